This design comes from an exercise in tuning for small area on the open sky130 flow, not from production work. RTL that was checked went through simulation tests only; none was proved equivalent to the original. The runs stand in the order in which they began. Some may have run side by side, so a run need not build on the results above it, and the first need not be the original design. The series may have gaps, and a smaller design here may also do less where the tests do not look. The RTL of runs 2, 3 and 6 was laid out without a check of its function.

==> flow/design.v <==
module rising (
    input clk,
    input signal,
    output wire is_rising
);
    reg sig1, sig2, sig3;
    always @(posedge clk) begin
        sig1 <= signal;
        sig2 <= sig1;
        sig3 <= sig2;
    end
    assign is_rising = ~sig3 & sig2;
endmodule
module falling (
    input clk,
    input signal,
    output wire is_falling
);
    reg sig1, sig2, sig3;
    always @(posedge clk) begin
        sig1 <= signal;
        sig2 <= sig1;
        sig3 <= sig2;
    end
    assign is_falling = ~sig2 & sig3;
endmodule
module debouncer (
    input clk,
    input rst,  
    input signal,
    output reg stable
);
    parameter delay = 32'd16;
    reg [31:0] counter;
    always @(posedge clk) begin
        if (rst) begin
            counter <= 32'd0;
            stable <= 1'b0;
        end else begin
        counter <= (signal == stable) ? 32'd0 : (counter + 32'd1);
        stable <= (counter >= delay) ? signal : stable;
        end
    end
endmodule
module minmax4 (
    data0, data1, data2, data3,
    min, max
);
    parameter BIT_WIDTH = 16;
    input [BIT_WIDTH-1:0] data0, data1, data2, data3;
    output wire [BIT_WIDTH-1:0] min, max;
    wire [BIT_WIDTH-1:0] min01, min23, max01, max23;
    assign min01 = data0 < data1 ? data0 : data1;
    assign max01 = data0 < data1 ? data1 : data0;
    assign min23 = data2 < data3 ? data2 : data3;
    assign max23 = data2 < data3 ? data3 : data2;
    assign min = min01 < min23 ? min01 : min23;
    assign max = max01 > max23 ? max01 : max23;
endmodule
module minmax8 (
    data0, data1, data2, data3,
    data4, data5, data6, data7,
    min, max
);
    parameter BIT_WIDTH = 16;
    input [BIT_WIDTH-1:0] data0, data1, data2, data3;
    input [BIT_WIDTH-1:0] data4, data5, data6, data7;
    output wire [BIT_WIDTH-1:0] min, max;
    wire [BIT_WIDTH-1:0] min0, min1, max0, max1;
    minmax4 #(BIT_WIDTH) comp1 (data0, data1, data2, data3, min0, max0);
    minmax4 #(BIT_WIDTH) comp2 (data4, data5, data6, data7, min1, max1);
    assign min = min0 < min1 ? min0 : min1;
    assign max = max0 > max1 ? max0 : max1;
endmodule
module pwm (
    input wire clk,
    input rst,  
    input enable,
    input [15:0] timeon,
    output reg PWM
    );
    reg [15:0] timerPWM;
    always @(posedge clk)
    begin
        if (rst)
        begin
            timerPWM <= 0;
            PWM <= 0;
        end
        else if (enable)
        begin
            timerPWM <= timerPWM + 1'b1;
            if (timerPWM == 16'd16000)
            begin
                timerPWM <= 0;
                PWM <= 1'b1;
            end
            else if (timerPWM > timeon)
                PWM <= 1'b0;
        end
        else
        begin
            timerPWM <=0;
            PWM <= 0;
        end
    end
endmodule
module IRcontrol (
    input wire clk,
    input wire rst,  
    input wire [7:0] channel_sel,
    input wire ir_snsrch0, ir_snsrch1, ir_snsrch2, ir_snsrch3,
            ir_snsrch4, ir_snsrch5, ir_snsrch6, ir_snsrch7,
    output wire ir_drive0, ir_drive1, ir_drive2, ir_drive3,
            ir_drive4, ir_drive5, ir_drive6, ir_drive7,
    output wire[16:0] ttd0, ttd1, ttd2, ttd3, ttd4, ttd5, ttd6, ttd7,
    output wire ir_evenLED, ir_oddLED
    );
    wire ir_evenLED_en, ir_oddLED_en;
    pwm irevenLED (clk, rst, ir_evenLED_en, 16'd16000, ir_evenLED);
    pwm iroddLED (clk, rst, ir_oddLED_en, 16'd16000, ir_oddLED);
    IRread ch0 (clk, rst, channel_sel[0], ir_snsrch0, ir_drive0, ttd0);
    IRread ch1 (clk, rst, channel_sel[1], ir_snsrch1, ir_drive1, ttd1);
    IRread ch2 (clk, rst, channel_sel[2], ir_snsrch2, ir_drive2, ttd2);
    IRread ch3 (clk, rst, channel_sel[3], ir_snsrch3, ir_drive3, ttd3);
    IRread ch4 (clk, rst, channel_sel[4], ir_snsrch4, ir_drive4, ttd4);
    IRread ch5 (clk, rst, channel_sel[5], ir_snsrch5, ir_drive5, ttd5);
    IRread ch6 (clk, rst, channel_sel[6], ir_snsrch6, ir_drive6, ttd6);
    IRread ch7 (clk, rst, channel_sel[7], ir_snsrch7, ir_drive7, ttd7);
    assign ir_evenLED_en = channel_sel[0] | channel_sel[2] | channel_sel[4] | channel_sel[6];
    assign ir_oddLED_en = channel_sel[1] | channel_sel[3] | channel_sel[5] | channel_sel[7];
endmodule
module IRread (
    input clk, rst, enable,
    input sensor,  
    output wire sensor_drive,  
    output reg[16:0] ttd
    );
    localparam s0	= 3'b000;
    localparam s1	= 3'b001;
    localparam s2	= 3'b010;
    localparam s3	= 3'b011;
    localparam s4	= 3'b100;
    localparam s5	= 3'b101;
    reg[2:0] current_state, next_state;
    reg timer10us_en, timerttd_en, drive_sensor, writettd;
    wire[31:0] timer10us;
    wire[31:0] timerttd;
    timer ten_us_buffer 	(clk, rst, timer10us_en, 1'b0, timer10us);
    timer decay_timer	(clk, rst, timerttd_en, 1'b0, timerttd);
    always @(posedge clk)
    begin
        if (rst)
            current_state <= 0;
        else if (enable)
            current_state <= next_state;
        else
            current_state <= 0;
    end
    always @(*)
    begin
        drive_sensor 	= 0;
        timer10us_en	= 0;
        timerttd_en 	= 0;
        writettd		= 0;
        next_state = s0;
        casex(current_state)
            s0: begin
                drive_sensor 	= 0;
                timer10us_en	= 0;
                timerttd_en 	= 0;
                writettd		= 0;
                next_state = s1;
            end
            s1: begin
                drive_sensor 	= 1;
                timer10us_en	= 1;
                timerttd_en 	= 0;
                writettd		= 0;
                if (timer10us == 32'd160)
                    next_state = s2;
                else
                    next_state = s1;
            end
            s2: begin
                drive_sensor 	= 0;
                timer10us_en	= 0;
                timerttd_en 	= 1;
                writettd		= 0;
                if (sensor == 0)
                    next_state = s3;
                else
                    next_state = s2;
            end
            s3: begin
                drive_sensor 	= 0;
                timer10us_en	= 0;
                timerttd_en 	= 1;
                writettd		= 1;
                next_state = s1;
            end
        endcase
    end
    assign sensor_drive = drive_sensor;
    always @(posedge clk)
    begin
        if (rst || !enable)
        begin
            ttd <= 0;
        end
        else if (writettd)
            ttd <= timerttd[15:0];
        else
            ttd <= ttd;
    end
endmodule
module timer (
    input clk, rst, enable, stop,
    output reg[31:0] counter
    );
    always @(posedge clk)
    begin
        if (rst || !enable)
            counter <= 0;
        else if (stop)
            counter <= counter;
        else
            counter <= counter + 1;
    end
endmodule
module speedctl (
    input clk,
    input rst,  
    input enable,
    input encoder,  
    input [15:0] deg_s,  
    output wire PWM
);
parameter LOG_DIVIDER = 3;  
parameter LOG_DELTA = 3;  
localparam TICKS = 32'd16000000 >> LOG_DIVIDER;
localparam IDLE = 2'b00;
localparam COUNT = 2'b01;
localparam UPDATE = 2'b10;
reg [1:0] current_state, next_state;
reg enc1, enc2, enc3;  
wire pulse;
always @(posedge clk) begin
    if (rst) begin
        enc1 <= 1'b0;
        enc2 <= 1'b0;
        enc3 <= 1'b0;
    end else begin
    enc1 <= encoder;
    enc2 <= enc1;
    enc3 <= enc2;
    end
end
assign pulse = ~enc3 & enc2;
reg signed [15:0] speed;  
reg signed [15:0] acceleration;
reg [31:0] timer, timer_next;  
reg signed [15:0] counter, counter_next;  
wire signed [15:0] target;  
assign target = deg_s >> LOG_DIVIDER;
pwm pwm_generator(clk, rst, enable, speed, PWM);
always @(posedge clk) begin
    if (rst) begin
        current_state <= IDLE;
        speed <= 16'd0;
        timer <= 32'd0;
        counter <= 16'sd0;
    end else begin
    current_state <= next_state;
    speed <= (enable && deg_s) ? speed + acceleration : 16'd0;
    timer <= timer_next;
    counter <= counter_next;
    end
end
always @(*) begin
    acceleration = 0;
    timer_next = TICKS;
    counter_next = 0;
    next_state = IDLE;
    case (current_state)
        IDLE: begin
            next_state = enable ? COUNT : IDLE;
        end
        COUNT: begin  
            acceleration = 0;
            counter_next = counter + {15'd0, pulse};
            timer_next = timer - 32'd1;
            if (enable) begin
                next_state = (timer == 32'd0) ? UPDATE : COUNT;
            end else begin
                next_state = IDLE;
            end
        end
        UPDATE: begin  
            acceleration = (target - counter) << LOG_DELTA;
            counter_next = 0;
            timer_next = TICKS;
            next_state = enable ? COUNT : IDLE;
        end
    endcase
end
endmodule
module stepctl (
    input clk,
    input reset,  
    input rst,
    input enable,
    input encoder,  
    input [15:0] ndegs,  
    output reg motor_en
);
localparam IDLE = 4'd0;
localparam COUNTDOWN = 4'd1;
reg [3:0] state, next;
reg [15:0] counter, counter_next;
reg enc1, enc2, enc3;
wire pulse;
always @(posedge clk) begin
    if (reset) begin
        enc1 <= 1'b0;
        enc2 <= 1'b0;
        enc3 <= 1'b0;
    end else begin
    enc1 <= encoder;
    enc2 <= enc1;
    enc3 <= enc2;
    end
end
assign pulse = ~enc3 & enc2;
always @(posedge clk) begin
    state <= (rst | reset) ? IDLE : next;
    counter <= reset ? 16'd0 : counter_next;
end
always @(*) begin
    next = IDLE;
    counter_next = 16'd0;
    motor_en = 0;
    case (state)
        IDLE: begin
            next = enable ? COUNTDOWN : IDLE;
            counter_next = enable ? ndegs : 16'd0;  
            motor_en = 0;
        end
        COUNTDOWN: begin
            next = (counter != 16'd0) ? COUNTDOWN : IDLE;
            counter_next = counter - {15'd0, pulse};
            motor_en = 1;
        end
    endcase
end
endmodule
module fpga_top (
    input wire WF_CLK, WF_BUTTON,
    input wire rst,  
    input bump0, bump1, bump2, bump3, bump4, bump5,
    input wire motorL_encdr, motorR_encdr,
    input wire ir_snsrch0, ir_snsrch1, ir_snsrch2, ir_snsrch3,
            ir_snsrch4, ir_snsrch5, ir_snsrch6, ir_snsrch7,
    output wire ir_drive0, ir_drive1, ir_drive2, ir_drive3,
            ir_drive4, ir_drive5, ir_drive6, ir_drive7,
    output wire ir_evenLED, ir_oddLED,
    output wire motorL_pwm, motorR_pwm,
    output wire motorL_en, motorR_en,
    output reg motorL_dir, motorR_dir,
    output reg WF_LED
    );
    localparam INIT	            = 4'd0;
    localparam WAIT             = 4'd1;
    localparam SEARCH	        = 4'd2;
    localparam LINE_FOLLOW_1    = 4'd3;
    localparam LINE_FOLLOW_2    = 4'd4;
    localparam LINE_FOLLOW_3    = 4'd5;
    localparam TURN_RIGHT	    = 4'd6;
    localparam TURN_AROUND_1    = 4'd7;
    localparam TURN_AROUND_2    = 4'd8;
    localparam END              = 4'd9;
    localparam STEP_CTL         = 4'd15;
    reg[3:0] next_state, current_state, return_state, next_return_state;
    reg [7:0] channel_sel;
    wire [16:0] ttd0, ttd1, ttd2, ttd3, ttd4, ttd5, ttd6, ttd7;  
    wire [7:0] ir_color;  
    wire [16:0] ttd_min, ttd_max;  
    reg [19:0] threshold, thresh_next;  
    wire bump;  
    wire right, left, on_track, lost, pos_ok, goal;  
    wire on_track_raw, lost_raw, pos_ok_raw, goal_raw;
    wire [2:0] left_sum, right_sum;
    assign bump = bump0 & bump1 & bump2 & bump3 & bump4 & bump5;
    assign ir_color[0] = ttd0 > threshold;
    assign ir_color[1] = ttd1 > threshold;
    assign ir_color[2] = ttd2 > threshold;
    assign ir_color[3] = ttd3 > threshold;
    assign ir_color[4] = ttd4 > threshold;
    assign ir_color[5] = ttd5 > threshold;
    assign ir_color[6] = ttd6 > threshold;
    assign ir_color[7] = ttd7 > threshold;
    assign on_track_raw = ir_color[3] | ir_color[4];  
    assign right = ir_color[3:0] == 4'b1111;  
    assign left = ir_color[7:4] == 4'b1111;  
    assign lost_raw = ir_color == 8'h00;  
    assign pos_ok_raw = (ir_color[3] | ir_color[4]) &
                    (ir_color[7:5] == {ir_color[0], ir_color[1], ir_color[2]});
    assign goal_raw = ir_color[0] & ir_color[7] & (~&ir_color);
    assign left_sum = {2'd0, ir_color[7]} + {2'd0, ir_color[6]}
                    + {2'd0, ir_color[5]} + {2'd0, ir_color[4]};
    assign right_sum = {2'd0, ir_color[0]} + {2'd0, ir_color[1]}
                     + {2'd0, ir_color[2]} + {2'd0, ir_color[3]};
    reg driver_sel;  
    wire driverL0_en, driverR0_en;
    wire driverL1_en, driverR1_en;
    reg speedctl_en;  
    reg stepctl_en;  
    wire step_done;  
    reg [15:0] degreeL, degreeR;
    reg [15:0] speedL, speedR, speedL_reg, speedR_reg;
    reg motorL_dir_reg, motorR_dir_reg;
    assign motorL_en = driver_sel ? driverL1_en : driverL0_en;
    assign motorR_en = driver_sel ? driverR1_en : driverR0_en;
    assign driverL0_en = speedctl_en;
    assign driverR0_en = speedctl_en;
    assign step_done = ~(driverL1_en | driverR1_en);
    reg [31:0] blink_cnt;
    debouncer #(32'd160000) db1 (WF_CLK, rst, on_track_raw, on_track);
    debouncer #(32'd160000) db2 (WF_CLK, rst, lost_raw, lost);
    debouncer #(32'd160000) db3 (WF_CLK, rst, pos_ok_raw, pos_ok);
    debouncer #(32'd160000)  db4 (WF_CLK, rst, goal_raw, goal);
    minmax8 #(17) comp (
        ttd0, ttd1, ttd2, ttd3, ttd4, ttd5, ttd6, ttd7, ttd_min, ttd_max
    );
    IRcontrol QRTX8ch (
        WF_CLK, rst, channel_sel,
        ir_snsrch0, ir_snsrch1, ir_snsrch2, ir_snsrch3,
        ir_snsrch4, ir_snsrch5, ir_snsrch6, ir_snsrch7,
        ir_drive0, ir_drive1, ir_drive2, ir_drive3,
        ir_drive4, ir_drive5, ir_drive6, ir_drive7,
        ttd0, ttd1, ttd2, ttd3, ttd4, ttd5, ttd6, ttd7,
        ir_evenLED, ir_oddLED
    );
    speedctl speedctlL(WF_CLK, rst, motorL_en, motorL_encdr, speedL, motorL_pwm);
    speedctl speedctlR(WF_CLK, rst, motorR_en, motorR_encdr, speedR, motorR_pwm);
    stepctl stepL(
        WF_CLK, rst, ~bump, stepctl_en, motorL_encdr, degreeL, driverL1_en
    );
    stepctl stepR(
        WF_CLK, rst, ~bump, stepctl_en, motorR_encdr, degreeR, driverR1_en
    );
    always @(posedge WF_CLK) begin
        if (rst) begin
            current_state <= INIT;
            return_state <= INIT;
            threshold <= 20'd0;
            speedL_reg <= 16'd0;
            speedR_reg <= 16'd0;
            motorL_dir_reg <= 1'b0;
            motorR_dir_reg <= 1'b0;
            blink_cnt <= 32'd0;
        end else begin
        current_state <= next_state;
        return_state <= next_return_state;
        threshold <= thresh_next;
        speedL_reg <= speedL;
        speedR_reg <= speedR;
        motorL_dir_reg <= motorL_dir;
        motorR_dir_reg <= motorR_dir;
        blink_cnt <= blink_cnt + 1;
        end
    end
    always @(*)
    begin
        channel_sel	= 8'hFF;
        thresh_next = threshold;
        next_state = INIT;
        next_return_state = return_state;
        WF_LED = 1;
        driver_sel = 0;
        speedctl_en = 0;
        stepctl_en = 0;
        degreeL = 0;
        degreeR = 0;
        motorL_dir = motorL_dir_reg;
        motorR_dir = motorR_dir_reg;
        speedL = speedL_reg;
        speedR = speedR_reg;
        casex(current_state)
            INIT: begin
                WF_LED = 0;
                motorL_dir = 0;
                motorR_dir = 0;
                speedL = 0;
                speedR = 0;
                if (~bump) begin
                    next_state = WAIT;
                    thresh_next = ({3'd0, ttd_min} + {3'd0, ttd_min}
                                + {3'd0, ttd_min} + {3'd0, ttd_max}) >> 2;
                end
                else begin
                    next_state = INIT;
                end
            end
            WAIT: begin
                motorL_dir = 0;
                motorR_dir = 0;
                speedL = 0;
                speedR = 0;
                next_state = WF_BUTTON ? WAIT : SEARCH;
            end
            SEARCH: begin
                driver_sel = 0;
                speedctl_en = 1;
                motorL_dir = 0;
                motorR_dir = 0;
                speedL = 16'd180;
                speedR = 16'd180;
                if (on_track) begin  
                    next_state = LINE_FOLLOW_1;
                end
                else next_state = SEARCH;
            end
            LINE_FOLLOW_1: begin
                driver_sel = 0;
                speedctl_en = 1;
                motorL_dir = 0;
                motorR_dir = 0;
                speedL = 16'd180;
                speedR = 16'd180;
                if (goal) begin
                    next_state = END;
                end else if (right) begin  
                    next_state = TURN_RIGHT;
                end else if (left) begin  
                    next_state = LINE_FOLLOW_1;
                end else if (pos_ok) begin
                    next_state = LINE_FOLLOW_1;
                end else if (~lost) begin  
                    next_state = LINE_FOLLOW_2;
                end else begin  
                    next_state = TURN_AROUND_1;
                end
            end
            LINE_FOLLOW_2: begin
                driver_sel = 0;
                speedctl_en = 1;
                speedL = 16'd180;
                speedR = 16'd180;
                if (left_sum > right_sum) begin  
                    motorL_dir = 1;
                    motorR_dir = 0;
                end else begin  
                    motorL_dir = 0;
                    motorR_dir = 1;
                end
                if (left_sum == right_sum) begin  
                    next_state = LINE_FOLLOW_1;
                end else begin
                    next_state = LINE_FOLLOW_2;
                end
            end
            TURN_RIGHT: begin
                driver_sel = 1;
                motorL_dir = 0;
                motorR_dir = 1;
                speedL = 16'd360;
                speedR = 16'd180;
                stepctl_en = 1;
                degreeL = 16'd240;
                degreeR = 16'd120;
                next_state = STEP_CTL;
                next_return_state = LINE_FOLLOW_1;
            end
            TURN_AROUND_1: begin
                driver_sel = 1;
                motorL_dir = 0;
                motorR_dir = 1;
                speedL = 16'd180;
                speedR = 16'd180;
                stepctl_en = 1;
                degreeL = 16'd360;
                degreeR = 16'd360;
                next_state = STEP_CTL;
                next_return_state = TURN_AROUND_2;
            end
            TURN_AROUND_2:  begin
                driver_sel = 0;
                speedctl_en = 1;
                motorL_dir = 1;
                motorR_dir = 1;
                speedL = 16'd180;
                speedR = 16'd180;
                next_state = lost ? SEARCH : TURN_AROUND_2;
            end
            STEP_CTL: begin
                driver_sel = 1;
                next_state = step_done ? return_state : STEP_CTL;
            end
            END: begin
                motorL_dir = 0;
                motorR_dir = 0;
                speedL = 0;
                speedR = 0;
                WF_LED = blink_cnt[23];
                next_state = END;  
            end
        endcase
        if (~bump) next_state = WAIT;
    end
endmodule
==> flow/run.sh <==
#!/bin/bash
# synth_recipe.tcl (not shown) runs the flow's synth.tcl, then flattens the netlist and writes it again
# the make line also repeats each setting of config.mk as NAME=value (left out here)
make -C /OpenROAD-flow-scripts/flow DESIGN_CONFIG=/design/flow/config.mk WORK_HOME=/design/flow/orfs CLKGATE_MAP_FILE= SYNTH_SCRIPT=/design/flow/synth_recipe.tcl finish
==> flow/config.mk <==
export PLATFORM = sky130hd
export DESIGN_NAME = fpga_top
export DESIGN_NICKNAME = fpga_top
export VERILOG_FILES = /design/flow/design.v
export SDC_FILE = /design/flow/constraint.sdc
export NUM_CORES = 4
export LEC_CHECK = 0
export CAP_MARGIN = 20
export CORE_MARGIN = 2
export CORE_UTILIZATION = 40
export PLACE_DENSITY = 0.6
export SLEW_MARGIN = 20
==> flow/constraint.sdc <==
create_clock -name core_clock -period 12.0 [get_ports {WF_CLK}]
set_input_delay 2.4000 -clock core_clock [delete_from_list [all_inputs] [get_ports {WF_CLK}]]
set_output_delay 2.4000 -clock core_clock [all_outputs]
set_load 0.01 [all_outputs]
==> flow_summary_export.csv, run 1 <==
group,metric,value,unit
outcome,status,"finished clean",
worst_setup_path,setup.worst_path.end_class,"flip-flop",
synth,synth_area,0.05314,mm2
layout,final_nets,6846,
timing,maxSlewViolCount,0,
layout,multi_input_area,0.03147,mm2
die,die_h,368.5,um
synth,syn_avg_cell_area,8.341,um2
grt,grt_most_used_layer,"met2",
timing,setup_ws,1.281,ns
synth,yosysMostFrequentCell,"nor2_1",
timing,finalSetupViolCount,0,
synth,synth_edf_count,0,
synth,yosys.area.top_type,"dfxtp_1",
worst_setup_path,crit_slowest_cell,"nand2_1",
timing,fin_crit_sh,0.8933,
grt,grt_pass1_vias,39710,
timing,finClkSkew,0.06845,ns
worst_setup_path,worst_ep_arrival_time,11.30,ns
worst_setup_path,cpMostUsedCell,"a21oi_1",
synth,synth_top_area_share,0.3647,
timing,hold_slack,0.4372,ns
clock_tree,path_clk_slew,0.06,ns
synth,synth_cells,6371,
grt,grt-ovfl-total,0,
clock_tree,root_buffer,"clkbuf_16",
clock_tree,clk_latency,0.75,ns
clock_tree,post_cts_buffers,0,
timing,setup_tns,0,ns
route,ant_nets,0,
die,start_util,0.4037,
worst_setup_path,worst-path-max-fanout,30,
synth,synth_area_leaders,"dfxtp_1 36%, ha_1 11%, nor2_1 7.4%, xor2_1 6.8%, mux2i_1 4.1%",
synth,synth_seq_area_share,0.3647,
die,num_rows,133,
route,drt_iter0_markers,2316,
layout,n_fill_cell,12910,
grt,grt_pass1_wl,207200,um
die,die_width,368.5,um
placed_design,numPortBuffers,35,
placed_design,place_congestion,0.9307,
worst_setup_path,critPathMaxStageDelay,0.72,ns
worst_setup_path,critical_path_class,"reg -> reg",
timing,tightest_slew,1.187,ns
route,avgViaCountPerCell,5.176,
route,drc,0,
timing,maxSlewHeadroom,0.2047,
layout,layout.area.seq,0.01938,mm2
worst_hold_path,hold_path_class,"reg -> reg",
synth,yosys_warnings,7,
grt,antenna_found_initial,0,
synth,syn-num-nets,6866,
timing,rsz0062_at_grt,"false",
placed_design,dp_worst_setup_slack,1.238,ns
die,ioPinCount,36,
clock_tree,post_cts_resized,0,
layout,drive_gt1_frac,0.04347,
clock_tree,h-tree-depth,3,
synth,synth_cell_type_count,81,
clock_tree,cts_buffer_depth,3,
timing,finalHoldViolCount,0,
grt,grt_max_degree,84,
route,drt_first_pass_iters,6,
clock_tree,hold_buffers,0,
placed_design,hpwlAfterDp,91890,um
die,coreArea,0.1316,mm2
layout,area_delta_synth_final,11.15,%
clock_tree,cts_made_buffers,108,
clock_tree,clock_sinks,968,
layout,finish.utilization,0.4487,
worst_setup_path,critPathLaunchType,"flip-flop",
grt,met3_usage,0.02434,
timing,fmax,93.29,MHz
clock_tree,cts_tree,"yes",
route,num_vias,42430,
worst_setup_path,crit_required,12.58,ns
grt,met2_usage,0.2921,
grt,track_usage,0.1839,
synth,ys_seq_elements,968,
synth,async_flop_share,0,
timing,period_needed,10.72,ns
route,wl_per_cell,15.50,um
grt,met1_usage,0.2549,
route,drt_wl_total,127000,um
job,maxCapViolations,0,
synth,synthFlopType,"dfxtp_1",
synth,synth_commonest_cells,"1,044 x nor2_1, 968 x dfxtp_1, 454 x ha_1",
die,die_area,0.1358,mm2
-- critical path, delay by kind of cell, from the launching register on --
family / cells / cell delay [ns]
compound gates: 21 / 5.04
simple gates: 10 / 2.29
fa+ha+maj: 5 / 1.77
buf+inv: 3 / 0.26
flops: 1 / 0.38
mux: 2 / 0.81
-- cells by family (layout without fill, tap and decap cells) --
logic type                 after synthesis  count (layout)  synth area share
adders and majority gates              477             477            0.1154
muxes                                  239             239           0.04565
and+or+nand+nor                       2640            2640            0.2355
xor gates and xnor gates               641             641            0.1056
other                                    0               1                 0
buffers and inverters                  614             684           0.04368
DFF                                    968             968            0.3647
AOI/OAI and AO/OA                      792             792           0.08942
-- metal layers --
metal	part of all wire	routed length, um
met5	0	0
met4	0.030	3870
met3	0.038	4834
met2	0.44	55550
met1	0.49	62770
-- through the flow --
stage | cells | area [um2]
floorplan | 6371 | 53140
global placement | 7990 | 55210
detailed placement | 7990 | 55210
CTS | 8190 | 58960
global route | 8196 | 59060
finish | 8197 | 59060
-- worst paths after layout --
kind	endpoint	slack (ns)	cells past startpoint	from
min	blink_cnt[0]$_SDFF_PP0_	0.44	1	blink_cnt[0]$_SDFF_PP0_
min reg2reg	blink_cnt[0]$_SDFF_PP0_	0.44	1	blink_cnt[0]$_SDFF_PP0_
max	threshold[15]$_SDFFE_PP0P_	1.28	41	QRTX8ch.ch5.ttd[15]$_SDFFE_PP0N_
max reg2reg	threshold[15]$_SDFFE_PP0P_	1.28	41	QRTX8ch.ch5.ttd[15]$_SDFFE_PP0N_
-- cell type report --
type | instances | area share
multi-input cells | 4789 | 0.5329
flip-flops and latches | 968 | 0.3281
clock buffers | 162 | 0.05412
well taps | 1755 | 0.03718
inverters | 402 | 0.02559
repair buffers | 82 | 0.01269
clock inverters | 38 | 0.009406
diodes | 1 | 0.00004237
-- layout by cell type, fill, tap and decap left out, drive strengths merged, types with 11 or more instances in the layout --
cell type / instances
o21a: 51
a21oi: 330
xor2: 414
buf: 48
nand3: 337
clkbuf: 162
clkdlybuf4s50: 34
fa: 22
nor2: 1044
and2: 49
clkinv: 19
or3: 72
o21ai: 198
a21o: 48
nand4: 124
nand2b: 22
nor2b: 60
nand2: 390
o31ai: 15
a211oi: 24
nor4: 95
mux2i: 218
a21boi: 14
xnor2: 227
nor3: 141
inv: 406
and3: 212
or2: 11
and4: 31
nor4b: 23
mux2: 21
or4: 11
ha: 454
a31oi: 19
dfxtp: 968
Power of run 1 is not shown: the default activity estimate is doubtful for this run.
==> run 2, diff against run 1 <==
==> flow/design.v (replaced) <==
module fpga_top (
    input wire WF_CLK, WF_BUTTON,
    input wire rst,  
    input bump0, bump1, bump2, bump3, bump4, bump5,
    input wire motorL_encdr, motorR_encdr,
    input wire ir_snsrch0, ir_snsrch1, ir_snsrch2, ir_snsrch3,
            ir_snsrch4, ir_snsrch5, ir_snsrch6, ir_snsrch7,
    output wire ir_drive0, ir_drive1, ir_drive2, ir_drive3,
            ir_drive4, ir_drive5, ir_drive6, ir_drive7,
    output wire ir_evenLED, ir_oddLED,
    output wire motorL_pwm, motorR_pwm,
    output wire motorL_en, motorR_en,
    output reg motorL_dir, motorR_dir,
    output reg WF_LED
    );
    localparam INIT          = 4'd0;
    localparam WAIT          = 4'd1;
    localparam SEARCH        = 4'd2;
    localparam LINE_FOLLOW_1 = 4'd3;
    localparam LINE_FOLLOW_2 = 4'd4;
    localparam TURN_RIGHT    = 4'd5;
    localparam TURN_AROUND_1 = 4'd6;
    localparam TURN_AROUND_2 = 4'd7;
    localparam STEP_LF1      = 4'd8;   
    localparam STEP_TA2      = 4'd9;   
    localparam END           = 4'd10;
    localparam [20:0] TICKS = 21'd2000000;
    reg [3:0] state, next_state;
    function [23:0] inc24(input [23:0] a);
        integer j; reg c;
        begin
            c = 1'b1;
            for (j = 0; j < 24; j = j + 1) begin
                inc24[j] = a[j] ^ c;
                c = c & a[j];
            end
        end
    endfunction
    function [23:0] dec24(input [23:0] a);
        integer j; reg b;
        begin
            b = 1'b1;
            for (j = 0; j < 24; j = j + 1) begin
                dec24[j] = a[j] ^ b;
                b = b & ~a[j];
            end
        end
    endfunction
    function gt16(input [15:0] a, input [15:0] b);
        integer j; reg g;
        begin
            g = 1'b0;
            for (j = 0; j < 16; j = j + 1)
                g = (a[j] & ~b[j]) | ((a[j] | ~b[j]) & g);
            gt16 = g;
        end
    endfunction
    function [17:0] add18(input [17:0] a, input [17:0] b, input ci);
        integer j; reg c;
        begin
            c = ci;
            for (j = 0; j < 18; j = j + 1) begin
                add18[j] = a[j] ^ b[j] ^ c;
                c = (a[j] & b[j]) | (a[j] & c) | (b[j] & c);
            end
        end
    endfunction
    wire press = ~(bump0 & bump1 & bump2 & bump3 & bump4 & bump5);
    wire [7:0] sns = {ir_snsrch7, ir_snsrch6, ir_snsrch5, ir_snsrch4,
                      ir_snsrch3, ir_snsrch2, ir_snsrch1, ir_snsrch0};
    reg [7:0] drv, wt;
    reg [127:0] cnt, ttd;
    integer i;
    always @(posedge WF_CLK) begin
        for (i = 0; i < 8; i = i + 1) begin
            if (rst) begin
                drv[i] <= 1'b0;
                wt[i] <= 1'b0;
            end else if (drv[i]) begin
                if (cnt[i*16+7] & cnt[i*16+5]) begin
                    drv[i] <= 1'b0;
                    wt[i] <= 1'b1;
                end
            end else if (wt[i]) begin
                if (!sns[i]) wt[i] <= 1'b0;
            end else begin
                drv[i] <= 1'b1;
            end
            if (rst || (!drv[i] && !wt[i]) ||
                (drv[i] && cnt[i*16+7] && cnt[i*16+5]))
                cnt[i*16 +: 16] <= 16'd0;
            else
                cnt[i*16 +: 16] <= inc24({8'd0, cnt[i*16 +: 16]});
            if (rst)
                ttd[i*16 +: 16] <= 16'd0;
            else if (!drv[i] && !wt[i])
                ttd[i*16 +: 16] <= cnt[i*16 +: 16];
        end
    end
    assign {ir_drive7, ir_drive6, ir_drive5, ir_drive4,
            ir_drive3, ir_drive2, ir_drive1, ir_drive0} = drv;
    function [31:0] sort2(input [15:0] a, input [15:0] b);  
        sort2 = gt16(a, b) ? {b, a} : {a, b};
    endfunction
    wire [31:0] p01 = sort2(ttd[15:0], ttd[31:16]);
    wire [31:0] p23 = sort2(ttd[47:32], ttd[63:48]);
    wire [31:0] p45 = sort2(ttd[79:64], ttd[95:80]);
    wire [31:0] p67 = sort2(ttd[111:96], ttd[127:112]);
    wire [15:0] mnA = gt16(p01[31:16], p23[31:16]) ? p23[31:16] : p01[31:16];
    wire [15:0] mnB = gt16(p45[31:16], p67[31:16]) ? p67[31:16] : p45[31:16];
    wire [15:0] mxA = gt16(p01[15:0], p23[15:0]) ? p01[15:0] : p23[15:0];
    wire [15:0] mxB = gt16(p45[15:0], p67[15:0]) ? p45[15:0] : p67[15:0];
    wire [15:0] tmin = gt16(mnA, mnB) ? mnB : mnA;
    wire [15:0] tmax = gt16(mxA, mxB) ? mxA : mxB;
    wire [17:0] thr_sum = add18(add18({2'd0, tmin}, {1'd0, tmin, 1'b0}, 1'b0), {2'd0, tmax}, 1'b0);
    reg [15:0] threshold;
    always @(posedge WF_CLK) begin
        if (rst)
            threshold <= 16'd0;
        else if (state == INIT && press)
            threshold <= thr_sum[17:2];
    end
    wire [7:0] ir_color;  
    genvar g;
    generate
        for (g = 0; g < 8; g = g + 1) begin : color
            assign ir_color[g] = gt16(ttd[g*16 +: 16], threshold);
        end
    endgenerate
    wire on_track_raw = ir_color[3] | ir_color[4];
    wire right = &ir_color[3:0];
    wire left = &ir_color[7:4];
    wire lost_raw = ~|ir_color;
    wire pos_ok_raw = (ir_color[3] | ir_color[4]) &
                      (ir_color[7:5] == {ir_color[0], ir_color[1], ir_color[2]});
    wire goal_raw = ir_color[0] & ir_color[7] & ~&ir_color;
    wire [2:0] left_sum = ir_color[7] + ir_color[6] + ir_color[5] + ir_color[4];
    wire [2:0] right_sum = ir_color[0] + ir_color[1] + ir_color[2] + ir_color[3];
    localparam [17:0] DB_END = 18'h082b9;  
    wire [3:0] db_in = {goal_raw, pos_ok_raw, lost_raw, on_track_raw};
    reg [3:0] db_out, db_hit;
    reg [71:0] db_cnt;
    reg [3:0] db_ge;
    always @(*)
        for (i = 0; i < 4; i = i + 1)
            db_ge[i] = db_hit[i] | (db_cnt[i*18 +: 18] == DB_END);
    always @(posedge WF_CLK) begin
        for (i = 0; i < 4; i = i + 1) begin
            if (rst || db_in[i] == db_out[i]) begin
                db_cnt[i*18 +: 18] <= 18'd0;
                db_hit[i] <= 1'b0;
            end else begin
                db_cnt[i*18 +: 18] <= {db_cnt[i*18 +: 17],
                                       ~(db_cnt[i*18+17] ^ db_cnt[i*18+10])};
                db_hit[i] <= db_ge[i];
            end
            if (rst)
                db_out[i] <= 1'b0;
            else if (db_ge[i])
                db_out[i] <= db_in[i];
        end
    end
    wire on_track = db_out[0];
    wire lost = db_out[1];
    wire pos_ok = db_out[2];
    wire goal = db_out[3];
    reg [2:0] encL, encR;
    always @(posedge WF_CLK) begin
        encL <= {encL[1:0], motorL_encdr};
        encR <= {encR[1:0], motorR_encdr};
    end
    wire pulseL = encL[1] & ~encL[2];
    wire pulseR = encR[1] & ~encR[2];
    wire stepctl_en = (state == TURN_RIGHT) | (state == TURN_AROUND_1);
    reg stepL, stepR;
    reg [8:0] scL, scR;
    always @(posedge WF_CLK) begin
        if (rst | press) begin
            stepL <= 1'b0;
            stepR <= 1'b0;
        end else begin
            stepL <= stepL ? (scL != 9'd0) : stepctl_en;
            stepR <= stepR ? (scR != 9'd0) : stepctl_en;
        end
        scL <= stepL ? (pulseL ? dec24({15'd0, scL}) : scL) :
               (state == TURN_RIGHT) ? 9'd240 : 9'd360;
        scR <= stepR ? (pulseR ? dec24({15'd0, scR}) : scR) :
               (state == TURN_RIGHT) ? 9'd120 : 9'd360;
    end
    wire step_done = ~(stepL | stepR);
    wire speed_states = (state == SEARCH) | (state == LINE_FOLLOW_1) |
                        (state == LINE_FOLLOW_2) | (state == TURN_AROUND_2);
    assign motorL_en = speed_states | stepL;
    assign motorR_en = speed_states | stepR;
    localparam [20:0] TM_END = 21'h15f5a9;  
    wire en_any = motorL_en | motorR_en;
    reg act;
    reg [20:0] tm;
    reg [12:0] ecL, ecR;    
    reg [12:0] spL, spR;    
    wire upd = act & (tm == TM_END);
    wire count = act & ~upd;
    wire [12:0] targetL = (state == STEP_LF1) ? 13'd45 : 13'd22;
    wire [12:0] targetR = 13'd22;
    always @(posedge WF_CLK) begin
        act <= ~rst & en_any;
        tm <= count ? {tm[19:0], ~(tm[20] ^ tm[18])} : 21'd0;
        ecL <= count ? (pulseL ? dec24({11'd0, ecL}) : ecL) : targetL;
        ecR <= count ? (pulseR ? dec24({11'd0, ecR}) : ecR) : targetR;
        if (rst | ~motorL_en)
            spL <= 13'd0;
        else if (upd)
            spL <= add18({5'd0, spL}, {5'd0, ecL}, 1'b0);
        if (rst | ~motorR_en)
            spR <= 13'd0;
        else if (upd)
            spR <= add18({5'd0, spR}, {5'd0, ecR}, 1'b0);
    end
    reg [13:0] pt;
    reg pwmL, pwmR;
    wire pt_end = &{pt[13:9], pt[7]};  
    always @(posedge WF_CLK) begin
        if (rst | ~en_any | pt_end)
            pt <= 14'd0;
        else
            pt <= inc24({10'd0, pt});
        if (rst | ~motorL_en)
            pwmL <= 1'b0;
        else if (pt_end)
            pwmL <= 1'b1;
        else if (gt16({2'd0, pt}, {spL, 3'd0}))
            pwmL <= 1'b0;
        if (rst | ~motorR_en)
            pwmR <= 1'b0;
        else if (pt_end)
            pwmR <= 1'b1;
        else if (gt16({2'd0, pt}, {spR, 3'd0}))
            pwmR <= 1'b0;
    end
    assign motorL_pwm = pwmL;
    assign motorR_pwm = pwmR;
    localparam [22:0] BL_16000 = 23'h15c220;  
    localparam [22:0] BL_LAST = 23'h400000;   
    reg [22:0] blink_lfsr;
    reg blink_hi, ir_led;
    always @(posedge WF_CLK) begin
        if (rst) begin
            blink_lfsr <= 23'd0;
            blink_hi <= 1'b0;
            ir_led <= 1'b0;
        end else begin
            blink_lfsr <= {blink_lfsr[21:0], ~(blink_lfsr[22] ^ blink_lfsr[17]) ^ (&blink_lfsr[21:0])};
            if (blink_lfsr == BL_LAST)
                blink_hi <= ~blink_hi;
            if (blink_lfsr == BL_16000)
                ir_led <= 1'b1;
        end
    end
    assign ir_evenLED = ir_led;
    assign ir_oddLED = ir_led;
    always @(posedge WF_CLK) begin
        if (rst)
            state <= INIT;
        else
            state <= next_state;
    end
    always @(*) begin
        next_state = state;
        WF_LED = 1'b1;
        motorL_dir = 1'b0;
        motorR_dir = 1'b0;
        case (state)
            INIT: begin
                WF_LED = 1'b0;
                next_state = INIT;
            end
            WAIT: next_state = WF_BUTTON ? WAIT : SEARCH;
            SEARCH: next_state = on_track ? LINE_FOLLOW_1 : SEARCH;
            LINE_FOLLOW_1: begin
                if (goal) next_state = END;
                else if (right) next_state = TURN_RIGHT;
                else if (left | pos_ok) next_state = LINE_FOLLOW_1;
                else if (~lost) next_state = LINE_FOLLOW_2;
                else next_state = TURN_AROUND_1;
            end
            LINE_FOLLOW_2: begin
                motorL_dir = left_sum > right_sum;
                motorR_dir = ~(left_sum > right_sum);
                next_state = (left_sum == right_sum) ? LINE_FOLLOW_1 : LINE_FOLLOW_2;
            end
            TURN_RIGHT: begin
                motorR_dir = 1'b1;
                next_state = STEP_LF1;
            end
            TURN_AROUND_1: begin
                motorR_dir = 1'b1;
                next_state = STEP_TA2;
            end
            TURN_AROUND_2: begin
                motorL_dir = 1'b1;
                motorR_dir = 1'b1;
                next_state = lost ? SEARCH : TURN_AROUND_2;
            end
            STEP_LF1: begin
                motorR_dir = 1'b1;
                next_state = step_done ? LINE_FOLLOW_1 : STEP_LF1;
            end
            STEP_TA2: begin
                motorR_dir = 1'b1;
                next_state = step_done ? TURN_AROUND_2 : STEP_TA2;
            end
            END: begin
                WF_LED = blink_hi;
                next_state = END;
            end
            default: next_state = INIT;
        endcase
        if (press) next_state = WAIT;
    end
endmodule
--- a/flow/config.mk
+++ b/flow/config.mk
@@ -7,6 +7,6 @@
 export LEC_CHECK = 0
 export CAP_MARGIN = 20
 export CORE_MARGIN = 2
-export CORE_UTILIZATION = 40
-export PLACE_DENSITY = 0.6
+export CORE_UTILIZATION = 70
+export PLACE_DENSITY = 0.8
 export SLEW_MARGIN = 20
==> run 2 against run 1 <==
Against the previous run: area after synthesis shrank 48%; the flow now stops in global routing (5_1_grt); synthesized cell count shrank 51%.
==> flow_summary_export.csv, run 2 <==
group,metric,value,unit
outcome,status,"aborted with a tool error",
outcome,stop_stage,"global routing (5_1_grt)",
outcome,error,"[ERROR GRT-0232] Routing congestion too high. Check the congestion heatmap in the GUI.",
synth,yosys.area.top_type,"dfxtp_1",
placed_design,hpwlAfterDp,65870,um
die,start_util,0.7096,
grt,antenna_found_initial,32,
synth,yosysMostFrequentCell,"dfxtp_1",
placed_design,dp_worst_setup_slack,-0.5667,ns
synth,synth_top_area_share,0.3510,
synth,synth_commonest_cells,"482 x dfxtp_1, 396 x nand2_1, 303 x a21oi_1",
synth,syn_avg_cell_area,8.785,um2
synth,synth_cell_type_count,87,
timing,crit_endpoint,"threshold[14]$_SDFFE_PP0P_/D",
synth,synth_edf_count,31,
synth,synth_area,0.02749,mm2
grt,grt-ovfl-total,19,
clock_tree,h-tree-depth,2,
die,die_h,202.2,um
synth,synth_area_leaders,"dfxtp_1 35%, ha_1 8.1%, a21oi_1 5.5%, nand2_1 5.4%, and2_1 4.7%",
placed_design,place_congestion,1.028,
grt,grt_max_degree,100,
synth,async_flop_share,0,
synth,yosys_warnings,1,
clock_tree,hold_buffers,0,
synth,synth_cells,3129,
synth,synth_seq_area_share,0.3849,
die,die_width,202.2,um
clock_tree,cts_buffer_depth,3,
placed_design,numPortBuffers,35,
die,ioPinCount,36,
clock_tree,clock_sinks,513,
grt,track_usage,0.7655,
synth,synthFlopType,"dfxtp_1",
die,num_rows,72,
synth,syn-num-nets,3378,
clock_tree,root_buffer,"clkbuf_16",
timing,worst-ep-kind,"sequential cell input",
clock_tree,cts_made_buffers,50,
synth,ys_seq_elements,513,
[run 2: cell families after synthesis]
| family | Yosys count | synth area share |
|---|---|---|
| and+or+nand+nor | 1099 | 0.1979 |
| AOI/OAI and AO/OA | 694 | 0.1571 |
| DFF | 513 | 0.3849 |
| buffers and inverters | 339 | 0.04793 |
| adders and majority gates | 336 | 0.1585 |
| muxes | 116 | 0.04347 |
| xor gates and xnor gates | 32 | 0.01020 |
[run 2: through the flow]
| stage | cell area [um2] | cells |
|---|---|---|
| floorplan | 27490 | 3129 |
| global placement | 31000 | 3949 |
| detailed placement | 31000 | 3949 |
| CTS | 32910 | 4048 |
[run 2: what timing repair did]
| action | CTS |
|---|---|
| setup buffers | 8 |
| endpoints found under the hold margin | 0 |
| endpoints found under the setup margin | 6 |
| pin swaps | 9 |
| resized for setup | 38 |
[run 2: how the worst max path moves through the flow]
stage | startpoint | endpoint | slack [ns] | cells after the start
3_3_place_gp | ttd[90]$_SDFFE_PP0P_ | threshold[14]$_SDFFE_PP0P_ | -0.34 | 43
2_1_floorplan | ttd[43]$_SDFFE_PP0P_ | threshold[14]$_SDFFE_PP0P_ | 0.32 | 40
4_1_cts | ttd[59]$_SDFFE_PP0P_ | threshold[14]$_SDFFE_PP0P_ | -0.09 | 41
3_5_place_dp | ttd[90]$_SDFFE_PP0P_ | threshold[14]$_SDFFE_PP0P_ | -0.57 | 42
[run 2: routing by layer]
layer	GRT overflow	track usage
met1	1	0.7764
met2	4	0.9111
met5	0	0.4429
met4	9	0.6734
met3	5	0.6582
==> run 3, diff against run 2 <==
--- a/flow/config.mk
+++ b/flow/config.mk
@@ -8,5 +8,6 @@
 export CAP_MARGIN = 20
 export CORE_MARGIN = 2
 export CORE_UTILIZATION = 70
+export CTS_BUF_LIST = sky130_fd_sc_hd__clkbuf_4
 export PLACE_DENSITY = 0.8
 export SLEW_MARGIN = 20
==> run 3 against run 2 <==
Against the previous run: the flow again stops in global routing (5_1_grt); synthesized cell count stayed put; area after synthesis did not move.
==> flow_summary_export.csv, run 3 <==
group,metric,value,unit
grt,antenna_found_initial,26,
outcome,stop_stage,"global routing (5_1_grt)",
grt,grt-ovfl-total,163,
clock_tree,h-tree-depth,3,
die,die_width,202.2,um
timing,worst-ep-kind,"sequential cell input",
synth,synth_edf_count,31,
synth,synth_area_leaders,"dfxtp_1 35%, ha_1 8.1%, a21oi_1 5.5%, nand2_1 5.4%, and2_1 4.7%",
die,ioPinCount,36,
synth,synth_cell_type_count,87,
timing,crit_endpoint,"threshold[14]$_SDFFE_PP0P_/D",
synth,ys_seq_elements,513,
synth,syn-num-nets,3378,
grt,grt_max_degree,100,
synth,synth_commonest_cells,"482 x dfxtp_1, 396 x nand2_1, 303 x a21oi_1",
synth,synth_area,0.02749,mm2
synth,synth_cells,3129,
synth,syn_avg_cell_area,8.785,um2
clock_tree,cts_made_buffers,120,
placed_design,place_congestion,1.028,
die,die_h,202.2,um
die,num_rows,72,
outcome,error,"[ERROR GRT-0232] Routing congestion too high. Check the congestion heatmap in the GUI.",
clock_tree,clock_sinks,513,
clock_tree,cts_buffer_depth,3,
placed_design,numPortBuffers,35,
synth,async_flop_share,0,
synth,synthFlopType,"dfxtp_1",
die,start_util,0.7096,
placed_design,hpwlAfterDp,65870,um
synth,yosysMostFrequentCell,"dfxtp_1",
synth,synth_seq_area_share,0.3849,
synth,yosys.area.top_type,"dfxtp_1",
synth,synth_top_area_share,0.3510,
outcome,status,"aborted with a tool error",
synth,yosys_warnings,1,
clock_tree,root_buffer,"clkbuf_4",
grt,track_usage,0.7683,
## run 3: timing repair
action	4_1_cts
cloned	0
buffers inserted	8
hold buffers	0
pin swaps	12
setup endpoints to repair	6
hold endpoints to repair	0
gates resized for setup	57
## run 3: worst min path at each step
stage / to / slack, ns / from / cells past startpoint
2_1_floorplan: encL[1]$_DFF_P_ / 0.31 / encL[0]$_DFF_P_ / 0
3_5_place_dp: encL[1]$_DFF_P_ / 0.32 / encL[0]$_DFF_P_ / 0
3_3_place_gp: encR[1]$_DFF_P_ / 0.31 / encR[0]$_DFF_P_ / 0
4_1_cts: encL[1]$_DFF_P_ / 0.34 / encL[0]$_DFF_P_ / 0
## run 3: kinds of logic after synthesis
family	share of synthesized area
adder cells (fa/ha/maj)	0.1585
flip-flops	0.3849
AND/OR/NAND/NOR	0.1979
multiplexers	0.04347
buffers and inverters	0.04793
AO/OA/AOI/OAI	0.1571
XOR/XNOR	0.01020
## run 3: through the flow
step / hold slack, ns / cell area, um2 / cells / setup WS [ns]
4_1_cts: 0.3351 / 32870 / 4172 / -0.003070
3_3_place_gp: 0.3139 / 31000 / 3949 / -0.3351
3_5_place_dp: 0.3197 / 31000 / 3949 / -0.5667
2_1_floorplan: 0.3096 / 27490 / 3129 / 0.3173
## run 3: layer usage
metal	GRT usage	GRT overflow
met1	0.7873	15
met2	0.9253	90
met3	0.6427	14
met5	0.4619	0
met4	0.6580	44
==> run 4, diff against run 3 <==
--- a/flow/design.v
+++ b/flow/design.v
@@ -66,6 +66,8 @@
         end
     endfunction
     wire press = ~(bump0 & bump1 & bump2 & bump3 & bump4 & bump5);
+    reg rst_d;
+    always @(posedge WF_CLK) rst_d <= rst;
     wire [7:0] sns = {ir_snsrch7, ir_snsrch6, ir_snsrch5, ir_snsrch4,
                       ir_snsrch3, ir_snsrch2, ir_snsrch1, ir_snsrch0};
     reg [7:0] drv, wt;
@@ -91,9 +93,7 @@
                 cnt[i*16 +: 16] <= 16'd0;
             else
                 cnt[i*16 +: 16] <= inc24({8'd0, cnt[i*16 +: 16]});
-            if (rst)
-                ttd[i*16 +: 16] <= 16'd0;
-            else if (!drv[i] && !wt[i])
+            if (!drv[i] && !wt[i])
                 ttd[i*16 +: 16] <= cnt[i*16 +: 16];
         end
     end
@@ -112,12 +112,18 @@
     wire [15:0] mxB = gt16(p45[15:0], p67[15:0]) ? p45[15:0] : p67[15:0];
     wire [15:0] tmin = gt16(mnA, mnB) ? mnB : mnA;
     wire [15:0] tmax = gt16(mxA, mxB) ? mxA : mxB;
-    wire [17:0] thr_sum = add18(add18({2'd0, tmin}, {1'd0, tmin, 1'b0}, 1'b0), {2'd0, tmax}, 1'b0);
+    wire [17:0] csa_a = {2'd0, tmin};
+    wire [17:0] csa_b = {1'd0, tmin, 1'b0};
+    wire [17:0] csa_c = {2'd0, tmax};
+    wire [17:0] csa_s = csa_a ^ csa_b ^ csa_c;
+    wire [17:0] csa_k = {(csa_a[16:0] & csa_b[16:0]) | (csa_a[16:0] & csa_c[16:0]) |
+                         (csa_b[16:0] & csa_c[16:0]), 1'b0};
+    wire [17:0] thr_sum = csa_s + csa_k;
     reg [15:0] threshold;
     always @(posedge WF_CLK) begin
         if (rst)
             threshold <= 16'd0;
-        else if (state == INIT && press)
+        else if (state == INIT && press && !rst_d)
             threshold <= thr_sum[17:2];
     end
     wire [7:0] ir_color;  
@@ -146,8 +152,8 @@
             db_ge[i] = db_hit[i] | (db_cnt[i*18 +: 18] == DB_END);
     always @(posedge WF_CLK) begin
         for (i = 0; i < 4; i = i + 1) begin
-            if (rst || db_in[i] == db_out[i]) begin
-                db_cnt[i*18 +: 18] <= 18'd0;
+            if (rst || rst_d || db_in[i] == db_out[i]) begin
+                db_cnt[i*18 +: 18] <= {17'd0, rst_d && !rst && i == 1};
                 db_hit[i] <= 1'b0;
             end else begin
                 db_cnt[i*18 +: 18] <= {db_cnt[i*18 +: 17],
@@ -203,24 +209,24 @@
     wire [12:0] targetL = (state == STEP_LF1) ? 13'd45 : 13'd22;
     wire [12:0] targetR = 13'd22;
     always @(posedge WF_CLK) begin
-        act <= ~rst & en_any;
+        act <= en_any;
         tm <= count ? {tm[19:0], ~(tm[20] ^ tm[18])} : 21'd0;
-        ecL <= count ? (pulseL ? dec24({11'd0, ecL}) : ecL) : targetL;
-        ecR <= count ? (pulseR ? dec24({11'd0, ecR}) : ecR) : targetR;
-        if (rst | ~motorL_en)
+        ecL <= act ? add18({5'd0, ecL}, {5'd0, upd ? targetL : {13{pulseL}}}, 1'b0) : targetL;
+        ecR <= act ? add18({5'd0, ecR}, {5'd0, upd ? targetR : {13{pulseR}}}, 1'b0) : targetR;
+        if (~motorL_en)
             spL <= 13'd0;
         else if (upd)
-            spL <= add18({5'd0, spL}, {5'd0, ecL}, 1'b0);
-        if (rst | ~motorR_en)
+            spL <= ecL;
+        if (~motorR_en)
             spR <= 13'd0;
         else if (upd)
-            spR <= add18({5'd0, spR}, {5'd0, ecR}, 1'b0);
+            spR <= ecR;
     end
     reg [13:0] pt;
     reg pwmL, pwmR;
     wire pt_end = &{pt[13:9], pt[7]};  
     always @(posedge WF_CLK) begin
-        if (rst | ~en_any | pt_end)
+        if (~en_any | pt_end)
             pt <= 14'd0;
         else
             pt <= inc24({10'd0, pt});
--- a/flow/config.mk
+++ b/flow/config.mk
@@ -7,7 +7,8 @@
 export LEC_CHECK = 0
 export CAP_MARGIN = 20
 export CORE_MARGIN = 2
-export CORE_UTILIZATION = 70
-export CTS_BUF_LIST = sky130_fd_sc_hd__clkbuf_4
-export PLACE_DENSITY = 0.8
+export CORE_UTILIZATION = 50
+export CTS_BUF_LIST = sky130_fd_sc_hd__clkbuf_8
+export GPL_TIMING_DRIVEN = 0
+export PLACE_DENSITY = 0.65
 export SLEW_MARGIN = 20
==> run 4 against run 3 <==
Against the previous run: now clean on timing, DRC and antenna; synthesized cell count decreased by 12%; area after synthesis increased by 0.30%.
==> flow_summary_export.csv, run 4 <==
group,metric,value,unit
worst_hold_path,hold_end,"encR[1]$_DFF_P_",
layout,reg_top3,"cnt x128, ttd x128, db_cnt x72",
outcome,status,"finished clean",
grt,grt_pass1_vias,20360,
worst_setup_path,regToRegEndpoint,"threshold[15]$_SDFFE_PP0P_",
synth,yosys.area.top_type,"dfxtp_1",
placed_design,hpwlAfterDp,55970,um
clock_tree,clock_sinks,514,
worst_hold_path,hold_path_class,"reg -> reg",
timing,rsz0062_at_grt,"false",
worst_setup_path,worst_ep_arrival_time,9.07,ns
layout,n_fill_cell,4786,
clock_tree,root_buffer,"clkbuf_8",
die,start_util,0.5034,
synth,syn_avg_cell_area,10.03,um2
route,drt_first_pass_iters,7,
layout,mostFrequentLayoutCells,"367 x dfxtp_1, 229 x and2_1, 189 x nand2_1",
route,ant_nets,0,
synth,async_flop_share,0,
grt,antenna_found_initial,2,
layout,drive_gt1_frac,0.1038,
worst_setup_path,critPathMaxStageDelay,0.60,ns
worst_hold_path,hold_start,"encR[0]$_DFF_P_",
placed_design,numPortBuffers,35,
synth,synth_seq_area_share,0.4262,
synth,yosys_warnings,1,
die,die_area,0.05704,mm2
worst_setup_path,setup.worst_path.end_class,"primary output",
route,num_vias,21040,
timing,setup_tns,0,ns
timing,maxSlewHeadroom,0.2892,
worst_setup_path,crit_required,9.60,ns
synth,ys_seq_elements,514,
synth,synthFlopType,"dfxtp_1",
timing,finalHoldViolCount,0,
synth,synth_edf_count,146,
timing,maxSlewViolCount,0,
clock_tree,h-tree-depth,3,
synth,synth_top_area_share,0.2672,
die,num_rows,86,
worst_setup_path,r2r_slack,2.00,ns
synth,synth_area,0.02757,mm2
timing,tightest_slew,1.055,ns
clock_tree,path_clk_slew,0.06,ns
synth,synth_cell_type_count,120,
timing,period_needed,11.47,ns
synth,yosysMostFrequentCell,"dfxtp_1",
die,ioPinCount,36,
die,coreArea,0.05477,mm2
grt,track_usage,0.2554,
synth,synth_commonest_cells,"368 x dfxtp_1, 229 x and2_1, 189 x nand2_1",
worst_setup_path,cp-startpoint,"threshold[0]$_SDFFE_PP0P_",
worst_setup_path,reg2reg_from,"ttd[5]$_DFFE_PP_",
grt,grt-ovfl-total,0,
route,drt_wl_total,72570,um
route,avgViaCountPerCell,5.775,
synth,synth_area_leaders,"dfxtp_1 27%, edfxtp_1 16%, ha_1 7.6%, and2_1 5.2%, mux2i_1 3.3%",
worst_setup_path,crit_slowest_cell,"dfxtp_2",
timing,finClkSkew,0.05252,ns
worst_setup_path,cpMostUsedCell,"maj3_1",
layout,area_delta_synth_final,10.63,%
die,die_h,238.8,um
route,drc,0,
synth,synth_cells,2748,
clock_tree,cts_made_buffers,82,
timing,finalSetupViolCount,0,
layout,final_common_cell,"dfxtp_1",
layout,final_nets,3085,
die,die_width,238.8,um
worst_setup_path,rr_worst_depth,44,
route,wl_per_cell,19.92,um
worst_setup_path,critical_path_class,"reg -> out",
worst_setup_path,critPathLaunchType,"flip-flop",
clock_tree,clk_latency,0.70,ns
clock_tree,cts_buffer_depth,3,
grt,grt_max_degree,20,
placed_design,place_congestion,0.9769,
timing,fmax,87.21,MHz
route,drt_iter0_markers,1547,
grt,grt_pass1_wl,112600,um
worst_setup_path,worst-path-max-fanout,9,
worst_hold_path,min_path_cells,0,
timing,fin_crit_sh,0.9555,
job,maxCapViolations,0,
clock_tree,cts_tree,"yes",
synth,syn-num-nets,2965,
run 4: changes by cell type after synthesis, moves of 17 or more:
cell,previous run,this run
dfxtp_1,482,368
o22ai_1,41,20
nor2_1,175,121
clkbuf_1,105,50
and2_1,208,229
edfxtp_1,31,146
a211oi_1,41,24
inv_1,203,147
maj3_2,29,47
fa_1,51,30
nand2_1,396,189
a21oi_1,303,162
run 4: kinds of logic after synthesis:
kind of cell	Yosys count	share of synthesized area
DFF	514	0.4262
buffers and inverters	250	0.03894
and+or+nand+nor	899	0.1770
AOI/OAI and AO/OA	558	0.1370
adders and majority gates	335	0.1500
muxes	138	0.05309
xor gates and xnor gates	54	0.01765
run 4: critical path, delay by kind of cell (launching register included):
kind,cells,cell delay (ns)
DFF,1,0.60
buffers and inverters,2,0.62
adders and majority gates,17,5.98
and+or+nand+nor,2,0.22
AOI/OAI and AO/OA,7,0.93
run 4: worst max path at each step:
stage	endpoint	cells past startpoint
floorplan	motorR_dir	27
finish	motorR_dir	28
global placement	motorR_dir	28
detailed placement	motorR_dir	28
CTS	motorR_dir	28
global route	motorR_dir	28
run 4: layer usage:
metal | part of all wire | up-vias | GRT usage
met5 | 0.00017 | - | 0
met4 | 0.043 | 2 | 0.1121
met3 | 0.067 | 177 | 0.05023
met2 | 0.45 | 662 | 0.4063
met1 | 0.44 | 10040 | 0.3379
li1 | - | 10160 | -
run 4: repair_timing:
item	in CTS	in global routing
hold buffers	0	0
gates resized for setup	0	1
setup buffers	0	0
endpoints found under the setup margin	0	1
run 4: cell type report:
class,count,area [um2],area share
Antenna cell,2,5.005,0.0001641
Buffer,85,455.4,0.01493
Clock buffer,98,1349,0.04422
Clock inverter,55,311.5,0.01021
Inverter,165,620.6,0.02035
Multi-Input combinational cell,1984,14770,0.4841
Sequential cell,514,11750,0.3853
Tap cell,704,880.8,0.02888
Timing Repair Buffer,36,361.6,0.01185
run 4: through the flow:
step / util / setup WS (ns) / area, um2 / hold WS, ns / instances
after floorplan: - / 2.442 / 27570 / 0.3096 / 2748
after global placement: 0.5259 / 1.072 / 28800 / 0.3186 / 3487
after detailed placement: 0.5265 / 1.080 / 28840 / 0.3213 / 3488
after CTS: 0.5568 / 0.3230 / 30500 / 0.3465 / 3641
after global routing: 0.5569 / 0.2524 / 30500 / 0.3481 / 3642
final: 0.5569 / 0.5339 / 30500 / 0.3418 / 3643
Power of run 4 is not shown: the default activity estimate is doubtful for this run.
==> run 5, diff against run 4 <==
--- a/flow/config.mk
+++ b/flow/config.mk
@@ -7,8 +7,10 @@
 export LEC_CHECK = 0
 export CAP_MARGIN = 20
 export CORE_MARGIN = 2
-export CORE_UTILIZATION = 50
-export CTS_BUF_LIST = sky130_fd_sc_hd__clkbuf_8
+export CORE_UTILIZATION = 60
+export CTS_BUF_LIST = sky130_fd_sc_hd__clkbuf_16
+export CTS_CLUSTER_DIAMETER = 150
+export CTS_CLUSTER_SIZE = 30
 export GPL_TIMING_DRIVEN = 0
-export PLACE_DENSITY = 0.65
+export PLACE_DENSITY = 0.7
 export SLEW_MARGIN = 20
==> run 5 against run 4 <==
Against the previous run: still clean on timing, DRC and antenna; setup slack worse by 0.016 ns; sequential share of layout area is 1.6 points higher; die area is 16% lower; clock skew is 0.016 ns lower; via count is 0.93% lower; final cell count is 6.1% lower; largest cell class unchanged.
==> flow_summary_export.csv, run 5 <==
group,metric,value,unit
outcome,status,"finished clean",
timing,finClkSkew,0.03637,ns
route,ant_nets,0,
timing,finalHoldViolCount,0,
timing,rsz0062_at_grt,"false",
layout,final_common_cell,"dfxtp_1",
synth,syn-num-nets,2965,
timing,maxSlewHeadroom,0.2779,
clock_tree,hold_buffers,0,
synth,ys_seq_elements,514,
route,drt_first_pass_iters,6,
clock_tree,cts_tree,"yes",
synth,synth_area,0.02757,mm2
grt,grt_pass1_vias,19710,
die,num_rows,78,
grt,grt_pass1_wl,109600,um
layout,diodes,0,
layout,fin_cells,3420,
clock_tree,path_clk_slew,0.12,ns
synth,synth_edf_count,146,
grt,grt_max_degree,32,
route,drt_wl_total,71250,um
die,die_h,218.4,um
synth,synthFlopType,"dfxtp_1",
clock_tree,clk_latency,0.58,ns
clock_tree,root_buffer,"clkbuf_16",
die,start_util,0.6076,
timing,tightest_slew,1.079,ns
die,coreArea,0.04538,mm2
grt,antenna_found_initial,0,
timing,hold_slack,0.3378,ns
synth,syn_avg_cell_area,10.03,um2
route,num_vias,20840,
worst_hold_path,hold_start,"encR[0]$_DFF_P_",
placed_design,place_congestion,1.002,
synth,synth_area_leaders,"dfxtp_1 27%, edfxtp_1 16%, ha_1 7.6%, and2_1 5.2%, mux2i_1 3.3%",
clock_tree,clock_sinks,514,
synth,yosys.area.top_type,"dfxtp_1",
clock_tree,h-tree-depth,1,
worst_setup_path,crit_required,9.60,ns
placed_design,placed_area,0.02870,mm2
worst_setup_path,critPathLaunchType,"flip-flop",
synth,yosys_warnings,1,
timing,period_needed,11.48,ns
grt,track_usage,0.2953,
placed_design,numPortBuffers,35,
placed_design,dp_cells,3383,
clock_tree,cts_made_buffers,21,
die,ioPinCount,36,
synth,synth_commonest_cells,"368 x dfxtp_1, 229 x and2_1, 189 x nand2_1",
placed_design,hpwlAfterDp,55190,um
worst_setup_path,cp-startpoint,"threshold[0]$_SDFFE_PP0P_",
layout,reg_top3,"cnt x128, ttd x128, db_cnt x72",
die,die_width,218.4,um
grt,grt-ovfl-total,0,
worst_hold_path,hold_path_class,"reg -> reg",
worst_setup_path,reg2reg_from,"ttd[123]$_DFFE_PP_",
timing,fmax,87.09,MHz
route,drt_iter0_markers,1900,
worst_setup_path,critPathMaxStageDelay,0.63,ns
route,avgViaCountPerCell,6.094,
worst_setup_path,setup.worst_path.end_class,"primary output",
route,wl_per_cell,20.83,um
layout,area_delta_synth_final,6.317,%
timing,maxSlewViolCount,0,
worst_setup_path,crit_slowest_cell,"dfxtp_2",
timing,finalSetupViolCount,0,
worst_setup_path,critical_path_class,"reg -> out",
synth,synth_cell_type_count,120,
layout,fin_area,0.02931,mm2
worst_setup_path,worst-path-max-fanout,9,
layout,mostFrequentLayoutCells,"367 x dfxtp_1, 229 x and2_1, 189 x nand2_1",
synth,async_flop_share,0,
synth,yosysMostFrequentCell,"dfxtp_1",
layout,final_nets,3023,
worst_setup_path,worst_ep_arrival_time,9.08,ns
timing,fin_crit_sh,0.9568,
layout,drive_gt1_frac,0.07660,
synth,synth_top_area_share,0.2672,
job,maxCapViolations,0,
clock_tree,cts_buffer_depth,3,
die,die_area,0.04768,mm2
route,drc,0,
synth,synth_seq_area_share,0.4262,
synth,synth_cells,2748,
timing,setup_tns,0,ns
worst_setup_path,cpMostUsedCell,"maj3_1",
run 5: cell count changes in the layout (fill, tap and decap cells not counted), moves of 2 or more:
| cell | before | now |
|---|---|---|
| clkbuf_8 | 99 | 1 |
| inv_1 | 182 | 160 |
| clkbuf_16 | 0 | 21 |
| clkinv_2 | 8 | 1 |
| clkinv_1 | 20 | 14 |
| bufinv_16 | 2 | 0 |
| diode_2 | 2 | 0 |
| inv_12 | 2 | 0 |
| inv_8 | 2 | 0 |
run 5: path summary, 6_finish.rpt:
path                           endpoint  cells after the start  slack, ns
min reg2reg             encR[1]$_DFF_P_                      0       0.34
max reg2reg  threshold[15]$_SDFFE_PP0P_                     42       1.91
max                          motorR_dir                     28       0.52
min                     encR[1]$_DFF_P_                      0       0.34
run 5: cells by family (layout without fill, tap and decap cells):
kind of cell,after synthesis,in the layout,synth area share
buffers and inverters,250,322,0.03894
multiplexers,138,138,0.05309
adder cells (fa/ha/maj),335,335,0.1500
flip-flops,514,514,0.4262
AND/OR/NAND/NOR,899,899,0.1770
XOR/XNOR,54,54,0.01765
AO/OA/AOI/OAI,558,558,0.1370
run 5: per-stage QoR:
step	util	worst slack, ns
after floorplan	-	2.442
after global placement	0.6318	0.9595
after detailed placement	0.6323	0.8374
after CTS	0.6459	0.2402
after global routing	0.6459	0.1505
final	0.6459	0.5178
run 5: final cells by class:
type / count / area, um2
plain buffers: 85 / 455.4
clock inverters: 16 / 91.34
clock buffers: 21 / 525.5
well taps: 600 / 750.7
flip-flops and latches: 514 / 11750
inverters: 165 / 620.6
repair buffers: 35 / 350.3
multi-input cells: 1984 / 14770
fillers: 3726 / 16070
run 5: worst max-delay path, delay by kind of cell, from the launching register on:
kind	cells	cell delay (ns)
adder cells (fa/ha/maj)	17	6.01
AO/OA/AOI/OAI	7	1.00
flip-flops	1	0.63
buffers and inverters	2	0.62
AND/OR/NAND/NOR	2	0.23
run 5: timing repair:
item | in CTS | in global routing
endpoints found under the setup margin | 0 | 2
buffers inserted | 0 | 0
resized for setup | 0 | 1
run 5: routing by layer:
layer / vias to the layer above / share of wire / GRT usage
li1: 9971 / - / -
met1: 10110 / 0.43 / 0.3984
met2: 663 / 0.47 / 0.4960
met3: 97 / 0.075 / 0.04551
met4: 0 / 0.024 / 0.07506
met5: - / 0 / 0
Power of run 5 is not shown: the default activity estimate is doubtful for this run.
==> run 6, diff against run 5 <==
--- a/flow/design.v
+++ b/flow/design.v
@@ -118,7 +118,32 @@
     wire [17:0] csa_s = csa_a ^ csa_b ^ csa_c;
     wire [17:0] csa_k = {(csa_a[16:0] & csa_b[16:0]) | (csa_a[16:0] & csa_c[16:0]) |
                          (csa_b[16:0] & csa_c[16:0]), 1'b0};
-    wire [17:0] thr_sum = csa_s + csa_k;
+    function [17:0] addbk(input [17:0] a, input [17:0] b);
+        reg [17:0] g, p, G, P;
+        reg [18:0] c;
+        integer j, d;
+        begin
+            g = a & b;
+            p = a ^ b;
+            G = g;
+            P = p;
+            for (d = 1; d < 18; d = d * 2)
+                for (j = 2 * d - 1; j < 18; j = j + 2 * d) begin
+                    G[j] = G[j] | (P[j] & G[j - d]);
+                    P[j] = P[j] & P[j - d];
+                end
+            for (d = 8; d >= 1; d = d / 2)
+                for (j = 3 * d - 1; j < 18; j = j + 2 * d) begin
+                    G[j] = G[j] | (P[j] & G[j - d]);
+                    P[j] = P[j] & P[j - d];
+                end
+            c[0] = 1'b0;
+            for (j = 0; j < 18; j = j + 1)
+                c[j + 1] = G[j];
+            addbk = p ^ c[17:0];
+        end
+    endfunction
+    wire [17:0] thr_sum = addbk(csa_s, csa_k);
     reg [15:0] threshold;
     always @(posedge WF_CLK) begin
         if (rst)
--- a/flow/config.mk
+++ b/flow/config.mk
@@ -7,10 +7,10 @@
 export LEC_CHECK = 0
 export CAP_MARGIN = 20
 export CORE_MARGIN = 2
-export CORE_UTILIZATION = 60
+export CORE_UTILIZATION = 65
 export CTS_BUF_LIST = sky130_fd_sc_hd__clkbuf_16
-export CTS_CLUSTER_DIAMETER = 150
-export CTS_CLUSTER_SIZE = 30
+export CTS_CLUSTER_DIAMETER = 120
+export CTS_CLUSTER_SIZE = 24
 export GPL_TIMING_DRIVEN = 0
-export PLACE_DENSITY = 0.7
+export PLACE_DENSITY = 0.75
 export SLEW_MARGIN = 20
==> run 6 against run 5 <==
Against the previous run: final cell count down 2.8%; die area down 8.3%; first-iteration DRC count increased by 8.8%; global-route usage increased by 1.5 points; sequential share of layout area increased by 0.23 points; count of clock-buffer cells in the layout rose by 5; register-to-register slack worse by 1.0 ns; sequential cell count unchanged; area after synthesis decreased by 0.80%; routed wire length down 3.7%; highest routed layer unchanged.
==> flow_summary_export.csv, run 6 <==
group,metric,value,unit
worst_setup_path,crit_required,9.60,ns
synth,synth_seq_area_share,0.4297,
route,ant_nets,0,
layout,reg_top3,"cnt x128, ttd x128, db_cnt x72",
route,wl_per_cell,20.64,um
synth,synth_cell_type_count,102,
worst_setup_path,crit_slowest_cell,"clkdlybuf4s50_1",
worst_setup_path,critPathLaunchType,"flip-flop",
clock_tree,cts_tree,"yes",
route,drt_iter0_markers,2067,
synth,synthSimpleGateAreaFrac,0.1660,
die,die_h,209.1,um
timing,rsz0062_at_grt,"false",
worst_hold_path,hold_start,"encL[0]$_DFF_P_",
timing,fmax,86.99,MHz
route,drt_first_pass_iters,7,
worst_hold_path,hold_end,"encL[1]$_DFF_P_",
synth,async_flop_share,0,
job,maxCapViolations,0,
die,die_width,209.1,um
grt,grt-ovfl-total,0,
layout,final_common_cell,"dfxtp_1",
route,drt_wl_total,68610,um
worst_setup_path,critPathMaxStageDelay,0.55,ns
synth,synth_compound_area_frac,0.1268,
layout,n_fill_cell,3203,
synth,synth_cells,2706,
worst_hold_path,min_path_cells,0,
route,avgViaCountPerCell,6.173,
worst_setup_path,cp-startpoint,"threshold[2]$_SDFFE_PP0P_",
timing,finClkSkew,0.01964,ns
grt,grt_max_degree,26,
worst_setup_path,setup.worst_path.end_class,"primary output",
worst_setup_path,worst-path-max-fanout,8,
layout,finish.utilization,0.6980,
outcome,status,"finished clean",
synth,synthFlopType,"dfxtp_1",
timing,finalSetupViolCount,0,
synth,synth_area,0.02735,mm2
synth,synth_commonest_cells,"368 x dfxtp_1, 227 x and2_1, 186 x inv_1",
die,start_util,0.6550,
layout,drive_gt1_frac,0.06425,
synth,synth-xor-area-share,0.01647,
clock_tree,clock_sinks,514,
die,ioPinCount,36,
worst_setup_path,rr_worst_depth,36,
synth,yosysMostFrequentCell,"dfxtp_1",
die,num_rows,75,
die,die_area,0.04373,mm2
grt,grt_pass1_wl,107600,um
die,coreArea,0.04176,mm2
timing,setup_tns,0,ns
clock_tree,cts_buffer_depth,3,
layout,final_nets,2995,
timing,maxSlewViolCount,0,
clock_tree,path_clk_slew,0.10,ns
layout,diodes,0,
placed_design,numPortBuffers,35,
grt,antenna_found_initial,1,
synth,synth_edf_count,146,
placed_design,dp_cells,3281,
synth,ys_seq_elements,514,
synth,synth_top_area_share,0.2694,
worst_setup_path,reg2reg_from,"ttd[47]$_DFFE_PP_",
synth,yosys_warnings,1,
timing,tightest_slew,1.035,ns
layout,fin_cells,3325,
worst_setup_path,regToRegEndpoint,"threshold[13]$_SDFFE_PP0P_",
synth,synth_area_leaders,"dfxtp_1 27%, edfxtp_1 16%, ha_1 7.6%, and2_1 5.2%, mux2i_1 4.1%",
timing,fin_crit_sh,0.9580,
clock_tree,root_buffer,"clkbuf_16",
synth,synth_mux_area_frac,0.06002,
synth,syn-num-nets,2932,
timing,period_needed,11.50,ns
worst_setup_path,critical_path_class,"reg -> out",
clock_tree,post_cts_buffers,0,
route,num_vias,20530,
worst_setup_path,cpMostUsedCell,"maj3_1",
timing,maxSlewHeadroom,0.3103,
grt,grt_pass1_vias,20030,
layout,mostFrequentLayoutCells,"367 x dfxtp_1, 227 x and2_1, 203 x inv_1",
synth,yosys.area_share.adder,0.1592,
clock_tree,clk_latency,0.58,ns
synth,synth_top_family_by_area,"simple AND/OR/NAND/NOR gates",
worst_setup_path,r2r_slack,0.87,ns
synth,syn_avg_cell_area,10.11,um2
clock_tree,h-tree-depth,1,
placed_design,hpwlAfterDp,52740,um
route,drc,0,
synth,yosys.area.top_type,"dfxtp_1",
timing,finalHoldViolCount,0,
worst_setup_path,worst_ep_arrival_time,9.10,ns
layout,area_delta_synth_final,6.579,%
worst_hold_path,hold_path_class,"reg -> reg",
grt,track_usage,0.3104,
placed_design,place_congestion,0.9564,
clock_tree,cts_made_buffers,25,
run 6: cell types whose count changed after synthesis, moves of 17 or more:
cell / previous run / this run
nor2_1: 121 / 150
o22ai_1: 20 / 40
maj3_2: 47 / 30
mux2i_1: 92 / 112
maj3_1: 89 / 111
nand2_1: 189 / 125
o21ai_0: 109 / 69
inv_1: 147 / 186
nor3_1: 59 / 39
run 6: worst max path at each step:
stage	to	slack (ns)	depth (start not counted)
2_1_floorplan	motorL_dir	2.28	25
3_3_place_gp	motorL_dir	0.79	25
3_5_place_dp	motorL_dir	0.67	25
4_1_cts	motorL_dir	0.05	25
5_1_grt	motorL_dir	0.11	32
6_report	motorL_dir	0.50	25
run 6: what timing repair did:
| action | in CTS | in global routing |
|---|---|---|
| hold buffers | 0 | 0 |
| endpoints found under the setup margin | 0 | 2 |
| resized for setup | 0 | 4 |
run 6: critical path, delay by kind of cell (launching register included):
kind	cells	cell delay, ns
compound gates	5	0.94
fa+ha+maj	16	5.81
buf+inv	2	1.00
flops	1	0.51
simple gates	2	0.25
run 6: layout make-up:
cell class / instances / area, um2 / share of cell area
Tap cell: 539 / 674.4 / 0.02314
Inverter: 202 / 764.5 / 0.02623
Sequential cell: 514 / 11750 / 0.4032
Multi-Input combinational cell: 1903 / 14490 / 0.4970
Timing Repair Buffer: 36 / 357.8 / 0.01228
Buffer: 87 / 387.9 / 0.01331
Clock buffer: 26 / 650.6 / 0.02232
Clock inverter: 18 / 75.07 / 0.002575
run 6: cells by family (layout without fill, tap and decap cells):
group / after synthesis / in the layout
AND/OR/NAND/NOR: 825 / 825
AO/OA/AOI/OAI: 522 / 522
adder cells (fa/ha/maj): 349 / 349
XOR/XNOR: 49 / 49
flip-flops: 514 / 514
multiplexers: 158 / 158
buffers and inverters: 289 / 369
run 6: routing by layer:
| layer | global-route usage | share of wire |
|---|---|---|
| met5 | 0 | 0 |
| met3 | 0.04178 | 0.076 |
| met2 | 0.5145 | 0.46 |
| met1 | 0.4216 | 0.43 |
| met4 | 0.1037 | 0.035 |
run 6: metrics by stage:
stage | worst slack [ns] | instance area, um2 | hold WS [ns]
6_report | 0.5046 | 29150 | 0.3411
5_1_grt | 0.1112 | 29150 | 0.3468
4_1_cts | 0.04626 | 29140 | 0.3438
3_5_place_dp | 0.6652 | 28410 | 0.3150
3_3_place_gp | 0.7882 | 28370 | 0.3219
2_1_floorplan | 2.275 | 27350 | 0.3096
Power of run 6 is not shown: the default activity estimate is doubtful for this run.
==> run 7, diff against run 6 <==
--- a/flow/design.v
+++ b/flow/design.v
@@ -167,24 +167,25 @@
     wire goal_raw = ir_color[0] & ir_color[7] & ~&ir_color;
     wire [2:0] left_sum = ir_color[7] + ir_color[6] + ir_color[5] + ir_color[4];
     wire [2:0] right_sum = ir_color[0] + ir_color[1] + ir_color[2] + ir_color[3];
-    localparam [17:0] DB_END = 18'h082b9;  
+    localparam [17:0] DB_START = 18'h2215b;
+    localparam [17:0] DB_ONE = 18'h042b6;   
     wire [3:0] db_in = {goal_raw, pos_ok_raw, lost_raw, on_track_raw};
-    reg [3:0] db_out, db_hit;
+    reg [3:0] db_out;
     reg [71:0] db_cnt;
-    reg [3:0] db_ge;
+    reg [3:0] db_ge, db_fix;
     always @(*)
-        for (i = 0; i < 4; i = i + 1)
-            db_ge[i] = db_hit[i] | (db_cnt[i*18 +: 18] == DB_END);
+        for (i = 0; i < 4; i = i + 1) begin
+            db_fix[i] = &db_cnt[i*18 +: 17];
+            db_ge[i] = db_fix[i] & db_cnt[i*18+17];
+        end
     always @(posedge WF_CLK) begin
         for (i = 0; i < 4; i = i + 1) begin
-            if (rst || rst_d || db_in[i] == db_out[i]) begin
-                db_cnt[i*18 +: 18] <= {17'd0, rst_d && !rst && i == 1};
-                db_hit[i] <= 1'b0;
-            end else begin
+            if (rst || rst_d || db_in[i] == db_out[i])
+                db_cnt[i*18 +: 18] <= (rst_d && !rst && i == 1) ? DB_ONE : DB_START;
+            else
                 db_cnt[i*18 +: 18] <= {db_cnt[i*18 +: 17],
-                                       ~(db_cnt[i*18+17] ^ db_cnt[i*18+10])};
-                db_hit[i] <= db_ge[i];
-            end
+                                       ~(db_cnt[i*18+17] ^ db_cnt[i*18+10]) ^
+                                       (db_fix[i] & ~db_cnt[i*18+17])};
             if (rst)
                 db_out[i] <= 1'b0;
             else if (db_ge[i])
==> run 7 against run 6 <==
Against the previous run: synthesized cell count up 1.7%; sequential share of layout area about the same; critical endpoint unchanged; area after synthesis down 0.51%; fmax up 0.60%; first-iteration DRC count up 7.9%; worst hold slack worse by 0.0086 ns; clock skew up 0.0088 ns; global-route usage up 2.9 points; non-clock buffer count up 10; via count up 3.9%.
==> flow_summary_export.csv, run 7 <==
group,metric,value,unit
layout,drive_gt1_frac,0.06608,
grt,grt_max_degree,26,
route,ant_nets,0,
timing,rsz0062_at_grt,"false",
worst_setup_path,reg2reg_from,"ttd[43]$_DFFE_PP_",
job,maxCapViolations,0,
timing,period_needed,11.43,ns
clock_tree,cts_made_buffers,25,
synth,synth_area_leaders,"dfxtp_1 27%, edfxtp_1 16%, ha_1 7.7%, and2_1 4.6%, a21oi_1 3.7%",
worst_setup_path,critPathMaxStageDelay,0.60,ns
route,wl_met1,31170,um
timing,fmax,87.51,MHz
route,top_layer,"met4",
worst_hold_path,hold_start,"encL[0]$_DFF_P_",
worst_hold_path,hold_end,"encL[1]$_DFF_P_",
synth,yosys_warnings,1,
worst_setup_path,crit_family,"adder cells",
route,wl_per_cell,22.26,um
route,drt_wl_total,74880,um
clock_tree,root_buffer,"clkbuf_16",
clock_tree,path_clk_slew,0.10,ns
worst_setup_path,worst-path-max-fanout,8,
worst_setup_path,rr_worst_depth,36,
placed_design,numPortBuffers,35,
synth,synth_seq_area_share,0.4289,
worst_setup_path,critPathLaunchType,"flip-flop",
die,die_width,208.6,um
worst_setup_path,regToRegEndpoint,"threshold[14]$_SDFFE_PP0P_",
worst_setup_path,cpMostUsedCell,"maj3_1",
timing,tightest_slew,0.9294,ns
clock_tree,clock_sinks,510,
synth,yosysMostFrequentCell,"dfxtp_1",
placed_design,hpwlAfterDp,56900,um
layout,area_delta_synth_final,6.502,%
route,wl_met3,6243,um
clock_tree,post_cts_buffers,0,
outcome,status,"finished clean",
synth,ys_seq_elements,510,
synth,syn-num-nets,2977,
timing,setup_tns,0,ns
clock_tree,post_cts_resized,0,
die,coreArea,0.04111,mm2
worst_hold_path,min_path_cells,0,
clock_tree,h-tree-depth,1,
synth,synth_cells,2751,
route,drt_iter0_markers,2231,
timing,maxSlewViolCount,0,
timing,finClkSkew,0.02841,ns
worst_hold_path,hold_path_class,"reg -> reg",
die,ioPinCount,36,
clock_tree,hold_buffers,0,
worst_setup_path,critical_path_class,"reg -> out",
worst_setup_path,crit_required,9.60,ns
grt,grt-ovfl-total,0,
worst_setup_path,cp_num_buf_inv,2,
synth,synth_area,0.02721,mm2
layout,reg_top3,"cnt x128, ttd x128, db_cnt x72",
worst_setup_path,setup.worst_path.end_class,"primary output",
route,num_vias,21330,
placed_design,placed_area,0.02825,mm2
route,drc,0,
die,start_util,0.6619,
layout,final_common_cell,"dfxtp_1",
placed_design,place_congestion,1.012,
die,num_rows,74,
synth,synth_edf_count,146,
layout,final_nets,3039,
worst_setup_path,r2r_slack,1.62,ns
clock_tree,cts_tree,"yes",
route,avgViaCountPerCell,6.342,
clock_tree,clk_latency,0.59,ns
synth,async_flop_share,0,
layout,n_fill_cell,2996,
grt,grt_pass1_wl,115500,um
layout,fin_area,0.02898,mm2
synth,syn_avg_cell_area,9.891,um2
route,drt_first_pass_iters,8,
die,die_area,0.04351,mm2
worst_setup_path,worst_ep_arrival_time,9.03,ns
layout,mostFrequentLayoutCells,"364 x dfxtp_1, 200 x and2_1, 199 x a21oi_1",
synth,synth_cell_type_count,102,
synth,synthFlopType,"dfxtp_1",
timing,maxSlewHeadroom,0.3751,
timing,finalHoldViolCount,0,
synth,yosys.area.top_type,"dfxtp_1",
timing,finalSetupViolCount,0,
grt,track_usage,0.3393,
synth,synth_commonest_cells,"364 x dfxtp_1, 200 x and2_1, 199 x a21oi_1",
synth,synth_top_area_share,0.2678,
clock_tree,cts_buffer_depth,3,
route,wl_met2,34150,um
grt,grt_pass1_vias,20870,
worst_setup_path,crit_slowest_cell,"maj3_1",
timing,fin_crit_sh,0.9523,
grt,antenna_found_initial,1,
die,die_h,208.6,um
==> run 7: how the worst max path moves through the flow <==
stage | from | endpoint | slack (ns) | cells past startpoint
after floorplan | ttd[80]$_DFFE_PP_ | motorL_dir | 3.01 | 27
after global placement | threshold[1]$_SDFFE_PP0P_ | motorL_dir | 1.52 | 28
after detailed placement | threshold[1]$_SDFFE_PP0P_ | motorL_dir | 1.37 | 28
after CTS | threshold[1]$_SDFFE_PP0P_ | motorL_dir | 0.69 | 28
after global routing | threshold[1]$_SDFFE_PP0P_ | motorL_dir | 0.30 | 35
final | threshold[1]$_SDFFE_PP0P_ | motorL_dir | 0.57 | 28
==> run 7: cells by family (layout without fill, tap and decap cells) <==
logic type      after synthesis  in the layout  share of synthesized area
xor+xnor                     48             48                    0.01596
buf+inv                     290            369                    0.04332
fa+ha+maj                   341            341                     0.1575
mux                         115            115                    0.04382
other cells                   0              2                          0
compound gates              588            588                     0.1412
flops                       510            510                     0.4289
simple gates                859            859                     0.1693
==> run 7: final cells by class <==
cell class,count,area [um2],area share
antenna,2,5.005,0.0001727
buffer,98,460.4,0.01589
clock buffer,25,625.6,0.02159
clock inverter,19,92.59,0.003195
inverter,192,720.7,0.02487
multi-input combinational,1951,14390,0.4965
sequential,510,11670,0.4027
tap,532,665.6,0.02297
timing repair buffer,35,350.3,0.01209
==> run 7: stage by stage <==
step | worst slack [ns] | utilization | hold WS [ns] | instances
final | 0.5729 | 0.7049 | 0.3325 | 3364
after global routing | 0.2997 | 0.7048 | 0.3570 | 3362
after CTS | 0.6885 | 0.7046 | 0.3304 | 3362
after detailed placement | 1.368 | 0.6872 | 0.3150 | 3318
after global placement | 1.516 | 0.6866 | 0.3183 | 3318
after floorplan | 3.007 | - | 0.3096 | 2751
==> run 7: metal layers <==
layer  up-vias  global-route usage
met4         0              0.1414
met1     10270              0.4525
met5         -                   0
met2       946              0.5565
li1       9951                   -
met3       169             0.05080
Power of run 7 is not shown: the default activity estimate is doubtful for this run.
==> run 8, diff against run 7 <==
==> flow/flow/run.sh (new file) <==
#!/bin/bash
# Standard layout, except that the combinational logic of the standard
# synthesis is re-mapped by ABC for area (every register instance is kept
# with its name and cell type), ports get buf_1 buffers, and CTS inserts no
# dummy loads. Each tool's output goes to its own log file here.
set -euo pipefail
F=$(cd "$(dirname "${BASH_SOURCE[0]}")" && pwd)
R=orfs/results/$FLOW_PLATFORM/fpga_top/base
export BUFFER_PORTS_ARGS="-buffer_cell sky130_fd_sc_hd__buf_1"
export CTS_ARGS="-sink_clustering_enable -repair_clock_nets -sink_clustering_size 24 -sink_clustering_max_diameter 120 -buf_list sky130_fd_sc_hd__clkbuf_16 -dont_use_dummy_load"
bash standard.sh synth > synth.log 2>&1
cp "$R/1_2_yosys.v" "$R/1_2_yosys_standard.v"
LIB="$FLOW_HOME/platforms/sky130hd/lib/sky130_fd_sc_hd__tt_025C_1v80.lib" \
SRC_NETLIST="$R/1_2_yosys_standard.v" DST_NETLIST="$R/1_2_yosys.v" \
ABC_SCRIPT="$F/abc_area.script" ABC_D=9000 \
  yosys -c "$F/reabc.tcl" > reabc.log 2>&1
rm -f "$R/1_synth.odb" "$R/1_synth.sdc"
bash standard.sh > layout.log 2>&1
==> flow/flow/abc_area.script (new file) <==
strash
&get -n
&dch
&nf -R 1000
&put
topo
stime -c
buffer -c
upsize -c
dnsize -c
==> flow/flow/reabc.tcl (new file) <==
# Re-map the combinational logic of the standard synthesis netlist for area,
# keeping every register instance (name, cell type) as it is.
yosys -import
set lib $::env(LIB)
set src $::env(SRC_NETLIST)
set dst $::env(DST_NETLIST)
set script $::env(ABC_SCRIPT)
read_liberty -ignore_miss_func $lib
read_verilog $src
hierarchy -top fpga_top
blackbox sky130_fd_sc_hd__*df* sky130_fd_sc_hd__*dl* sky130_fd_sc_hd__tap* sky130_fd_sc_hd__conb*
flatten
hierarchy -top fpga_top
techmap
opt -purge
set du {}
foreach c {lpflow_bleeder_1 lpflow_clkbufkapwr_1 lpflow_clkbufkapwr_16 lpflow_clkbufkapwr_2 lpflow_clkbufkapwr_4 lpflow_clkbufkapwr_8 lpflow_clkinvkapwr_1 lpflow_clkinvkapwr_16 lpflow_clkinvkapwr_2 lpflow_clkinvkapwr_4 lpflow_clkinvkapwr_8 lpflow_decapkapwr_12 lpflow_decapkapwr_3 lpflow_decapkapwr_4 lpflow_decapkapwr_6 lpflow_decapkapwr_8 lpflow_inputiso0n_1 lpflow_inputiso0p_1 lpflow_inputiso1n_1 lpflow_inputiso1p_1 lpflow_inputisolatch_1 lpflow_isobufsrc_1 lpflow_isobufsrc_16 lpflow_isobufsrc_2 lpflow_isobufsrc_4 lpflow_isobufsrc_8 lpflow_isobufsrckapwr_16 lpflow_lsbuf_lh_hl_isowell_tap_1 lpflow_lsbuf_lh_hl_isowell_tap_2 lpflow_lsbuf_lh_hl_isowell_tap_4 lpflow_lsbuf_lh_isowell_4 lpflow_lsbuf_lh_isowell_tap_1 lpflow_lsbuf_lh_isowell_tap_2 lpflow_lsbuf_lh_isowell_tap_4 probe_p_8 probec_p_8} {
  lappend du -dont_use sky130_fd_sc_hd__$c
}
set fp [open abc.constr w]
puts $fp "set_driving_cell sky130_fd_sc_hd__buf_1"
puts $fp "set_load 5"
close $fp
abc -liberty $lib {*}$du -script $script -constr abc.constr -D $::env(ABC_D)
opt_clean -purge
setundef -zero
hilomap -singleton -hicell sky130_fd_sc_hd__conb_1 HI -locell sky130_fd_sc_hd__conb_1 LO
insbuf -buf sky130_fd_sc_hd__buf_4 A X
opt_clean -purge
read_liberty -lib $lib
hierarchy -top fpga_top
check -assert -mapped
stat -liberty $lib
write_verilog -noattr -nohex -nodec $dst
==> flow/standard.sh (new file) <==
#!/bin/bash
# synth_recipe.tcl (not shown) runs the flow's synth.tcl, then flattens the netlist and writes it again
# the make line also repeats each setting of config.mk as NAME=value (left out here)
make -C /OpenROAD-flow-scripts/flow DESIGN_CONFIG=/design/flow/config.mk WORK_HOME=/design/flow/orfs CLKGATE_MAP_FILE= SYNTH_SCRIPT=/design/flow/synth_recipe.tcl "${@:-finish}"
removed: flow/run.sh
==> run 8 against run 7 <==
Against the previous run: critical endpoint is now motorR_dir; highest routed layer unchanged; final cell count down 0.27%; sequential share of layout area increased by 4.1 points; sequential cell count unchanged; global-route usage decreased by 2.6 points; first-iteration DRC count decreased by 16%; routed wire length decreased by 16%; still clean on timing, DRC and antenna; non-clock buffer count decreased by 3; largest cell class unchanged; fmax is essentially flat; utilization decreased by 0.59 points; die area shrank 8.4%.
==> flow_summary_export.csv, run 8 <==
group,metric,value,unit
route,wl_per_cell,18.80,um
layout,reg_top3,"cnt x128, ttd x128, db_cnt x72",
grt,track_usage,0.3134,
route,drt_first_pass_iters,6,
die,num_rows,71,
placed_design,dp_cells,3329,
outcome,status,"finished clean",
placed_design,numPortBuffers,35,
synth,yosys_warnings,1,
placed_design,hpwlAfterDp,48670,um
layout,area_delta_synth_final,5.765,%
grt,grt_max_degree,25,
timing,finalHoldViolCount,0,
grt,grt-ovfl-total,0,
clock_tree,post_cts_resized,0,
route,drt_wl_total,63060,um
layout,final_common_cell,"dfxtp_1",
worst_setup_path,cpMostUsedCell,"maj3_1",
worst_setup_path,crit_slowest_cell,"dfxtp_1",
clock_tree,cts_buffer_depth,3,
timing,rsz0062_at_grt,"false",
clock_tree,post_cts_buffers,0,
timing,maxSlewHeadroom,0.2632,
worst_setup_path,critPathLaunchType,"flip-flop",
synth,syn-num-nets,2801,
die,die_h,199.7,um
die,die_width,199.7,um
worst_setup_path,worst_ep_arrival_time,9.04,ns
grt,antenna_found_initial,1,
route,avgViaCountPerCell,6.083,
placed_design,place_congestion,1.025,
timing,fin_crit_sh,0.9531,
die,start_util,0.6609,
route,drc,0,
synth,synth_area,0.02489,mm2
worst_setup_path,crit_family,"adder cells",
layout,drive_gt1_frac,0.04432,
clock_tree,hold_buffers,0,
timing,period_needed,11.44,ns
worst_setup_path,worst-path-max-fanout,7,
route,drt_iter0_markers,1885,
worst_setup_path,cp_num_buf_inv,2,
timing,fmax,87.44,MHz
synth,syn_avg_cell_area,8.948,um2
worst_setup_path,setup.worst_path.end_class,"primary output",
clock_tree,clock_sinks,510,
synth,synth_cells,2782,
clock_tree,root_buffer,"clkbuf_16",
timing,setup_tns,0,ns
clock_tree,clk_latency,0.61,ns
timing,tightest_slew,1.105,ns
die,coreArea,0.03767,mm2
route,ant_nets,0,
layout,finish.utilization,0.6990,
timing,maxSlewViolCount,0,
layout,final_nets,2864,
timing,finalSetupViolCount,0,
worst_setup_path,crit_required,9.60,ns
clock_tree,h-tree-depth,1,
layout,fin_cells,3355,
timing,hold_slack,0.3328,ns
job,maxCapViolations,0,
route,num_vias,20410,
die,die_area,0.03988,mm2
worst_setup_path,critPathMaxStageDelay,0.57,ns
clock_tree,path_clk_slew,0.09,ns
layout,mostFrequentLayoutCells,"364 x dfxtp_1, 328 x nor2_1, 227 x a21oi_1",
grt,grt_pass1_wl,98270,um
worst_setup_path,critical_path_class,"reg -> out",
die,ioPinCount,36,
grt,grt_pass1_vias,18840,
timing,finClkSkew,0.06963,ns
worst_hold_path,hold_path_class,"reg -> reg",
clock_tree,cts_made_buffers,25,
clock_tree,cts_tree,"yes",
==> run 8: cell types whose count changed in the layout (fill, tap and decap cells not counted), moves of 40 or more <==
cell	change
nand2_1	+57
nor3_1	+51
fa_1	-40
inv_1	-52
o21ai_0	+60
and2_1	-123
xnor2_1	+53
and3_1	+40
ha_1	-167
nor2_1	+197
==> run 8: layer usage <==
| metal | vias to the layer above | global-route usage | routed length, um |
|---|---|---|---|
| met2 | 613 | 0.5167 | 28780 |
| met5 | - | 0 | 0 |
| met4 | 0 | 0.1078 | 2252 |
| li1 | 10010 | - | - |
| met3 | 106 | 0.03308 | 3683 |
| met1 | 9676 | 0.4317 | 28340 |
==> run 8: worst reg2reg max path: cells and delay by family, from the launching register on <==
kind	cells	cell delay [ns]
multiplexers	1	0.27
buffers and inverters	2	0.35
AO/OA/AOI/OAI	33	6.16
AND/OR/NAND/NOR	11	1.60
adder cells (fa/ha/maj)	2	0.60
flip-flops	1	0.45
==> run 8: path summary, 6_finish.rpt <==
path                                                 from                    endpoint  slack, ns  depth (start not counted)
worst min register to register            encR[0]$_DFF_P_             encR[1]$_DFF_P_       0.33                          0
worst max register to register         ttd[112]$_DFFE_PP_  threshold[15]$_SDFFE_PP0P_       2.50                         49
worst max-delay path            threshold[1]$_SDFFE_PP0P_                  motorR_dir       0.56                         27
worst min-delay path                      encR[0]$_DFF_P_             encR[1]$_DFF_P_       0.33                          0
==> run 8: layout make-up <==
cell class | count | area [um2]
flip-flops and latches | 510 | 11670
clock buffers | 25 | 625.6
multi-input cells | 2023 | 12180
diodes | 1 | 2.502
repair buffers | 36 | 146.4
well taps | 511 | 639.4
plain buffers | 94 | 478.0
fillers | 3029 | 11340
inverters | 155 | 581.8
==> run 8: per-stage QoR <==
step | setup slack [ns] | cell area (um2)
final | 0.5633 | 26330
after global routing | 0.2782 | 26330
after CTS | 0.6052 | 26330
after detailed placement | 1.264 | 25700
after global placement | 1.349 | 25660
after floorplan | 2.088 | 24890
Power of run 8 is not shown: the default activity estimate is doubtful for this run.
==> run 9, diff against run 8 <==
--- a/flow/flow/run.sh
+++ b/flow/flow/run.sh
@@ -7,7 +7,7 @@
 F=$(cd "$(dirname "${BASH_SOURCE[0]}")" && pwd)
 R=orfs/results/$FLOW_PLATFORM/fpga_top/base
 export BUFFER_PORTS_ARGS="-buffer_cell sky130_fd_sc_hd__buf_1"
-export CTS_ARGS="-sink_clustering_enable -repair_clock_nets -sink_clustering_size 24 -sink_clustering_max_diameter 120 -buf_list sky130_fd_sc_hd__clkbuf_16 -dont_use_dummy_load"
+export CTS_ARGS="-sink_clustering_enable -repair_clock_nets -sink_clustering_size 16 -sink_clustering_max_diameter 100 -buf_list sky130_fd_sc_hd__clkbuf_8 -dont_use_dummy_load"
 bash standard.sh synth > synth.log 2>&1
 cp "$R/1_2_yosys.v" "$R/1_2_yosys_standard.v"
 LIB="$FLOW_HOME/platforms/sky130hd/lib/sky130_fd_sc_hd__tt_025C_1v80.lib" \
==> flow/flow/abc_area.script (replaced) <==
strash
&get -n
&dch
&nf -R 1000
&put
topo
upsize -c
dnsize -c
&get -n
&dch
&nf -R 1000
&put
topo
upsize -c
dnsize -c
&get -n
&dch
&nf -R 1000
&put
topo
upsize -c
dnsize -c
==> flow/config.mk (replaced) <==
export PLATFORM = sky130hd
export DESIGN_NAME = fpga_top
export DESIGN_NICKNAME = fpga_top
export VERILOG_FILES = /design/flow/design.v
export SDC_FILE = /design/flow/constraint.sdc
export NUM_CORES = 4
export LEC_CHECK = 0
export CAP_MARGIN = 20
export CORE_MARGIN = 2
export CORE_UTILIZATION = 70
export CTS_BUF_LIST = sky130_fd_sc_hd__clkbuf_8
export CTS_CLUSTER_DIAMETER = 100
export CTS_CLUSTER_SIZE = 16
export GPL_TIMING_DRIVEN = 0
export PLACE_DENSITY = 0.8
export SLEW_MARGIN = 20
==> run 9 against run 8 <==
Against the previous run: fmax grew 0.66%; routed wire length is 13% lower; final cell count decreased by 3.7%; final area is 1.7% lower.
==> flow_summary_export.csv, run 9 <==
group,metric,value,unit
clock_tree,cts_buffer_depth,3,
layout,mostFrequentLayoutCells,"364 x dfxtp_1, 322 x nor2_1, 274 x a21oi_1",
layout,fin_area,0.02589,mm2
clock_tree,clock_sinks,510,
layout,final_common_cell,"dfxtp_1",
route,wl_per_cell,16.89,um
route,avgViaCountPerCell,6.247,
synth,synth_area,0.02419,mm2
layout,drive_gt1_frac,0.04285,
die,num_rows,68,
synth,synth_cells,2670,
worst_setup_path,critical_path_class,"reg -> out",
route,drt_first_pass_iters,8,
worst_setup_path,crit_slowest_cell,"dfxtp_1",
grt,grt_pass1_wl,86860,um
worst_setup_path,cpMostUsedCell,"maj3_1",
worst_setup_path,crit_required,9.60,ns
timing,period_needed,11.36,ns
grt,grt_pass1_vias,18420,
worst_setup_path,worst_ep_arrival_time,8.96,ns
layout,layout.area.seq,0.01167,mm2
route,drc,0,
timing,setup_ws,0.6382,ns
synth,syn-num-nets,2689,
grt,antenna_found_initial,0,
clock_tree,cts_tree,"yes",
layout,reg_top3,"cnt x128, ttd x128, db_cnt x72",
layout,area_delta_synth_final,7.031,%
synth,syn_avg_cell_area,9.058,um2
worst_setup_path,setup.worst_path.end_class,"primary output",
die,die_area,0.03605,mm2
die,ioPinCount,36,
layout,n_fill_cell,2469,
grt,track_usage,0.2931,
layout,final_nets,2798,
clock_tree,hold_buffers,0,
timing,hold_slack,0.3479,ns
layout,finish.utilization,0.7550,
timing,fmax,88.01,MHz
synth,yosys_warnings,1,
die,die_h,189.9,um
route,ant_nets,0,
route,num_vias,20190,
placed_design,place_congestion,0.9032,
worst_setup_path,critPathLaunchType,"flip-flop",
placed_design,numPortBuffers,35,
job,maxCapViolations,0,
route,drt_iter0_markers,1722,
worst_setup_path,critPathMaxStageDelay,0.54,ns
layout,multi_input_area,0.01202,mm2
outcome,status,"finished clean",
clock_tree,root_buffer,"clkbuf_8",
worst_setup_path,worst-path-max-fanout,10,
die,die_width,189.9,um
clock_tree,cts_made_buffers,38,
clock_tree,path_clk_slew,0.10,ns
timing,maxSlewHeadroom,0.2629,
grt,grt-ovfl-total,0,
timing,finClkSkew,0.08158,ns
timing,finalHoldViolCount,0,
grt,grt_max_degree,45,
timing,finalSetupViolCount,0,
route,drt_wl_total,54590,um
layout,diodes,0,
die,start_util,0.7054,
placed_design,placed_area,0.02513,mm2
timing,fin_crit_sh,0.9468,
timing,tightest_slew,1.105,ns
clock_tree,clk_latency,0.63,ns
placed_design,hpwlAfterDp,39830,um
clock_tree,h-tree-depth,2,
timing,maxSlewViolCount,0,
placed_design,dp_worst_setup_slack,0.5941,ns
worst_hold_path,hold_path_class,"reg -> reg",
die,coreArea,0.03429,mm2
[run 9: layout make-up]
cell class	instances	area share
inverter	159	0.02306
tap	455	0.02199
clock buffer	38	0.02020
multi-input combinational	2005	0.4645
buffer	1	0.0002900
timing repair buffer	64	0.01914
sequential	510	0.4509
[run 9: path summary, 6_finish.rpt]
kind	from	to	slack, ns	depth (start not counted)
setup / recovery	threshold[1]$_SDFFE_PP0P_	motorR_dir	0.64	31
hold / removal	encR[0]$_DFF_P_	encR[1]$_DFF_P_	0.35	0
setup reg to reg	ttd[64]$_DFFE_PP_	threshold[14]$_SDFFE_PP0P_	0.79	62
hold reg to reg	encR[0]$_DFF_P_	encR[1]$_DFF_P_	0.35	0
[run 9: metal layers]
layer | vias to the layer above | part of all wire | track usage
li1 | 9988 | - | -
met2 | 613 | 0.46 | 0.4832
met3 | 94 | 0.062 | 0.03339
met5 | - | 0 | 0
met1 | 9496 | 0.46 | 0.4118
met4 | 0 | 0.021 | 0.08110
[run 9: timing repair]
item,in CTS,in global routing
gates resized for setup,0,4
buffers inserted,0,14
endpoints found under the setup margin,0,5
[run 9: critical path, delay by kind of cell (launching register included)]
family | cells | cell delay (ns)
flip-flops | 1 | 0.54
AO/OA/AOI/OAI | 6 | 0.91
buffers and inverters | 2 | 0.59
AND/OR/NAND/NOR | 9 | 1.11
adder cells (fa/ha/maj) | 14 | 5.19
[run 9: stage by stage]
| stage | setup TNS, ns | std cells |
|---|---|---|
| after floorplan | 0 | 2670 |
| after global routing | -0.04311 | 3232 |
| after CTS | 0 | 3210 |
| after global placement | 0 | 3160 |
| after detailed placement | 0 | 3172 |
| final | 0 | 3232 |
Power of run 9 is not shown: the default activity estimate is doubtful for this run.
==> run 10, diff against run 9 <==
--- a/flow/flow/run.sh
+++ b/flow/flow/run.sh
@@ -7,7 +7,7 @@
 F=$(cd "$(dirname "${BASH_SOURCE[0]}")" && pwd)
 R=orfs/results/$FLOW_PLATFORM/fpga_top/base
 export BUFFER_PORTS_ARGS="-buffer_cell sky130_fd_sc_hd__buf_1"
-export CTS_ARGS="-sink_clustering_enable -repair_clock_nets -sink_clustering_size 16 -sink_clustering_max_diameter 100 -buf_list sky130_fd_sc_hd__clkbuf_8 -dont_use_dummy_load"
+export CTS_ARGS="-sink_clustering_enable -repair_clock_nets -sink_clustering_size 24 -sink_clustering_max_diameter 120 -buf_list sky130_fd_sc_hd__clkbuf_16 -dont_use_dummy_load"
 bash standard.sh synth > synth.log 2>&1
 cp "$R/1_2_yosys.v" "$R/1_2_yosys_standard.v"
 LIB="$FLOW_HOME/platforms/sky130hd/lib/sky130_fd_sc_hd__tt_025C_1v80.lib" \
==> flow/config.mk (replaced) <==
export PLATFORM = sky130hd
export DESIGN_NAME = fpga_top
export DESIGN_NICKNAME = fpga_top
export VERILOG_FILES = /design/flow/design.v
export SDC_FILE = /design/flow/constraint.sdc
export NUM_CORES = 4
export LEC_CHECK = 0
export CAP_MARGIN = 20
export CORE_MARGIN = 2
export CORE_UTILIZATION = 65
export CTS_BUF_LIST = sky130_fd_sc_hd__clkbuf_16
export CTS_CLUSTER_DIAMETER = 120
export CTS_CLUSTER_SIZE = 24
export GPL_TIMING_DRIVEN = 0
export PLACE_DENSITY = 0.75
export SLEW_MARGIN = 20
==> run 10 against run 9 <==
Against the previous run: still clean on timing, DRC and antenna; clock skew is 0.037 ns lower; sequential cell count is the same; worst hold slack worse by 0.0078 ns; final area about the same; register-to-register slack better by 0.08 ns; global-route usage down 2.2 points; sequential share of layout area is essentially flat.
==> flow_summary_export.csv, run 10 <==
group,metric,value,unit
clock_tree,path_clk_slew,0.10,ns
worst_setup_path,cpMostUsedCell,"maj3_1",
worst_setup_path,cp.depth,31,
layout,drive_gt1_frac,0.03488,
timing,finClkSkew,0.04476,ns
die,die_h,196.9,um
worst_setup_path,rr_worst_depth,65,
die,num_rows,70,
worst_setup_path,cp_num_buf_inv,2,
worst_setup_path,critical_path_class,"reg -> out",
timing,tightest_slew,1.051,ns
worst_setup_path,crit_slowest_cell,"dfxtp_1",
timing,fmax,88.53,MHz
worst_setup_path,setup.worst_path.end_class,"primary output",
grt,track_usage,0.2716,
layout,reg_top3,"cnt x128, ttd x128, db_cnt x72",
die,die_width,196.9,um
placed_design,place_congestion,0.8836,
job,maxCapViolations,0,
synth,synth_cells,2670,
route,drt_iter0_markers,1244,
timing,hold_slack,0.3401,ns
layout,area_delta_synth_final,7.129,%
synth,syn_avg_cell_area,9.058,um2
clock_tree,hold_buffers,0,
die,start_util,0.6606,
route,ant_nets,0,
route,num_vias,19650,
timing,setup_tns,0,ns
route,drc,0,
timing,period_needed,11.30,ns
synth,yosys_warnings,1,
clock_tree,clock_sinks,510,
synth,syn-num-nets,2689,
worst_setup_path,worst-path-max-fanout,10,
synth,synth_area,0.02419,mm2
clock_tree,h-tree-depth,1,
grt,grt_pass1_vias,18110,
grt,met2_usage,0.4489,
worst_hold_path,hold_path_class,"reg -> reg",
route,avgViaCountPerCell,6.103,
grt,grt_pass1_wl,86860,um
timing,finalSetupViolCount,0,
route,wl_per_cell,16.63,um
layout,final_common_cell,"dfxtp_1",
grt,met3_usage,0.02687,
timing,rsz0062_at_grt,"false",
outcome,status,"finished clean",
timing,maxSlewViolCount,0,
grt,grt_max_degree,45,
layout,finish.utilization,0.7077,
grt,met1_usage,0.3957,
layout,final_nets,2773,
clock_tree,clk_latency,0.58,ns
worst_hold_path,min_path_cells,0,
clock_tree,cts_buffer_depth,3,
timing,fin_crit_sh,0.9413,
placed_design,dp_worst_setup_slack,0.3594,ns
die,die_area,0.03877,mm2
timing,setup_ws,0.7043,ns
layout,mostFrequentLayoutCells,"363 x dfxtp_1, 323 x nor2_1, 272 x a21oi_1",
worst_setup_path,crit_required,9.60,ns
die,coreArea,0.03661,mm2
worst_setup_path,worst_ep_arrival_time,8.90,ns
route,drt_first_pass_iters,8,
grt,grt_most_used_layer,"met2",
grt,antenna_found_initial,0,
worst_setup_path,critPathMaxStageDelay,0.52,ns
worst_setup_path,critPathLaunchType,"flip-flop",
clock_tree,cts_tree,"yes",
worst_setup_path,crit_family,"adder cells",
timing,maxSlewHeadroom,0.2968,
route,drt_wl_total,53540,um
placed_design,hpwlAfterDp,39640,um
layout,diodes,0,
clock_tree,root_buffer,"clkbuf_16",
clock_tree,cts_made_buffers,25,
placed_design,numPortBuffers,35,
timing,finalHoldViolCount,0,
grt,grt-ovfl-total,0,
die,ioPinCount,36,
==> run 10: stage by stage <==
step	instance area (um2)	std cells
after floorplan	24190	2670
after global placement	24900	3173
after detailed placement	25150	3185
after CTS	25780	3210
after global routing	25910	3220
final	25910	3220
==> run 10: area by class of cell <==
type,count,area (um2)
inverters,159,596.8
multi-input cells,2002,11990
repair buffers,55,427.9
fillers,2871,10700
well taps,468,585.6
flip-flops and latches,510,11670
clock buffers,25,625.6
plain buffers,1,7.507
==> run 10: worst register-to-register path, delay by kind of cell (launching register included) <==
family	cells	cell delay (ns)
AOI/OAI and AO/OA	29	4.94
and+or+nand+nor	23	2.53
adders and majority gates	4	1.38
muxes	3	0.86
buffers and inverters	5	0.73
DFF	1	0.51
xor gates and xnor gates	1	0.15
==> run 10: path summary, 6_finish.rpt <==
check	from	end	slack [ns]
worst max register to register	ttd[64]$_DFFE_PP_	threshold[15]$_SDFFE_PP0P_	0.87
worst min-delay path	encR[0]$_DFF_P_	encR[1]$_DFF_P_	0.34
worst min register to register	encR[0]$_DFF_P_	encR[1]$_DFF_P_	0.34
worst max-delay path	threshold[1]$_SDFFE_PP0P_	motorR_dir	0.70
==> run 10: repair_timing <==
| item | in CTS | in global routing |
|---|---|---|
| setup buffers | 0 | 6 |
| setup endpoints to repair | 0 | 5 |
| gates resized for setup | 0 | 3 |
==> run 10: routing by layer <==
| metal | up-vias | share of wire |
|---|---|---|
| met5 | - | 0 |
| met3 | 53 | 0.050 |
| li1 | 9939 | - |
| met2 | 450 | 0.45 |
| met1 | 9209 | 0.48 |
| met4 | 0 | 0.013 |
Power of run 10 is not shown: the default activity estimate is doubtful for this run.
==> run 11, diff against run 10 <==
--- a/flow/config.mk
+++ b/flow/config.mk
@@ -5,7 +5,7 @@
 export SDC_FILE = /design/flow/constraint.sdc
 export NUM_CORES = 4
 export LEC_CHECK = 0
-export CAP_MARGIN = 20
+export CAP_MARGIN = 5
 export CORE_MARGIN = 2
 export CORE_UTILIZATION = 65
 export CTS_BUF_LIST = sky130_fd_sc_hd__clkbuf_16
@@ -13,4 +13,4 @@
 export CTS_CLUSTER_SIZE = 24
 export GPL_TIMING_DRIVEN = 0
 export PLACE_DENSITY = 0.75
-export SLEW_MARGIN = 20
+export SLEW_MARGIN = 5
==> run 11 against run 10 <==
Against the previous run: setup slack worse by 0.051 ns; count of clock-buffer cells in the layout unchanged; synthesized cell count unchanged; via count up 1.0%; sequential share of layout area up 0.093 points; register-to-register slack worse by 0.02 ns; fmax down 0.45%; critical path depth unchanged; worst hold slack worse by 0.00053 ns; clock skew down 0.0060 ns.
==> flow_summary_export.csv, run 11 <==
group,metric,value,unit
route,drc,0,
synth,syn-num-nets,2689,
die,start_util,0.6606,
timing,finalHoldViolCount,0,
route,num_vias,19850,
job,maxCapViolations,0,
worst_setup_path,cp-endpoint,"motorR_dir",
worst_setup_path,setup.worst_path.end_class,"primary output",
route,drt_iter0_markers,1307,
worst_setup_path,rr_worst_depth,64,
worst_setup_path,r2r_slack,0.85,ns
synth,yosys_warnings,1,
route,drt_first_pass_iters,10,
timing,maxSlewHeadroom,0.1644,
route,avgViaCountPerCell,6.162,
grt,grt-ovfl-total,0,
clock_tree,clock_sinks,510,
layout,multi_input_area,0.01202,mm2
clock_tree,cts_buffer_depth,3,
timing,rsz0062_at_grt,"false",
die,num_rows,70,
timing,maxSlewViolCount,0,
layout,final_nets,2774,
worst_setup_path,worst_ep_arrival_time,8.95,ns
die,die_area,0.03877,mm2
synth,synth_cells,2670,
timing,fin_crit_sh,0.9455,
worst_setup_path,crit_slowest_cell,"dfxtp_1",
clock_tree,cts_tree,"yes",
layout,final_common_cell,"dfxtp_1",
synth,syn_avg_cell_area,9.058,um2
placed_design,hpwlAfterDp,39570,um
worst_hold_path,hold_path_class,"reg -> reg",
route,drt_wl_total,53820,um
timing,tightest_slew,1.249,ns
grt,grt_pass1_wl,87700,um
worst_setup_path,crit_required,9.60,ns
route,wl_per_cell,16.71,um
grt,grt_pass1_vias,18310,
worst_setup_path,reg2reg_from,"ttd[64]$_DFFE_PP_",
worst_setup_path,critPathMaxStageDelay,0.53,ns
layout,diodes,0,
timing,finClkSkew,0.03876,ns
worst_setup_path,regToRegEndpoint,"threshold[15]$_SDFFE_PP0P_",
clock_tree,h-tree-depth,1,
worst_setup_path,crit_family,"adder cells",
timing,setup_tns,0,ns
worst_setup_path,critPathLaunchType,"flip-flop",
synth,synth_area,0.02419,mm2
layout,layout.area.seq,0.01167,mm2
clock_tree,cts_made_buffers,25,
clock_tree,clk_latency,0.58,ns
die,die_h,196.9,um
die,coreArea,0.03661,mm2
layout,area_delta_synth_final,6.896,%
grt,track_usage,0.2737,
timing,fmax,88.13,MHz
die,die_width,196.9,um
worst_setup_path,cpMostUsedCell,"maj3_1",
placed_design,place_congestion,0.8836,
placed_design,numPortBuffers,35,
layout,n_fill_cell,2897,
outcome,status,"finished clean",
layout,drive_gt1_frac,0.03269,
layout,mostFrequentLayoutCells,"364 x dfxtp_1, 326 x nor2_1, 274 x a21oi_1",
clock_tree,hold_buffers,0,
worst_setup_path,cp-startpoint,"threshold[1]$_SDFFE_PP0P_",
clock_tree,root_buffer,"clkbuf_16",
timing,finalSetupViolCount,0,
route,ant_nets,0,
die,ioPinCount,36,
worst_setup_path,cp_num_buf_inv,2,
worst_setup_path,cp.depth,31,
clock_tree,path_clk_slew,0.10,ns
worst_setup_path,critical_path_class,"reg -> out",
grt,antenna_found_initial,0,
grt,grt_max_degree,58,
layout,reg_top3,"cnt x128, ttd x128, db_cnt x72",
timing,period_needed,11.35,ns
worst_setup_path,worst-path-max-fanout,10,
[run 11: what timing repair did]
item | in CTS | in global routing
hold endpoints to repair | 0 | 0
resized for setup | 0 | 5
endpoints found under the setup margin | 0 | 5
buffers inserted | 0 | 6
[run 11: worst min path at each step]
stage | from | to | slack [ns] | cells past startpoint
floorplan | encL[0]$_DFF_P_ | encL[1]$_DFF_P_ | 0.31 | 0
global placement | encL[0]$_DFF_P_ | encL[1]$_DFF_P_ | 0.32 | 0
detailed placement | encL[0]$_DFF_P_ | encL[1]$_DFF_P_ | 0.31 | 0
CTS | encR[0]$_DFF_P_ | encR[1]$_DFF_P_ | 0.34 | 0
global route | encR[0]$_DFF_P_ | encR[1]$_DFF_P_ | 0.35 | 0
finish | encR[0]$_DFF_P_ | encR[1]$_DFF_P_ | 0.34 | 0
[run 11: worst reg2reg max path: cells and delay by family (launching register included)]
family | cells | cell delay, ns
adders and majority gates | 4 | 1.38
DFF | 1 | 0.51
muxes | 3 | 0.93
and+or+nand+nor | 23 | 2.53
AOI/OAI and AO/OA | 29 | 5.14
xor gates and xnor gates | 1 | 0.15
buffers and inverters | 4 | 0.46
[run 11: final cells by class]
class / instances / share of cell area
multi-input combinational: 2005 / 0.4649
sequential: 510 / 0.4514
clock buffer: 25 / 0.02420
inverter: 159 / 0.02308
tap: 468 / 0.02265
timing repair buffer: 53 / 0.01341
buffer: 1 / 0.0002904
[run 11: stage by stage]
step                cell area [um2]    util  std cells  setup WS (ns)  hold WS (ns)
CTS                           25640  0.7004       3207         0.3123        0.3432
global placement              24900  0.6802       3173         0.3232        0.3155
finish                        25850  0.7062       3221         0.6536        0.3396
global route                  25850  0.7062       3221        0.06053        0.3467
floorplan                     24190       -       2670          2.317        0.3096
detailed placement            25020  0.6834       3182         0.3189        0.3135
[run 11: routing by layer]
layer / GRT usage / vias to the layer above / part of all wire
met1: 0.3978 / 9307 / 0.48
met5: 0 / - / 0
met2: 0.4509 / 522 / 0.46
met4: 0.05152 / 0 / 0.017
met3: 0.02550 / 66 / 0.051
li1: - / 9952 / -
Power of run 11 is not shown: the default activity estimate is doubtful for this run.
==> run 12, diff against run 11 <==
--- a/flow/flow/run.sh
+++ b/flow/flow/run.sh
@@ -7,7 +7,7 @@
 F=$(cd "$(dirname "${BASH_SOURCE[0]}")" && pwd)
 R=orfs/results/$FLOW_PLATFORM/fpga_top/base
 export BUFFER_PORTS_ARGS="-buffer_cell sky130_fd_sc_hd__buf_1"
-export CTS_ARGS="-sink_clustering_enable -repair_clock_nets -sink_clustering_size 24 -sink_clustering_max_diameter 120 -buf_list sky130_fd_sc_hd__clkbuf_16 -dont_use_dummy_load"
+export CTS_ARGS="-sink_clustering_enable -repair_clock_nets -sink_clustering_size 28 -sink_clustering_max_diameter 130 -buf_list sky130_fd_sc_hd__clkbuf_16 -dont_use_dummy_load"
 bash standard.sh synth > synth.log 2>&1
 cp "$R/1_2_yosys.v" "$R/1_2_yosys_standard.v"
 LIB="$FLOW_HOME/platforms/sky130hd/lib/sky130_fd_sc_hd__tt_025C_1v80.lib" \
--- a/flow/flow/abc_area.script
+++ b/flow/flow/abc_area.script
@@ -20,3 +20,10 @@
 topo
 upsize -c
 dnsize -c
+&get -n
+&dch
+&nf -R 1000
+&put
+topo
+upsize -c
+dnsize -c
--- a/flow/config.mk
+++ b/flow/config.mk
@@ -9,8 +9,8 @@
 export CORE_MARGIN = 2
 export CORE_UTILIZATION = 65
 export CTS_BUF_LIST = sky130_fd_sc_hd__clkbuf_16
-export CTS_CLUSTER_DIAMETER = 120
-export CTS_CLUSTER_SIZE = 24
+export CTS_CLUSTER_DIAMETER = 130
+export CTS_CLUSTER_SIZE = 28
 export GPL_TIMING_DRIVEN = 0
 export PLACE_DENSITY = 0.75
 export SLEW_MARGIN = 5
==> run 12 against run 11 <==
Against the previous run: via count increased by 2.4%; fmax shrank 0.45%; critical path depth increased by 34; sequential share of layout area is 0.44 points lower; routed wire length is 5.4% higher; final area grew 0.99%; first-iteration DRC count grew 20%.
==> flow_summary_export.csv, run 12 <==
group,metric,value,unit
outcome,status,"finished clean",
layout,final_common_cell,"dfxtp_1",
synth,syn-num-nets,2702,
clock_tree,h-tree-depth,1,
worst_setup_path,worst_ep_arrival_time,11.88,ns
clock_tree,clk_latency,0.57,ns
die,die_width,196.5,um
timing,maxSlewHeadroom,0.1712,
clock_tree,root_buffer,"clkbuf_16",
layout,multi_input_area,0.01204,mm2
worst_hold_path,hold_path_class,"reg -> reg",
worst_setup_path,crit_required,12.49,ns
layout,reg_top3,"cnt x128, ttd x128, db_cnt x72",
timing,hold_slack,0.3532,ns
worst_setup_path,critPathMaxStageDelay,0.43,ns
grt,grt_pass1_wl,88960,um
layout,area_delta_synth_final,8.456,%
worst_setup_path,crit_slowest_cell,"edfxtp_1",
die,die_area,0.03859,mm2
layout,n_fill_cell,2874,
timing,fmax,87.73,MHz
job,maxCapViolations,0,
route,ant_nets,0,
layout,layout.area.seq,0.01167,mm2
layout,drive_gt1_frac,0.05007,
grt,antenna_found_initial,0,
route,drt_wl_total,56730,um
timing,tightest_slew,1.239,ns
route,drc,0,
placed_design,numPortBuffers,35,
timing,finalSetupViolCount,0,
die,start_util,0.6592,
layout,final_nets,2817,
route,num_vias,20330,
worst_setup_path,critical_path_class,"reg -> reg",
die,coreArea,0.03652,mm2
clock_tree,cts_made_buffers,22,
timing,fin_crit_sh,0.9498,
synth,yosys_warnings,1,
placed_design,placed_area,0.02500,mm2
route,drt_first_pass_iters,7,
die,ioPinCount,36,
layout,mostFrequentLayoutCells,"364 x dfxtp_1, 285 x nor2_1, 248 x a21oi_1",
timing,finClkSkew,0.07323,ns
timing,setup_tns,0,ns
clock_tree,clock_sinks,510,
clock_tree,cts_tree,"yes",
die,die_h,196.5,um
worst_setup_path,worst-path-max-fanout,5,
route,drt_iter0_markers,1564,
placed_design,place_congestion,0.9187,
route,avgViaCountPerCell,6.226,
timing,finalHoldViolCount,0,
grt,track_usage,0.2805,
route,wl_per_cell,17.38,um
synth,syn_avg_cell_area,8.973,um2
synth,synth_area,0.02407,mm2
clock_tree,path_clk_slew,0.11,ns
grt,grt-ovfl-total,0,
grt,grt_pass1_vias,18450,
clock_tree,cts_buffer_depth,3,
die,num_rows,70,
layout,fin_area,0.02611,mm2
worst_setup_path,critPathLaunchType,"flip-flop",
timing,maxSlewViolCount,0,
timing,period_needed,11.40,ns
worst_setup_path,cpMostUsedCell,"a21oi_1",
synth,synth_cells,2683,
worst_setup_path,setup.worst_path.end_class,"flip-flop",
grt,grt_max_degree,46,
clock_tree,hold_buffers,0,
placed_design,hpwlAfterDp,40670,um
## run 12: layout make-up
cell class / count / area share
clock buffers: 22 / 0.02108
repair buffers: 80 / 0.02214
well taps: 468 / 0.02243
plain buffers: 1 / 0.0002875
diodes: 1 / 0.00009584
flip-flops and latches: 510 / 0.4470
inverters: 181 / 0.02602
multi-input cells: 2002 / 0.4609
## run 12: per-stage QoR
stage / setup slack, ns / utilization / std cells
after floorplan: 1.051 / - / 2683
after global placement: -0.7556 / 0.6788 / 3186
after detailed placement: -0.7274 / 0.6846 / 3197
after CTS: 0.09334 / 0.7015 / 3226
after global routing: -0.1106 / 0.7148 / 3264
final: 0.6020 / 0.7149 / 3265
## run 12: final timing paths
check / start / endpoint / slack [ns] / depth (start not counted)
worst min-delay path: encL[0]$_DFF_P_ / encL[1]$_DFF_P_ / 0.35 / 0
worst min register to register: encL[0]$_DFF_P_ / encL[1]$_DFF_P_ / 0.35 / 0
worst max-delay path: ttd[34]$_DFFE_PP_ / threshold[15]$_SDFFE_PP0P_ / 0.60 / 65
worst max register to register: ttd[34]$_DFFE_PP_ / threshold[15]$_SDFFE_PP0P_ / 0.60 / 65
## run 12: timing repair
item / CTS / global route
gates resized for setup: 1 / 28
gates cloned: 4 / 7
hold endpoints to repair: 0 / 0
setup buffers: 3 / 30
pin swaps: 1 / 6
setup endpoints to repair: 5 / 8
## run 12: critical path: cells and delay by family (launching register included)
family          cells  cell delay, ns
compound gates     35            5.20
simple gates       15            2.12
fa+ha+maj           6            1.90
mux                 3            0.94
buf+inv             5            0.59
flops               1            0.43
xor+xnor            1            0.13
## run 12: per-layer routing
| layer | share of wire | global-route usage | vias to the layer above |
|---|---|---|---|
| met5 | 0 | 0 | - |
| met4 | 0.025 | 0.06453 | 0 |
| met3 | 0.055 | 0.02361 | 87 |
| met2 | 0.46 | 0.4666 | 626 |
| met1 | 0.46 | 0.4007 | 9509 |
| li1 | - | - | 10110 |
Power of run 12 is not shown: the default activity estimate is doubtful for this run.

==> port drivers added, routing unchanged <==
Ports are ideal in the flow. The routed layouts listed here were re-timed in OpenROAD.
Step 1, drivers: a clkbuf_16 drives WF_CLK and a buf_2 each remaining input, both assumed.
Step 2 also shifts input and output timing later by t, the mid clock arrival at the registers, as if the neighbouring blocks saw the same clock.
a / b / c = no drivers / after step 1 / after step 2; a / b = the first two.
| run | shift t [ns] | setup slack, ns | clock arrival spread, ns | pins driven straight from the clock port |
|---|---|---|---|---|
| run 1 | 0.798 | 1.281 / 1.281 / 1.281 | 0.070 / 0.070 | 1 |
| run 4 | 0.728 | 0.534 / 0.482 / 1.210 | 0.053 / 0.053 | 1 |
| run 5 | 0.621 | 0.518 / 0.460 / 1.081 | 0.037 / 0.036 | 1 |
| run 6 | 0.627 | 0.505 / 0.449 / 0.871 | 0.019 / 0.019 | 1 |
| run 7 | 0.641 | 0.573 / 0.511 / 1.151 | 0.029 / 0.029 | 1 |
| run 8 | 0.627 | 0.563 / 0.507 / 1.134 | 0.069 / 0.070 | 1 |
| run 9 | 0.633 | 0.638 / 0.591 / 0.794 | 0.081 / 0.081 | 1 |
| run 10 | 0.618 | 0.704 / 0.646 / 0.870 | 0.046 / 0.046 | 1 |
| run 11 | 0.618 | 0.654 / 0.597 / 0.845 | 0.039 / 0.038 | 1 |
| run 12 | 0.592 | 0.602 / 0.602 / 0.602 | 0.073 / 0.073 | 1 |
After both steps setup and hold are still met in every run listed.
